From an optimization exercise on the open Yosys and OpenROAD flow, aimed at a short achievable clock period and few clock cycles per item; shortcuts taken in it are not production practice.
Function was checked by simulation only, so behaviour that the tests miss may differ from the original.
The runs stand in the order in which they began. Some may have run side by side, so a run need not build on the results above it, and the first need not be the original design.
The series may have gaps, and a smaller design here may also do less where the tests do not look.
Power is estimated from default activity; no workload was simulated.

==> design.v <==
module CacheController (
    input logic clk,
    input logic reset,
    input logic re_imem,
    input logic hit_imem,
    input logic dmem_access,
    input logic hit_dmem,
    input logic dirty_dmem,
    input logic full_cl,
    input logic mem_valid_mm,
    output logic clr,
    output logic memValid1,
    output logic memValid2,
    output logic [1:0] sel_cl,
    output logic we_imem,
    output logic we_dmem,
    output logic we_cl,
    output logic next_cl,
    output logic re_mm,
    output logic we_mm  
    );
    typedef enum logic [2:0] {
        INIT,
        CHECK_L1,
        FETCH_IMEM,
        FILL_IMEM,
        WB_DMEM,
        FILL_MM,
        FETCH_DMEM,
        FILL_DMEM
    } state_t;
    state_t state, next_state;
    always_ff @(posedge clk) begin
        if (reset == 1) 
            state <= INIT;
        else
            state <= next_state;
    end
    always_comb begin
        clr = 1'b0; memValid1 = 1'b0; memValid2 = 1'b0; sel_cl = 2'b0; 
        we_imem = 1'b0; we_dmem = 1'b0; we_cl = 1'b0; next_cl = 1'b0; re_mm = 1'b0; we_mm = 1'b0;
        case (state)
            INIT: begin
                clr = 1'b1;
                next_state = CHECK_L1;
            end
            CHECK_L1: begin
                memValid1 = hit_imem & re_imem;
                memValid2 = hit_dmem & dmem_access;
                if (hit_imem && re_imem && ~dmem_access) begin
                    next_state = CHECK_L1;
                end
                else if (!hit_imem && re_imem) begin
                    next_state = FETCH_IMEM;
                end
                else if (hit_dmem && dmem_access) begin
                    next_state = CHECK_L1;
                end
                else if (!hit_dmem && dmem_access && dirty_dmem) begin
                    next_state = WB_DMEM;
                end
                else if (!hit_dmem && dmem_access && !dirty_dmem) begin
                    next_state = FETCH_DMEM;
                end
                else begin
                    next_state = CHECK_L1;
                end
            end
            FETCH_IMEM: begin
                we_cl = 1'b1;
                next_cl = mem_valid_mm;
                sel_cl = 2'b00;
                re_mm = 1'b1;
                if (full_cl & mem_valid_mm)
                    next_state = FILL_IMEM;
                else 
                    next_state = FETCH_IMEM;
            end
            FILL_IMEM: begin
                we_imem = 1'b1;
                sel_cl = 2'b00;
                next_cl = 1'b1;
                if (full_cl)
                    next_state = CHECK_L1;
                else
                    next_state = FILL_IMEM;
            end
            WB_DMEM: begin
                we_cl = 1'b1;
                sel_cl = 2'b10;
                next_cl = 1'b1;
                if (full_cl)
                    next_state = FILL_MM;
                else
                    next_state = WB_DMEM;
            end
            FILL_MM: begin
                we_mm = 1'b1;
                next_cl = mem_valid_mm;
                sel_cl = 2'b10;
                if (full_cl & mem_valid_mm)
                    next_state = FETCH_DMEM;
                else
                    next_state = FILL_MM;
            end
            FETCH_DMEM: begin
                we_cl = 1'b1;
                sel_cl = 2'b01;
                next_cl = mem_valid_mm;
                re_mm = 1'b1;
                if (full_cl & mem_valid_mm)
                    next_state = FILL_DMEM;
                else
                    next_state = FETCH_DMEM;
            end
            FILL_DMEM: begin
                we_dmem = 1'b1;
                sel_cl = 2'b01;
                next_cl = 1'b1;
                if (full_cl)
                    next_state = CHECK_L1;
                else
                    next_state = FILL_DMEM;
            end
        default: next_state = INIT;
        endcase
    end
endmodule
module CacheLineAdapter #(
    parameter WORD_SIZE = 32,
    parameter WORDS_PER_LINE = 8
    ) (
    input clk,
    input clr,
    input [WORD_SIZE - 1:0] addr_i,
    input [WORD_SIZE - 1:0] data_i,
    input we,
    input next,
    output logic [WORD_SIZE - 1:0] addr_o,
    output logic [WORD_SIZE - 1:0] data_o,
    output logic full
    );
    localparam LINE_BITS = $clog2(WORDS_PER_LINE);
    localparam BYTE_BITS = 2;
    logic [LINE_BITS - 1:0] counter;
    always_ff @(posedge clk) begin
        if (clr == 1) begin
            counter <= 0;
        end
        else if (next == 1)
            counter <= counter + 1;
    end
    logic [WORD_SIZE - 1:0] line_buffer [WORDS_PER_LINE - 1:0];
    always_comb begin
        full = (counter == WORDS_PER_LINE - 1);
        addr_o = {addr_i[WORD_SIZE - 1:LINE_BITS + BYTE_BITS], counter, {BYTE_BITS{1'b0}}};
        data_o = line_buffer[counter]; 
    end
    always_ff @(posedge clk) begin
        if (we) 
            line_buffer[counter] <= data_i;
    end
endmodule
module DataL1 #(
    parameter WORD_SIZE = 32,
    parameter ADDR_SIZE = 32,
    parameter LINES_PER_SET = 32,
    parameter WORDS_PER_LINE = 8
    ) (
    input logic clk,
    input logic reset,
    input logic we,
    input logic we_cache,
    input logic sign,
    input logic [1:0] size,
    input logic [ADDR_SIZE - 1:0] addr,
    input logic [WORD_SIZE - 1:0] data,
    output logic [ADDR_SIZE - 1:0] aout,
    output logic [WORD_SIZE - 1:0] dout,
    output logic hit,
    output logic dirty
    );
    localparam BYTE_SIZE = 8;
    localparam BYTE_OFFSET_BITS = 2;
    localparam SET_LINE_BITS = $clog2(LINES_PER_SET);
    localparam WORD_OFFSET_BITS = $clog2(WORDS_PER_LINE);
    localparam TAG_BITS = ADDR_SIZE - SET_LINE_BITS - WORD_OFFSET_BITS - BYTE_OFFSET_BITS;
    localparam SET_SIZE = WORDS_PER_LINE * WORD_SIZE;
    logic [SET_SIZE - 1:0] set0 [LINES_PER_SET - 1:0];
    logic [SET_SIZE - 1:0] set1 [LINES_PER_SET - 1:0];
    logic [TAG_BITS - 1:0] tag0 [LINES_PER_SET - 1:0];
    logic [TAG_BITS - 1:0] tag1 [LINES_PER_SET - 1:0];
    logic [LINES_PER_SET - 1:0] dirty0, dirty1;
    logic [LINES_PER_SET - 1:0] valid0, valid1;
    logic [LINES_PER_SET - 1:0] lru_bits;    
    logic [WORD_SIZE * WORDS_PER_LINE - 1:0] line_buffer;
    logic [WORD_SIZE - 1:0] word_buffer;
    logic [WORD_OFFSET_BITS - 1:0] word_offset;
    logic [SET_LINE_BITS - 1:0] set_index;
    logic [TAG_BITS:0] tag;
    logic [BYTE_OFFSET_BITS - 1:0] byte_offset;
    logic hit0, hit1;
    always_comb begin
        byte_offset = addr[BYTE_OFFSET_BITS - 1:0];
        word_offset = addr[WORD_OFFSET_BITS + BYTE_OFFSET_BITS - 1:BYTE_OFFSET_BITS];
        set_index = addr[SET_LINE_BITS + WORD_OFFSET_BITS + BYTE_OFFSET_BITS - 1:WORD_OFFSET_BITS + BYTE_OFFSET_BITS];
        tag = addr[ADDR_SIZE - 1:SET_LINE_BITS + WORD_OFFSET_BITS + BYTE_OFFSET_BITS];
    end
    always_comb begin
        if (valid0[set_index] && tag0[set_index] == tag) begin
            hit0 = 1'b1;
            hit1 = 1'b0;
            line_buffer = set0[set_index];
        end else if (valid1[set_index] && tag1[set_index] == tag) begin
            hit1 = 1'b1;
            hit0 = 1'b0;
            line_buffer = set1[set_index];
        end else begin
            hit0 = 1'b0;
            hit1 = 1'b0;
            line_buffer = lru_bits[set_index] ? set1[set_index] : set0[set_index];
        end
        dirty = lru_bits[set_index] ? dirty1[set_index] : dirty0[set_index];
        hit = hit0 ^ hit1;
        word_buffer = line_buffer[WORD_SIZE * (word_offset + 1) - 1 -: WORD_SIZE];
        aout = lru_bits[set_index] ? {tag1[set_index], set_index} << (WORD_OFFSET_BITS + BYTE_OFFSET_BITS) : {tag0[set_index], set_index} << (WORD_OFFSET_BITS + BYTE_OFFSET_BITS);
    end
    always_comb begin
        case({sign, size, byte_offset})
            5'b00011: dout = {{24{word_buffer[31]}},word_buffer[31:24]};     
            5'b00010: dout = {{24{word_buffer[23]}},word_buffer[23:16]};
            5'b00001: dout = {{24{word_buffer[15]}},word_buffer[15:8]};
            5'b00000: dout = {{24{word_buffer[7]}},word_buffer[7:0]};
            5'b00110: dout = {{16{word_buffer[31]}},word_buffer[31:16]};     
            5'b00101: dout = {{16{word_buffer[23]}},word_buffer[23:8]};
            5'b00100: dout = {{16{word_buffer[15]}},word_buffer[15:0]};
            5'b01000: dout = word_buffer;                    
            5'b10011: dout = {24'd0,word_buffer[31:24]};     
            5'b10010: dout = {24'd0,word_buffer[23:16]};
            5'b10001: dout = {24'd0,word_buffer[15:8]};
            5'b10000: dout = {24'd0,word_buffer[7:0]};
            5'b10110: dout = {16'd0,word_buffer[31:16]};     
            5'b10101: dout = {16'd0,word_buffer[23:8]};
            5'b10100: dout = {16'd0,word_buffer[15:0]};
            default:  dout = word_buffer;      
        endcase
    end
    always_ff @( posedge clk ) begin
        if (reset) begin
            for (int i = 0; i < LINES_PER_SET; i++) begin
                valid0[i] <= 0;
                valid1[i] <= 0;
                lru_bits[i] <= 0;
                dirty0[i] <= 0;
                dirty1[i] <= 0;
            end
        end
        else begin
            if (we_cache) begin  
                if (lru_bits[set_index] == 0) begin  
                    set0[set_index][WORD_SIZE * word_offset +: WORD_SIZE] <= data;
                    if (word_offset == 2 ** WORD_OFFSET_BITS - 1) begin   
                        valid0[set_index] <= 1;
                        tag0[set_index] <= tag;
                        dirty0[set_index] <= 0;
                    end
                end
                else begin    
                    set1[set_index][WORD_SIZE * word_offset +: WORD_SIZE] <= data;
                    if (word_offset == 2 ** WORD_OFFSET_BITS - 1) begin   
                        valid1[set_index] <= 1;
                        tag1[set_index] <= tag;
                        dirty1[set_index] <= 0;
                    end
                end
            end
            else if (we) begin  
                if (hit0) begin
                    case (size)
                        2'b00: set0[set_index][WORD_SIZE * word_offset + (BYTE_SIZE * byte_offset) +: WORD_SIZE / 4] <= data[WORD_SIZE / 2 - 1:0];  
                        2'b01: set0[set_index][WORD_SIZE * word_offset + (BYTE_SIZE * byte_offset) +: WORD_SIZE / 2] <= data[WORD_SIZE / 2 - 1:0];  
                        2'b10: set0[set_index][WORD_SIZE * word_offset +: WORD_SIZE] <= data;  
                    endcase
                    dirty0[set_index] <= 1;
                end
                else if (hit1) begin
                    case (size)
                        2'b00: set1[set_index][WORD_SIZE * word_offset + (BYTE_SIZE * byte_offset) +: WORD_SIZE / 4] <= data[WORD_SIZE / 4 - 1:0];  
                        2'b01: set1[set_index][WORD_SIZE * word_offset + (BYTE_SIZE * byte_offset) +: WORD_SIZE / 2] <= data[WORD_SIZE / 2 - 1:0];  
                        2'b10: set1[set_index][WORD_SIZE * word_offset +: WORD_SIZE] <= data;  
                    endcase
                    dirty1[set_index] <= 1;
                end
            end
            if (hit0) begin
                lru_bits[set_index] <= 1;
            end
            else if (hit1) begin
                lru_bits[set_index] <= 0;
            end
        end
    end
endmodule
module InstrL1 #(
    parameter WORD_SIZE = 32,
    parameter ADDR_SIZE = 14,
    parameter LINES_PER_SET = 32,
    parameter WORDS_PER_LINE = 8
    ) (
    input logic clk,
    input logic reset,
    input logic we,
    input logic [ADDR_SIZE - 1:0] addr,
    input logic [WORD_SIZE - 1:0] data,
    output logic [WORD_SIZE - 1:0] dout,
    output logic hit
    );
    localparam SET_LINE_BITS = $clog2(LINES_PER_SET);
    localparam WORD_OFFSET_BITS = $clog2(WORDS_PER_LINE);
    localparam TAG_BITS = ADDR_SIZE - SET_LINE_BITS - WORD_OFFSET_BITS;
    localparam SET_SIZE = WORDS_PER_LINE * WORD_SIZE;
    logic [SET_SIZE - 1:0] set0 [LINES_PER_SET - 1:0];
    logic [SET_SIZE - 1:0] set1 [LINES_PER_SET - 1:0];
    logic [TAG_BITS - 1:0] tag0 [LINES_PER_SET - 1:0];
    logic [TAG_BITS - 1:0] tag1 [LINES_PER_SET - 1:0];
    logic [LINES_PER_SET - 1:0] valid0, valid1;
    logic [LINES_PER_SET - 1:0] lru_bits;
    logic [WORD_SIZE * WORDS_PER_LINE - 1:0] line_buffer;
    logic [WORD_OFFSET_BITS - 1:0] word_offset;
    logic [SET_LINE_BITS - 1:0] set_index;
    logic [TAG_BITS:0] tag;
    logic hit0, hit1;
    always_comb begin
        word_offset = addr[WORD_OFFSET_BITS - 1:0];
        set_index = addr[SET_LINE_BITS + WORD_OFFSET_BITS - 1:WORD_OFFSET_BITS];
        tag = addr[ADDR_SIZE - 1:SET_LINE_BITS + WORD_OFFSET_BITS];
    end
    always_comb begin
        if (valid0[set_index] && tag0[set_index] == tag) begin
            hit0 = 1'b1;
            hit1 = 1'b0;
            line_buffer = set0[set_index];
        end else if (valid1[set_index] && tag1[set_index] == tag) begin
            hit1 = 1'b1;
            hit0 = 1'b0;
            line_buffer = set1[set_index];
        end else begin
            hit0 = 1'b0;
            hit1 = 1'b0;
            line_buffer = -1;
        end
        hit = hit0 ^ hit1;
        dout = line_buffer[WORD_SIZE * (word_offset + 1) - 1 -: WORD_SIZE];
    end
    always_ff @( posedge clk ) begin
        if (reset) begin
            for (int i = 0; i < LINES_PER_SET; i++) begin
                valid0[i] <= 0;
                valid1[i] <= 0;
                lru_bits[i] <= 0;
            end
        end
        else begin
            if (we) begin
                if (lru_bits[set_index] == 0) begin  
                    set0[set_index][WORD_SIZE * word_offset +: WORD_SIZE] <= data;
                    if (word_offset == 2 ** WORD_OFFSET_BITS - 1) begin   
                        valid0[set_index] <= 1;
                        tag0[set_index] <= tag;
                    end
                end
                else begin    
                    set1[set_index][WORD_SIZE * word_offset +: WORD_SIZE] <= data;
                    if (word_offset == 2 ** WORD_OFFSET_BITS - 1) begin   
                        valid1[set_index] <= 1;
                        tag1[set_index] <= tag;
                    end
                end
            end
            if (hit0) begin
                lru_bits[set_index] <= 1;
            end
            else if (hit1) begin
                lru_bits[set_index] <= 0;
            end
        end
    end
endmodule
module OtterMemory (
    input MEM_RST,
    input MEM_CLK,
    input MEM_RDEN1,                 
    input MEM_RDEN2,                 
    input MEM_WE2,                   
    input [13:0] MEM_ADDR1,          
    input [31:0] MEM_ADDR2,          
    input [31:0] MEM_DIN2,           
    input [1:0] MEM_SIZE,            
    input MEM_SIGN,                  
    input [31:0] IO_IN,              
    output logic IO_WR,              
    output logic [31:0] MEM_DOUT1,   
    output logic [31:0] MEM_DOUT2,   
    output logic MEM_VALID1,
    output logic MEM_VALID2,
    output logic MM_RE,
    output logic MM_WE,
    output logic [13:0] MM_ADDR,
    output logic [31:0] MM_DIN,
    input [31:0] MM_DOUT,
    input MM_VALID
    );
    localparam INSTR_ADDR_BITS = 14;
    localparam DATA_ADDR_BITS = 32;
    localparam WORD_SIZE = 32;
    localparam WORDS_PER_LINE = 4;
    localparam LINES_PER_SET = 8;
    localparam WORD_OFFSET_BITS = $clog2(WORDS_PER_LINE);
    localparam BYTE_OFFSET_BITS = 2;
    logic imem_hit;
    logic [31:0] instr_buffer;
    logic dmem_hit, dmem_dirty;
    logic [31:0] wb_addr, data_buffer, dmem_addr_i;
    logic cl_full;
    logic [31:0] line_data, line_addr, cl_addr_i, cl_data_i;
    logic mm_mem_valid;
    logic [31:0] mm_data;
    logic clr, imem_we, dmem_we, cl_we, cl_next, mm_re, mm_we, memValid2_control;
    logic [1:0] cl_sel;
    logic mem_addr_valid1, mem_addr_valid2, mem_map_io;
    always_comb begin
        mem_addr_valid1 = MEM_ADDR1 < (16'h6000 >> 2);
        mem_addr_valid2 = MEM_ADDR2 >= (16'h6000 >> 2);
        mem_map_io = MEM_ADDR2 >= (17'h1_0000);
    end
    InstrL1 #(
        .ADDR_SIZE      (INSTR_ADDR_BITS),
        .WORD_SIZE      (WORD_SIZE),
        .LINES_PER_SET  (LINES_PER_SET),
        .WORDS_PER_LINE (WORDS_PER_LINE)
    ) instr_mem (
        .clk            (MEM_CLK),
        .reset          (clr),
        .we             (imem_we),
        .addr           (imem_we ? line_addr[15:2] : MEM_ADDR1),
        .data           (line_data),
        .dout           (instr_buffer),
        .hit            (imem_hit)
    );
    always_comb begin
       case (cl_sel)
            2'b00: dmem_addr_i = MEM_ADDR2;
            2'b01: dmem_addr_i = {MEM_ADDR2[31:WORD_OFFSET_BITS + BYTE_OFFSET_BITS], line_addr[WORD_OFFSET_BITS + BYTE_OFFSET_BITS - 1:0]};
            2'b10: dmem_addr_i = {MEM_ADDR2[31:WORD_OFFSET_BITS + BYTE_OFFSET_BITS], line_addr[WORD_OFFSET_BITS + BYTE_OFFSET_BITS - 1:0]};
            default: dmem_addr_i = 32'hdead_beef;
        endcase
    end
    DataL1 #(
        .ADDR_SIZE      (DATA_ADDR_BITS),
        .WORD_SIZE      (WORD_SIZE),
        .LINES_PER_SET  (LINES_PER_SET),
        .WORDS_PER_LINE (WORDS_PER_LINE)
    ) data_mem (
        .clk            (MEM_CLK),
        .reset          (clr),
        .we             (MEM_WE2),
        .we_cache       (dmem_we),
        .sign           (cl_sel != 2'b00 ? 1'b0 : MEM_SIGN),
        .size           (cl_sel != 2'b00 ? 2'b10 : MEM_SIZE),
        .addr           (dmem_addr_i),
        .data           (cl_sel[0] ? line_data : MEM_DIN2),
        .aout           (wb_addr),
        .dout           (data_buffer),
        .hit            (dmem_hit),
        .dirty          (dmem_dirty)
    );
    always_comb begin
        case (cl_sel)
            2'b00: cl_addr_i = {16'h0, MEM_ADDR1, 2'b0};
            2'b01: cl_addr_i = MEM_ADDR2;
            2'b10: cl_addr_i = {wb_addr[31:WORD_OFFSET_BITS + BYTE_OFFSET_BITS], line_addr[WORD_OFFSET_BITS + BYTE_OFFSET_BITS - 1:0]};
            default: cl_addr_i = 32'hdead_beef;
        endcase
    end
    CacheLineAdapter #(
        .WORD_SIZE      (WORD_SIZE),
        .WORDS_PER_LINE (WORDS_PER_LINE)
    ) cache_line_adapter (
        .clk            (MEM_CLK),
        .clr            (clr),
        .addr_i         (cl_addr_i),
        .data_i         (cl_sel[1] ? data_buffer : mm_data),
        .we             (cl_we),
        .next           (cl_next),
        .addr_o         (line_addr),
        .data_o         (line_data),
        .full           (cl_full)
    );
    always_comb begin
        MM_RE = mm_re;
        MM_WE = mm_we;
        MM_ADDR = line_addr[15:2];
        MM_DIN = line_data;
        mm_data = MM_DOUT;
        mm_mem_valid = MM_VALID;
    end
    CacheController cache_controller (
        .clk            (MEM_CLK),
        .reset          (MEM_RST),
        .re_imem        (MEM_RDEN1),
        .hit_imem       (imem_hit),
        .dmem_access    ((MEM_RDEN2 | MEM_WE2) & ~mem_map_io),
        .hit_dmem       (dmem_hit),
        .dirty_dmem     (dmem_dirty),
        .full_cl        (cl_full),
        .mem_valid_mm   (mm_mem_valid),
        .clr            (clr),
        .memValid1      (MEM_VALID1),
        .memValid2      (memValid2_control),
        .sel_cl         (cl_sel),
        .we_imem        (imem_we),
        .we_dmem        (dmem_we),
        .we_cl          (cl_we),
        .next_cl        (cl_next),
        .re_mm          (mm_re),
        .we_mm          (mm_we)
    );
    always_comb begin
        if (mem_map_io) begin  
            IO_WR = MEM_WE2;
            MEM_DOUT2 = MEM_RDEN2 ? IO_IN : 32'hdead_beef;
        end
        else begin
            IO_WR = 1'b0;
            MEM_DOUT2 = memValid2_control & mem_addr_valid2 ? data_buffer : 32'hdead_beef;
        end
        MEM_DOUT1 = MEM_VALID1 & mem_addr_valid1 ? instr_buffer : 32'hdead_beef;
        MEM_VALID2 = (MEM_WE2 || MEM_RDEN2) && ~mem_map_io ? memValid2_control : 1'b1;
    end
endmodule
==> run.sh <==
#!/bin/bash
# synth_recipe.tcl (not shown) runs the flow's synth.tcl, then flattens the netlist and writes it again
# the make line also repeats each setting of config.mk as NAME=value (left out here)
make -C /OpenROAD-flow-scripts/flow DESIGN_CONFIG=/design/flow/config.mk WORK_HOME=/design/flow/orfs CLKGATE_MAP_FILE= SYNTH_SCRIPT=/design/flow/synth_recipe.tcl finish
==> config.mk <==
export PLATFORM = sky130hd
export DESIGN_NAME = OtterMemory
export DESIGN_NICKNAME = OtterMemory
export VERILOG_FILES = /design/flow/design.v
export SDC_FILE = /design/flow/constraint.sdc
export NUM_CORES = 4
export LEC_CHECK = 0
export ABC_CLOCK_PERIOD_IN_PS = 9000
export CAP_MARGIN = 20
export CORE_MARGIN = 2
export CORE_UTILIZATION = 30
export SETUP_SLACK_MARGIN = 0.3
export SLEW_MARGIN = 20
==> constraint.sdc <==
create_clock -name core_clock -period 12.0 [get_ports {MEM_CLK}]
set_input_delay 2.4000 -clock core_clock [delete_from_list [all_inputs] [get_ports {MEM_CLK}]]
set_output_delay 2.4000 -clock core_clock [all_outputs]
set_load 0.01 [all_outputs]
==> flow_summary.json, run 1 <==
{
  "status": "no timing/DRC/antenna violations",
  "drt_wl_total_mm": 749.1,
  "drive_gt1_share_pct": 12.03,
  "r2r_cells": 19,
  "final_max_slew_viol_count": 0,
  "start_kind": "input pin",
  "hold_path_class": "reg -> reg",
  "critPathCaptureType": "output pin",
  "portBuffers": 265,
  "syn_to_final_growth_pct": 16.78,
  "place_congestion": 0.9882,
  "nNetsFinal": 14650,
  "r2r_end": "instr_mem.set0[4][112]$_DFFE_PP_",
  "cp.depth": 21,
  "r2r_start": "cache_controller.state[2]$_SDFF_PP0_",
  "fp.dieW_um": 808.7,
  "initial_core_util_pct": 30.11,
  "grt_pass1_wl_mm": 1024,
  "power_density_mw_per_mm2": 165.0,
  "die_area_sq_mm": 0.6539,
  "r2r_slack_ns": 3.36,
  "cp_top_family": "buffers and inverters",
  "htree_num_levels": 5,
  "worstPathMaxFanout": 56,
  "period_needed_ns": 11.62,
  "vias_per_cell": 5.796,
  "instances_no_fill": 23560,
  "cts_made_buffers": 463,
  "vias": 136500,
  "power_leakage_nw": 72.29,
  "grt_max_degree": 135,
  "cts_tree": "built",
  "wl_per_cell_um": 31.80,
  "async_flop_share_pct": 0,
  "grt_usage_pct": 21.88,
  "synth-seq-cells": 4839,
  "path_cells": "clkdlybuf4s50_1 -> nor2b_1 -> nand3_1 -> buf_4 -> buf_4 -> a211oi_1 -> or3_1 -> nand4_1 -> nor4_1 -> nand4_1 -> buf_4 -> a2bb2oi_4 -> buf_12 -> buf_4 -> mux2_2 -> o22ai_1 -> a41oi_2 -> a2111oi_1 -> buf_4 -> nor2_1 -> clkdlybuf4s50_1",
  "critPathSlowestCell": "clkdlybuf4s50_1",
  "grt_pass1_vias": 124500,
  "yosysTopAreaCellShare_pct": 73.71,
  "synth_edf_count": 4768,
  "critPathRequiredTime_ns": 9.60,
  "hpwl_mm": 484.7,
  "yosys-top-cells-area": "edfxtp_1 74%, nand2_1 3.9%, nor2_1 2.2%",
  "netlist_area_sq_mm": 0.1942,
  "yosysWarnings": 5,
  "crit_buf_inv": 8,
  "synthCells": 14070,
  "grt-ovfl-total": 0,
  "drt-initial-drc-count": 22580,
  "synthDistinctLibCells": 98,
  "clkTransAtPathRegs_ns": 0.06,
  "worstPathArrival_ns": 9.22,
  "finalHoldViolations": 0,
  "seq_area_frac_synth_pct": 74.44,
  "final_antenna_net_count": 0,
  "max_freq_mhz": 86.07,
  "drc_errors": 0,
  "avgSynthCellArea_sq_um": 13.80,
  "drt_pass1_iterations": 7,
  "antenna_found_initial": 81,
  "core.rowCount": 295,
  "cts_sinks": 4839,
  "setup.worst_path.class": "in -> out",
  "core_sq_mm": 0.6452,
  "synth_top_area_cell": "edfxtp_1",
  "setup_tns_ns": 0,
  "fin_crit_sh_pct": 96.82,
  "cp-endpoint": "MEM_DOUT2[1]",
  "cpMostUsedCell": "buf_4",
  "slew_headroom_pct": 11.76,
  "cts-root-buf": "clkbuf_16",
  "cpPeakStageDelay_ns": 0.73,
  "setup_ws_ns": 0.3816,
  "numPlacedInstances": 22600,
  "dp_slack_ns": -0.03051,
  "rsz0062_at_grt": "false",
  "fin_util_pct": 35.16,
  "startpoint": "MEM_ADDR2[6]",
  "ys.flop_type": "edfxtp_1",
  "peakVddDrop_mv": 0.1613,
  "clock_path_buffers": 4,
  "die_h_um": 808.7,
  "syn_nets": 14240,
  "io_pins": 266,
  "finalSetupViolations": 0,
  "synth_commonest_cells": "4768 x edfxtp_1, 2043 x nand2_1, 1159 x nor2_1",
  "synthMostInstantiatedCell": "edfxtp_1",
  "maxCapViolations": 0,
  "worstMarginPinSlew_ns": 1.287,
  "fin_worst_skew_ns": 0.09670,
  "insertion_delay_ns": 1.10
}
==> metal layers <==
metal / routed length (um) / global-route usage (%) / vias to the layer above
met5: 119 / 0 / -
met2: 326200 / 32.71 / 10260
met4: 42610 / 10.58 / 18
met3: 105600 / 6.857 / 1830
li1: - / - / 55510
met1: 274700 / 28.84 / 68920
==> how the worst min path moves through the flow <==
stage                                                 from                          endpoint  slack [ns]  cells after the start
after global placement    instr_mem.valid1[6]$_SDFFE_PN0P_  instr_mem.valid1[6]$_SDFFE_PN0P_        0.44                      2
after floorplan            data_mem.valid0[7]$_SDFFE_PN0P_   data_mem.valid0[7]$_SDFFE_PN0P_        0.42                      2
after detailed placement  instr_mem.valid1[4]$_SDFFE_PN0P_  instr_mem.valid1[4]$_SDFFE_PN0P_        0.44                      2
after CTS                 instr_mem.valid1[4]$_SDFFE_PN0P_  instr_mem.valid1[4]$_SDFFE_PN0P_        0.46                      2
final                     instr_mem.valid1[5]$_SDFFE_PN0P_  instr_mem.valid1[5]$_SDFFE_PN0P_        0.46                      2
after global routing      instr_mem.valid1[4]$_SDFFE_PN0P_  instr_mem.valid1[4]$_SDFFE_PN0P_        0.48                      2
==> placed cells by master, fill, tap and decap left out, types with 107 or more instances in the layout <==
master,n
edfxtp_1,4768
nand2_1,2024
nor2_1,1028
a21oi_1,603
o21ai_0,598
o22ai_1,597
buf_4,569
clkbuf_16,467
nand3_1,416
a31oi_1,273
clkdlybuf4s50_1,259
o221ai_1,252
nor3_1,235
a211oi_1,223
mux2i_1,211
and3_1,125
clkbuf_1,108
a221oi_1,107
==> cell families (layout without fill, tap and decap cells) <==
family,after synthesis,after routing,synth area share [%]
and+or+nand+nor,4358,4358,9.564
DFF,4839,4839,74.44
other,0,74,0
buffers and inverters,1052,1848,2.110
adders and majority gates,21,21,0.1353
xor gates and xnor gates,49,49,0.2209
muxes,355,355,2.133
AOI/OAI and AO/OA,3398,3398,11.40
==> flip-flops by register name (all words and copies together), names as in the netlist, 72 cells and up, named ones only <==
signal	cells
instr_mem.tag1	72
cache_line_adapter.line_buffer	128
data_mem.set0	1024
instr_mem.set0	1024
data_mem.tag1	200
instr_mem.tag0	72
data_mem.set1	1024
data_mem.tag0	200
instr_mem.set1	1024
==> tightest hold or removal path, stage by stage, from the launching register on <==
cell and delay [ns]:
dfxtp_1 0.32, nand2_1 0.05, o21ai_0 0.06
==> per-stage QoR <==
| step | hold slack, ns | power (mW) | instance area (sq um) |
|---|---|---|---|
| 2_1_floorplan | 0.4168 | 20.50 | 194200 |
| 3_3_place_gp | 0.4356 | 22.71 | 210900 |
| 3_5_place_dp | 0.4437 | 22.74 | 211100 |
| 4_1_cts | 0.4581 | 37.27 | 226300 |
| 5_1_grt | 0.4791 | 38.12 | 226700 |
| 6_report | 0.4563 | 37.43 | 226800 |
==> area by class of cell <==
cell class                      count  area, sq um
Multi-Input combinational cell   8181        47280
Antenna cell                       74        185.2
Sequential cell                  4839       144600
Tap cell                         8613        10780
Inverter                           74        307.8
Timing Repair Buffer              917         8542
Clock buffer                      586        12240
Fill cell                       61900       418400
Clock inverter                    271         2895
==> power breakdown <==
| group | leakage, nW | internal, mW | switching [mW] |
|---|---|---|---|
| Combinational | 20.4 | 0.870 | 3.01 |
| Sequential | 44.5 | 18.7 | 0.0188 |
| Clock | 7.35 | 8.25 | 6.61 |
==> repair_timing <==
action / CTS / global route
gates resized for setup: 5 / 5
hold buffers: 0 / 0
setup endpoints to repair: 18 / 18
setup buffers: 2 / 8
pin swaps: 1 / 4
Testbench counts, summed over its fixed seeds: cycles 593,015, instrs 80,000.
==> run 2, diff against run 1 <==
==> design.v (replaced) <==
module OtterMemory (
    input MEM_RST,
    input MEM_CLK,
    input MEM_RDEN1,                 
    input MEM_RDEN2,                 
    input MEM_WE2,                   
    input [13:0] MEM_ADDR1,          
    input [31:0] MEM_ADDR2,          
    input [31:0] MEM_DIN2,           
    input [1:0] MEM_SIZE,            
    input MEM_SIGN,                  
    input [31:0] IO_IN,              
    output logic IO_WR,              
    output logic [31:0] MEM_DOUT1,   
    output logic [31:0] MEM_DOUT2,   
    output logic MEM_VALID1,
    output logic MEM_VALID2,
    output logic MM_RE,
    output logic MM_WE,
    output logic [13:0] MM_ADDR,
    output logic [31:0] MM_DIN,
    input [31:0] MM_DOUT,
    input MM_VALID
    );
    localparam K_I  = 2'd0;          
    localparam K_D  = 2'd1;
    localparam K_WB = 2'd2;
    logic [31:0] idat [0:63];
    logic [8:0]  itag [0:15];
    logic [15:0] ilv;                
    logic [63:0] iwv;                
    logic [7:0]  ilru;               
    logic [31:0] ddat [0:63];
    logic [8:0]  dtag [0:15];
    logic [15:0] dlv;
    logic [63:0] dwv;
    logic [15:0] ddirty;
    logic [7:0]  dlru;
    logic [127:0] wbuf;              
    logic        mb;                 
    logic [1:0]  mk;
    logic [11:0] mline;
    logic [1:0]  mctr, mcnt;
    logic        mway;
    logic        xfer;               
    logic [13:0] m_addr;             
    assign m_addr = {mline, mctr};
    assign xfer = MM_VALID && mb;
    logic [13:0] P;                  
    logic        ph, pway, pmiss;    
    logic [31:0] pw;                 
    logic        dact;               
    logic [15:0] dq_addr;
    logic        dq_we, dq_sign;
    logic [1:0]  dq_size;
    logic [31:0] dq_din;
    logic        dk_h0, dk_h1, dk_miss;
    logic        dk_vway, dk_vdirty;    
    logic [8:0]  dk_vtag;
    logic [31:0] dk_load;           
    function automatic logic [34:0] ilookup(input logic [13:0] a, input logic fwd, input logic fway,
                                     input logic [31:0] fword);
        logic [34:0] r;
        logic [2:0] s;
        logic m0, m1, h0, h1;
        s  = a[4:2];
        m0 = ilv[{1'b0, s}] && itag[{1'b0, s}] == a[13:5];
        m1 = ilv[{1'b1, s}] && itag[{1'b1, s}] == a[13:5];
        h0 = m0 && iwv[{1'b0, s, a[1:0]}];
        h1 = m1 && iwv[{1'b1, s, a[1:0]}];
        r[32] = !(m0 || m1);
        if (fwd) begin
            r[34] = 1'b1; r[33] = fway; r[31:0] = fword;
        end else begin
            r[34] = h0 || h1;
            r[33] = !h0;
            r[31:0] = h0 ? idat[{1'b0, s, a[1:0]}] : idat[{1'b1, s, a[1:0]}];
        end
        ilookup = r;
    endfunction
    function automatic logic [31:0] align(input logic [31:0] w, input logic [1:0] off,
                                          input logic [1:0] size, input logic uns);
        logic [31:0] r;
        case (size)
            2'd0: begin
                case (off)
                    2'd0: r = {{24{!uns && w[7]}},  w[7:0]};
                    2'd1: r = {{24{!uns && w[15]}}, w[15:8]};
                    2'd2: r = {{24{!uns && w[23]}}, w[23:16]};
                    default: r = {{24{!uns && w[31]}}, w[31:24]};
                endcase
            end
            2'd1: r = off[1] ? {{16{!uns && w[31]}}, w[31:16]} : {{16{!uns && w[15]}}, w[15:0]};
            default: r = w;
        endcase
        align = r;
    endfunction
    logic        i_mm, i_done, a_eq_p;
    logic [13:0] P1;
    logic [34:0] lk_p, lk_p1, lk_a, lk_n;
    always_comb begin
        a_eq_p = MEM_ADDR1 == P;
        i_mm   = MM_VALID && mb && mk == K_I && m_addr == P;
        i_done = MEM_RDEN1 && a_eq_p && (ph || i_mm);
        MEM_VALID1 = i_done;
        MEM_DOUT1  = ph ? pw : MM_DOUT;
        P1 = P + 14'd1;
        lk_p  = ilookup(P,  xfer && mk == K_I && m_addr == P,  mway, MM_DOUT);
        lk_p1 = ilookup(P1, xfer && mk == K_I && m_addr == P1, mway, MM_DOUT);
        lk_a  = ilookup(MEM_ADDR1, xfer && mk == K_I && m_addr == MEM_ADDR1, mway, MM_DOUT);
        if (i_done) lk_n = lk_p1;
        else if (MEM_RDEN1 && !a_eq_p) lk_n = lk_a;
        else lk_n = lk_p;
    end
    always_ff @(posedge MEM_CLK) begin
        if (i_done) P <= P1;
        else if (MEM_RDEN1 && !a_eq_p) P <= MEM_ADDR1;
        ph    <= lk_n[34] && !MEM_RST;
        pway  <= lk_n[33];
        pmiss <= lk_n[32];
        pw    <= lk_n[31:0];
    end
    logic        io, d_mm, d_hit, d_done, d_way;
    logic [2:0]  dsa;
    logic [1:0]  doa;
    logic        fwd_d;
    logic        h0n, h1n, m0n, m1n;
    logic [31:0] w0n, w1n;
    always_comb begin
        io = MEM_ADDR2[31:16] != 16'd0;
        IO_WR = MEM_WE2 && io;
        dsa = MEM_ADDR2[6:4];
        doa = MEM_ADDR2[3:2];
        fwd_d = xfer && mk == K_D && m_addr == MEM_ADDR2[15:2];
        m0n = dlv[{1'b0, dsa}] && dtag[{1'b0, dsa}] == MEM_ADDR2[15:7];
        m1n = dlv[{1'b1, dsa}] && dtag[{1'b1, dsa}] == MEM_ADDR2[15:7];
        h0n = m0n && dwv[{1'b0, dsa, doa}];
        h1n = m1n && dwv[{1'b1, dsa, doa}];
        w0n = ddat[{1'b0, dsa, doa}];
        w1n = ddat[{1'b1, dsa, doa}];
        if (fwd_d) begin
            if (mway) begin h1n = 1'b1; w1n = MM_DOUT; end
            else       begin h0n = 1'b1; w0n = MM_DOUT; end
        end
        d_hit  = dk_h0 || dk_h1;
        d_mm   = MM_VALID && dact && dq_we && mb && mk == K_D && m_addr == dq_addr[15:2];
        d_done = (dact && d_hit) || d_mm;
        d_way  = d_hit ? !dk_h0 : mway;
        MEM_VALID2 = io || d_done;
        MEM_DOUT2 = dact ? dk_load : IO_IN;
    end
    always_ff @(posedge MEM_CLK) begin
        dact    <= (MEM_RDEN2 || MEM_WE2) && !io && !d_done && !MEM_RST;
        dq_addr <= MEM_ADDR2[15:0];
        dq_we   <= MEM_WE2;
        dq_sign <= MEM_SIGN;
        dq_size <= MEM_SIZE;
        dq_din  <= MEM_DIN2;
        dk_h0   <= h0n;
        dk_h1   <= h1n;
        dk_miss <= !(m0n || m1n);
        dk_vway   <= dlru[dsa];
        dk_vdirty <= dlv[{dlru[dsa], dsa}] && ddirty[{dlru[dsa], dsa}];
        dk_vtag   <= dtag[{dlru[dsa], dsa}];
        dk_load <= align(h0n ? w0n : w1n, MEM_ADDR2[1:0], MEM_SIZE, MEM_SIGN);
    end
    logic [3:0]  st_be;
    logic [31:0] st_data;
    always_comb begin
        case (dq_size)
            2'd0: begin st_be = 4'b0001 << dq_addr[1:0]; st_data = {4{dq_din[7:0]}}; end
            2'd1: begin st_be = dq_addr[1] ? 4'b1100 : 4'b0011; st_data = {2{dq_din[15:0]}}; end
            default: begin st_be = 4'b1111; st_data = dq_din; end
        endcase
    end
    logic         d_need, i_need, d_go, i_go, w_go;
    logic [3:0]   dvl;               
    logic [2:0]   ms;                
    logic [127:0] wb_line;
    always_comb begin
        d_need = dact && dk_miss;
        i_need = pmiss && MEM_RDEN1 && a_eq_p;    
        dvl    = {dk_vway, dq_addr[6:4]};
        d_go   = !mb && d_need && !dk_vdirty;
        w_go   = !mb && d_need && dk_vdirty;
        i_go   = !mb && !d_need && i_need;
        MM_RE  = (mb ? mk != K_WB : d_go) || (!mb && !d_need && pmiss && MEM_RDEN1 && a_eq_p);
        MM_WE  = mb ? mk == K_WB : w_go;
        MM_ADDR = mb ? m_addr : d_go ? dq_addr[15:2] : w_go ? {dk_vtag, dq_addr[6:4], 2'b00} : P;
        MM_DIN = wbuf[32 * mctr +: 32];
        wb_line = {ddat[{dvl, 2'd3}], ddat[{dvl, 2'd2}], ddat[{dvl, 2'd1}], ddat[{dvl, 2'd0}]};
        ms = mline[2:0];
    end
    always_ff @(posedge MEM_CLK) begin
        if (MEM_RST) begin
            mb <= 1'b0;
        end else if (mb) begin
            if (xfer && mcnt == 2'd3) mb <= 1'b0;
        end else begin
            mb <= d_go || w_go || i_go;
        end
        if (mb) begin
            mctr <= mctr + {1'b0, xfer};
            mcnt <= mcnt + {1'b0, xfer};
        end else if (d_go) begin
            mk <= K_D; mline <= dq_addr[15:4]; mctr <= dq_addr[3:2]; mcnt <= 2'd0; mway <= dk_vway;
        end else if (w_go) begin
            mk <= K_WB; mline <= {dk_vtag, dq_addr[6:4]}; mctr <= 2'd0; mcnt <= 2'd0;
            wbuf <= wb_line;
        end else begin
            mk <= K_I; mline <= P[13:2]; mctr <= P[1:0]; mcnt <= 2'd0; mway <= ilru[P[4:2]];
        end
    end
    always_ff @(posedge MEM_CLK) begin
        if (MEM_RST) begin
            ilv  <= '0;
            ilru <= '0;
        end else begin
            if (i_go) begin
                ilv[{ilru[P[4:2]], P[4:2]}]  <= 1'b1;
                itag[{ilru[P[4:2]], P[4:2]}] <= P[13:5];
                for (int o = 0; o < 4; o++) iwv[{ilru[P[4:2]], P[4:2], o[1:0]}] <= 1'b0;
            end
            if (xfer && mk == K_I) begin
                idat[{mway, ms, mctr}] <= MM_DOUT;
                iwv[{mway, ms, mctr}]  <= 1'b1;
            end
            if (i_done) ilru[P[4:2]] <= ph ? !pway : !mway;
        end
    end
    always_ff @(posedge MEM_CLK) begin
        if (MEM_RST) begin
            dlv    <= '0;
            dlru   <= '0;
            ddirty <= '0;
        end else begin
            if (w_go) dlv[dvl] <= 1'b0;
            if (d_go) begin
                dlv[dvl]    <= 1'b1;
                dtag[dvl]   <= dq_addr[15:7];
                ddirty[dvl] <= 1'b0;
                for (int o = 0; o < 4; o++) dwv[{dvl, o[1:0]}] <= 1'b0;
            end
            if (xfer && mk == K_D) begin
                for (int b = 0; b < 4; b++)
                    ddat[{mway, ms, mctr}][8*b +: 8] <=
                        (d_mm && st_be[b]) ? st_data[8*b +: 8] : MM_DOUT[8*b +: 8];
                dwv[{mway, ms, mctr}] <= 1'b1;
            end
            if (d_done && d_hit && dq_we) begin
                for (int b = 0; b < 4; b++)
                    if (st_be[b]) ddat[{d_way, dq_addr[6:4], dq_addr[3:2]}][8*b +: 8] <= st_data[8*b +: 8];
            end
            if (d_done && dq_we) ddirty[{d_way, dq_addr[6:4]}] <= 1'b1;
            if (d_done) dlru[dq_addr[6:4]] <= !d_way;
        end
    end
endmodule
==> config.mk (replaced) <==
export PLATFORM = sky130hd
export DESIGN_NAME = OtterMemory
export DESIGN_NICKNAME = OtterMemory
export VERILOG_FILES = /design/flow/design.v
export SDC_FILE = /design/flow/constraint.sdc
export NUM_CORES = 4
export LEC_CHECK = 0
export ABC_CLOCK_PERIOD_IN_PS = 5000
export CAP_MARGIN = 20
export CORE_MARGIN = 2
export CORE_UTILIZATION = 40
export SETUP_SLACK_MARGIN = 5
export SLEW_MARGIN = 20
==> run 2 against run 1 <==
Still clean on timing, DRC and antenna. Die area is 3.6% higher. Sequential power is essentially flat. Register-to-register slack better by 1.9 ns. Critical path depth down 11. Design area up 33%. Final cell count rose by 5.7%. Core utilization is 10 points higher. Non-clock buffer count increased by 1. Critical path type unchanged. Largest cell class unchanged. Highest routed layer unchanged.
==> flow_summary.json, run 2 <==
{
  "start_kind": "input pin",
  "cpPeakStageDelay_ns": 0.56,
  "r2r_end": "pw[14]$_DFF_P_",
  "synthAdderAreaFrac_pct": 0.1118,
  "area.sequential_sq_mm": 0.1444,
  "hold-path-cell-count": 2,
  "period_needed_ns": 7.149,
  "antenna_found_initial": 143,
  "syn_to_final_growth_pct": 12.38,
  "insertion_delay_ns": 1.12,
  "r2r_slack_ns": 5.26,
  "min-delay-start": "ilru[5]$_SDFFE_PP0P_",
  "critPathRequiredTime_ns": 9.60,
  "yosys.area_share.simple_pct": 2.839,
  "synth_compound_area_share_pct": 2.666,
  "instances_no_fill": 24910,
  "cts_tree": "built",
  "whs_endpoint": "ilru[5]$_SDFFE_PP0P_",
  "final_cell_mix": "4669 x edfxtp_1, 3322 x mux4_2, 1907 x mux2i_1, 863 x nand2_1, 623 x mux2_2",
  "core_sq_mm": 0.6681,
  "place_congestion": 0.9769,
  "fp.dieW_um": 823.3,
  "syn_nets": 15610,
  "vias": 176900,
  "slew_headroom_pct": 8.617,
  "die_h_um": 823.3,
  "worstPathArrival_ns": 4.75,
  "clkTransAtPathRegs_ns": 0.06,
  "core.rowCount": 300,
  "htree_num_levels": 6,
  "cts-root-buf": "clkbuf_16",
  "setup_tns_ns": 0,
  "hold_path_class": "reg -> reg",
  "fin_worst_skew_ns": 0.04105,
  "final_antenna_net_count": 0,
  "synth-seq-cells": 4876,
  "finalHoldViolations": 0,
  "synth_commonest_cells": "4669 x edfxtp_1, 3322 x mux4_2, 1942 x mux2i_1",
  "r2r_cells": 14,
  "cp_top_family": "simple AND/OR/NAND/NOR gates",
  "cts_hold_buffers": 0,
  "synthCells": 15430,
  "cts_made_buffers": 551,
  "drt_wl_total_mm": 1102,
  "rsz0062_at_grt": "true",
  "synth.area.mux_share_pct": 37.79,
  "multi_input_area_sq_mm": 0.1197,
  "fillCellCount": 57300,
  "wl_per_cell_um": 44.26,
  "synthXorXnorAreaFrac_pct": 0.5513,
  "async_flop_share_pct": 0,
  "synthMostInstantiatedCell": "edfxtp_1",
  "die_area_sq_mm": 0.6778,
  "fin_crit_sh_pct": 59.57,
  "critPathCaptureType": "output pin",
  "use_met3_pct": 11.63,
  "max_freq_mhz": 139.9,
  "worstMarginPinSlew_ns": 1.367,
  "synth_top_family_by_area": "multiplexers",
  "met1_usage_pct": 39.67,
  "setup.worst_path.class": "in -> out",
  "worstPathMaxFanout": 6,
  "grt_busiest_layer": "met2",
  "reg.largest.list": "ddat (2048), idat (2048)",
  "power_density_mw_per_mm2": 138.1,
  "yosys-top-cells-area": "edfxtp_1 52%, mux4_2 28%, mux2i_1 7.2%",
  "initial_core_util_pct": 40.19,
  "drc_errors": 0,
  "r2r_start": "P[3]$_DFFE_PN_",
  "ys.flop_type": "edfxtp_1",
  "grt-ovfl-total": 0,
  "drt_pass1_iterations": 9,
  "grt_usage_pct": 31.63,
  "synth_top_area_cell": "edfxtp_1",
  "peakVddDrop_mv": 0.1607,
  "clock_path_buffers": 4,
  "crit_buf_inv": 3,
  "netlist_area_sq_mm": 0.2685,
  "status": "no timing/DRC/antenna violations",
  "layout_commonest_cell": "edfxtp_1",
  "cts_sinks": 4876,
  "avgSynthCellArea_sq_um": 17.40,
  "hpwl_mm": 714.8,
  "path_cells": "clkdlybuf4s15_2 -> xor2_1 -> nor4_2 -> nand4_1 -> buf_4 -> nor2_4 -> nand2_2 -> nor3b_4 -> nand2b_4 -> clkdlybuf4s50_1",
  "io_pins": 266,
  "yosysTopAreaCellShare_pct": 52.22,
  "met2_usage_pct": 46.67,
  "synth_edf_count": 4669,
  "drt-initial-drc-count": 27670,
  "portBuffers": 265,
  "grt_pass1_vias": 168000,
  "synthDistinctLibCells": 83,
  "maxCapViolations": 0,
  "grt_pass1_wl_mm": 1483,
  "critPathSlowestCell": "clkdlybuf4s50_1",
  "yosysWarnings": 1,
  "numPlacedInstances": 23720,
  "seq_area_frac_synth_pct": 53.76,
  "nNetsFinal": 15560,
  "vias_per_cell": 7.101,
  "drive_gt1_share_pct": 36.43,
  "power_leakage_nw": 98.81,
  "grt_max_degree": 132,
  "final_max_slew_viol_count": 0,
  "finalSetupViolations": 0
}
-- run 2: changes by cell type after synthesis, moves of 260 or more --
cell      before   now
mux2i_1      211  1942
o21ai_0      653   347
mux2_2       106   631
a31oi_1      274    14
nand3_1      420   102
clkbuf_1     675  1117
o22ai_1      597    40
mux4_2        36  3322
nand2_1     2043   875
a21oi_1      609   269
nor2_1      1159   412
-- run 2: worst max path at each step --
stage                        startpoint  endpoint  slack (ns)  cells past startpoint
after detailed placement  MEM_ADDR1[10]     MM_RE        3.67                      9
after global placement    MEM_ADDR1[10]     MM_RE        3.53                      9
after floorplan            MEM_ADDR1[2]     MM_RE        5.16                     11
final                     MEM_ADDR1[10]     MM_RE        4.85                     10
after global routing      MEM_ADDR1[10]     MM_RE        4.76                     10
after CTS                  MEM_ADDR1[7]     MM_RE        4.82                     10
-- run 2: final cells by class --
cell class	instances	share of cell area, %
clock inverters	296	0.9932
well taps	8909	3.694
flip-flops and latches	4876	47.86
multi-input cells	8982	39.68
diodes	176	0.1460
clock buffers	698	4.922
inverters	52	0.07506
repair buffers	918	2.636
-- run 2: stage by stage --
stage | util (%) | setup WS (ns) | cell area, sq um | power, mW | hold slack, ns
2_1_floorplan | - | 5.159 | 268500 | 22.57 | 0.4289
3_3_place_gp | 42.35 | 3.535 | 283000 | 24.64 | 0.4418
3_5_place_dp | 42.36 | 3.674 | 283100 | 24.65 | 0.4542
4_1_cts | 45.06 | 4.816 | 301100 | 41.60 | 0.4641
5_1_grt | 45.11 | 4.759 | 301400 | 42.49 | 0.4868
6_report | 45.16 | 4.851 | 301700 | 41.68 | 0.4633
-- run 2: logic make-up after synthesis --
| kind of cell | count (synthesis) |
|---|---|
| AO/OA/AOI/OAI | 1143 |
| AND/OR/NAND/NOR | 1745 |
| multiplexers | 5900 |
| adder cells (fa/ha/maj) | 24 |
| XOR/XNOR | 169 |
| flip-flops | 4876 |
| buffers and inverters | 1573 |
-- run 2: metal layers --
| layer | vias to the layer above | part of all wire, % | routed length, um |
|---|---|---|---|
| met3 | 3042 | 14 | 154900 |
| met5 | - | 0.048 | 533 |
| met1 | 93610 | 34 | 379800 |
| met2 | 14900 | 44 | 486500 |
| met4 | 82 | 7.3 | 80520 |
| li1 | 65220 | - | - |
-- run 2: repair_timing --
| action | CTS | global route |
|---|---|---|
| pin swaps | 9 | 1 |
| buffers inserted | 9 | 0 |
| gates cloned | 1 | 1 |
| setup endpoints to repair | 8 | 10 |
| resized for setup | 42 | 13 |
-- run 2: worst register-to-register path, cell delays in order, from the launching register on --
cell	delay, ns
edfxtp_1	0.33
buf_4	0.61
ha_1	0.71
nand2_1	0.33
xnor2_2	0.60
buf_4	0.61
mux2i_1	0.17
a211oi_1	0.53
xnor2_1	0.16
nor3_1	0.20
nand4_1	0.48
or3_2	0.63
buf_4	0.38
a221oi_1	0.67
o21ai_0	0.17
-- run 2: power by group --
| group | internal (mW) | switching (mW) | leakage (nW) |
|---|---|---|---|
| Sequential | 18.7 | 0.205 | 43.8 |
| Combinational | 2.29 | 3.24 | 46.3 |
| Clock | 9.73 | 7.50 | 8.72 |
Testbench counts for the RTL of run 2, summed over its fixed seeds: cycles 414,706, instrs 80,000.
==> run 3, diff against run 2 <==
==> flow/run.sh (new file) <==
#!/bin/bash
set -euo pipefail
bash standard.sh SETUP_SLACK_MARGIN=6.5 finish > make_finish.log 2>&1
==> standard.sh (new file) <==
#!/bin/bash
# synth_recipe.tcl (not shown) runs the flow's synth.tcl, then flattens the netlist and writes it again
# the make line also repeats each setting of config.mk as NAME=value (left out here)
make -C /OpenROAD-flow-scripts/flow DESIGN_CONFIG=/design/flow/config.mk WORK_HOME=/design/flow/orfs CLKGATE_MAP_FILE= SYNTH_SCRIPT=/design/flow/synth_recipe.tcl "${@:-finish}"
--- a/config.mk
+++ b/config.mk
@@ -9,5 +9,4 @@
 export CAP_MARGIN = 20
 export CORE_MARGIN = 2
 export CORE_UTILIZATION = 40
-export SETUP_SLACK_MARGIN = 5
 export SLEW_MARGIN = 20
removed: run.sh
==> run 3 against run 2 <==
Power up 0.89%. Non-clock buffer count up 73. Core utilization up 0.43 points. Sequential power about the same. Design area up 0.96%. Critical endpoint unchanged. Combinational power up 2%. Count of clock-buffer cells in the layout up 15. Clock power about the same. Critical path depth unchanged.
==> flow_summary.json, run 3 <==
{
  "status": "no timing/DRC/antenna violations",
  "worstPathMaxFanout": 31,
  "hpwl_mm": 708.8,
  "synth_edf_count": 4669,
  "final_max_slew_viol_count": 0,
  "cp_top_family": "simple AND/OR/NAND/NOR gates",
  "r2r_end": "ddat[55][13]$_DFFE_PP_",
  "final_cell_mix": "4669 x edfxtp_1, 3322 x mux4_2, 1886 x mux2i_1, 859 x nand2_1, 600 x buf_4",
  "multi_input_area_sq_mm": 0.1204,
  "hold_path_class": "reg -> reg",
  "fin_util_pct": 45.59,
  "dpl_cell_area_sq_mm": 0.2830,
  "nNetsFinal": 15640,
  "synth.area.mux_share_pct": 37.79,
  "synthAdderAreaFrac_pct": 0.1118,
  "hold-path-cell-count": 2,
  "power_density_mw_per_mm2": 138.0,
  "yosys-top-cells-area": "edfxtp_1 52%, mux4_2 28%, mux2i_1 7.2%",
  "yosys.area_share.simple_pct": 2.839,
  "synthMostInstantiatedCell": "edfxtp_1",
  "htree_num_levels": 6,
  "start_kind": "input pin",
  "drive_gt1_share_pct": 37.74,
  "drt_wl_total_mm": 1102,
  "clkTransAtPathRegs_ns": 0.06,
  "clock_path_buffers": 4,
  "syn_nets": 15610,
  "ys.flop_type": "edfxtp_1",
  "critPathRequiredTime_ns": 9.60,
  "netlist_area_sq_mm": 0.2685,
  "fillCellCount": 57210,
  "stdcell_area_sq_mm": 0.3046,
  "core_sq_mm": 0.6681,
  "r2r_cells": 8,
  "cpPeakStageDelay_ns": 0.26,
  "synthDistinctLibCells": 83,
  "avgSynthCellArea_sq_um": 17.40,
  "slew_headroom_pct": 10.37,
  "report.power.total_mw": 42.05,
  "drt_pass1_iterations": 8,
  "critPathCaptureType": "output pin",
  "setup_tns_ns": 0,
  "vias": 176200,
  "path_cells": "clkbuf_8 -> xor2_1 -> nor2_1 -> nand4_1 -> buf_6 -> nor2_4 -> nand2_4 -> nor3b_4 -> nand2b_4 -> buf_6",
  "r2r_start": "mway$_DFFE_PP_",
  "peakVddDrop_mv": 0.1627,
  "finalSetupViolations": 0,
  "cts_hold_buffers": 0,
  "syn_to_final_growth_pct": 13.46,
  "synthCells": 15430,
  "reg.largest.list": "ddat (2048), idat (2048)",
  "fin_crit_sh_pct": 54.51,
  "cts-root-buf": "clkbuf_16",
  "synth_commonest_cells": "4669 x edfxtp_1, 3322 x mux4_2, 1942 x mux2i_1",
  "yosysTopAreaCellShare_pct": 52.22,
  "die_area_sq_mm": 0.6778,
  "vias_per_cell": 7.066,
  "finalHoldViolations": 0,
  "fin_worst_skew_ns": 0.06214,
  "synth_compound_area_share_pct": 2.666,
  "synth_top_family_by_area": "multiplexers",
  "final_antenna_net_count": 0,
  "layout_commonest_cell": "edfxtp_1",
  "cts_sinks": 4876,
  "io_pins": 266,
  "setup.worst_path.class": "in -> out",
  "worstMarginPinSlew_ns": 1.343,
  "initial_core_util_pct": 40.19,
  "place_congestion": 0.9800,
  "crit_buf_inv": 3,
  "synth-seq-cells": 4876,
  "drc_errors": 0,
  "rsz0062_at_grt": "true",
  "yosysWarnings": 1,
  "maxCapViolations": 0,
  "grt-ovfl-total": 0,
  "period_needed_ns": 6.541,
  "area.sequential_sq_mm": 0.1444,
  "seq_area_frac_synth_pct": 53.76,
  "synth_top_area_cell": "edfxtp_1",
  "critPathSlowestCell": "clkbuf_8",
  "r2r_slack_ns": 6.22,
  "max_freq_mhz": 152.9,
  "grt_usage_pct": 31.63,
  "cts_tree": "built",
  "whs_ns": 0.4751,
  "drt-initial-drc-count": 28570,
  "fp.dieW_um": 823.3,
  "whs_endpoint": "ilru[5]$_SDFFE_PP0P_",
  "die_h_um": 823.3,
  "async_flop_share_pct": 0,
  "cpMostUsedCell": "buf_6",
  "antenna_found_initial": 145,
  "cts_made_buffers": 559,
  "grt_max_degree": 119,
  "portBuffers": 265,
  "grt_pass1_wl_mm": 1482,
  "insertion_delay_ns": 1.12,
  "wl_per_cell_um": 44.20,
  "power_leakage_nw": 100.4,
  "min-delay-start": "ilru[5]$_SDFFE_PP0P_",
  "core.rowCount": 300,
  "grt_pass1_vias": 168300,
  "cp.depth": 10,
  "synthXorXnorAreaFrac_pct": 0.5513,
  "worstPathArrival_ns": 4.14
}
[run 3: cells by family (layout without fill, tap and decap cells)]
| kind of cell | Yosys count | count (layout) |
|---|---|---|
| DFF | 4876 | 4876 |
| xor gates and xnor gates | 169 | 169 |
| muxes | 5900 | 5900 |
| buffers and inverters | 1573 | 2054 |
| adders and majority gates | 24 | 24 |
| and+or+nand+nor | 1745 | 1746 |
| AOI/OAI and AO/OA | 1143 | 1144 |
| other | 0 | 118 |
[run 3: how the worst max path moves through the flow]
stage / to / slack [ns] / startpoint
after floorplan: MM_RE / 5.64 / MEM_ADDR1[2]
after global placement: MM_RE / 3.63 / MEM_ADDR1[8]
after detailed placement: MEM_VALID1 / 3.65 / MM_VALID
after CTS: MM_RE / 5.51 / MEM_ADDR1[2]
after global routing: MM_RE / 5.38 / MEM_ADDR1[9]
final: MM_RE / 5.46 / MEM_ADDR1[3]
[run 3: what timing repair did]
action	4_1_cts	5_1_grt
buffers inserted	69	3
gates resized for setup	827	138
gates cloned	23	3
setup endpoints to repair	4049	132
pin swaps	27	10
[run 3: worst min-delay path, delay by kind of cell (launching register included)]
family	cells	cell delay (ns)
compound gates	1	0.06
flops	1	0.31
simple gates	1	0.05
[run 3: layout make-up]
type	count	share of cell area, %
clock inverter	297	1.094
timing repair buffer	991	3.239
inverter	52	0.08790
timing repair inverter	1	0.001643
tap	8909	3.659
multi-input combinational	8983	39.52
clock buffer	713	4.900
sequential	4876	47.41
antenna	118	0.09693
[run 3: routing by layer]
metal,up-vias,global-route usage [%],routed length [um]
li1,65390,-,-
met2,13920,47.43,493400
met1,93770,39.44,379200
met5,-,0.02825,866
met4,98,18.95,80010
met3,3040,11.39,148800
[run 3: report_power, final]
part	internal, mW	switching (mW)
registers	18.7	0.175
logic	2.36	3.29
clock network	9.98	7.53
total	31.1	11.0
[run 3: metrics by stage]
step                worst slack, ns  instances
detailed placement            3.653      23710
finish                        5.459      24940
global placement              3.633      23710
floorplan                     5.644      15430
global route                  5.379      24830
CTS                           5.506      24810
==> run 4, diff against run 3 <==
--- a/design.v
+++ b/design.v
@@ -37,6 +37,7 @@
     logic [15:0] ddirty;
     logic [7:0]  dlru;
     logic [127:0] wbuf;              
+    logic [31:0]  mdin;              
     logic        mb;                 
     logic [1:0]  mk;
     logic [11:0] mline;
@@ -47,14 +48,20 @@
     assign m_addr = {mline, mctr};
     assign xfer = MM_VALID && mb;
     logic [13:0] P;                  
+    logic        preq;               
+    logic        i_pre, d_pre;       
     logic        ph, pway, pmiss;    
     logic [31:0] pw;                 
+    logic        sel;                
+    logic [13:0] Pa, Pb;
+    logic [34:0] lkA, lkB;           
+    logic        ipa, ipb;           
     logic        dact;               
     logic [15:0] dq_addr;
     logic        dq_we, dq_sign;
     logic [1:0]  dq_size;
     logic [31:0] dq_din;
-    logic        dk_h0, dk_h1, dk_miss;
+    logic        dk_h0, dk_hit, dk_miss;
     logic        dk_vway, dk_vdirty;    
     logic [8:0]  dk_vtag;
     logic [31:0] dk_load;           
@@ -96,29 +103,33 @@
         align = r;
     endfunction
     logic        i_mm, i_done, a_eq_p;
-    logic [13:0] P1;
-    logic [34:0] lk_p, lk_p1, lk_a, lk_n;
-    always_comb begin
+    logic [13:0] P1, PB;
+    logic [34:0] lk_cur, lk_p1, lk_b;
+    always_comb begin
+        P      = sel ? Pa : Pb;
+        lk_cur = sel ? lkA : lkB;
+        ph     = lk_cur[34];
+        pway   = lk_cur[33];
+        pmiss  = lk_cur[32];
+        pw     = lk_cur[31:0];
+        i_pre  = sel ? ipa : ipb;
         a_eq_p = MEM_ADDR1 == P;
-        i_mm   = MM_VALID && mb && mk == K_I && m_addr == P;
+        i_mm   = MM_VALID && i_pre;
         i_done = MEM_RDEN1 && a_eq_p && (ph || i_mm);
         MEM_VALID1 = i_done;
         MEM_DOUT1  = ph ? pw : MM_DOUT;
         P1 = P + 14'd1;
-        lk_p  = ilookup(P,  xfer && mk == K_I && m_addr == P,  mway, MM_DOUT);
+        PB = MEM_RDEN1 ? MEM_ADDR1 : P;
         lk_p1 = ilookup(P1, xfer && mk == K_I && m_addr == P1, mway, MM_DOUT);
-        lk_a  = ilookup(MEM_ADDR1, xfer && mk == K_I && m_addr == MEM_ADDR1, mway, MM_DOUT);
-        if (i_done) lk_n = lk_p1;
-        else if (MEM_RDEN1 && !a_eq_p) lk_n = lk_a;
-        else lk_n = lk_p;
-    end
-    always_ff @(posedge MEM_CLK) begin
-        if (i_done) P <= P1;
-        else if (MEM_RDEN1 && !a_eq_p) P <= MEM_ADDR1;
-        ph    <= lk_n[34] && !MEM_RST;
-        pway  <= lk_n[33];
-        pmiss <= lk_n[32];
-        pw    <= lk_n[31:0];
+        lk_b  = ilookup(PB, xfer && mk == K_I && m_addr == PB, mway, MM_DOUT);
+    end
+    always_ff @(posedge MEM_CLK) begin
+        sel  <= i_done;
+        Pa   <= P1;
+        Pb   <= PB;
+        lkA  <= {lk_p1[34] && !MEM_RST, lk_p1[33:0]};
+        lkB  <= {lk_b[34] && !MEM_RST, lk_b[33:0]};
+        preq <= MEM_RDEN1 && !i_done && !MEM_RST;
     end
     logic        io, d_mm, d_hit, d_done, d_way;
     logic [2:0]  dsa;
@@ -142,9 +153,9 @@
             if (mway) begin h1n = 1'b1; w1n = MM_DOUT; end
             else       begin h0n = 1'b1; w0n = MM_DOUT; end
         end
-        d_hit  = dk_h0 || dk_h1;
-        d_mm   = MM_VALID && dact && dq_we && mb && mk == K_D && m_addr == dq_addr[15:2];
-        d_done = (dact && d_hit) || d_mm;
+        d_hit  = dk_hit;
+        d_mm   = MM_VALID && d_pre;
+        d_done = d_hit || d_mm;              
         d_way  = d_hit ? !dk_h0 : mway;
         MEM_VALID2 = io || d_done;
         MEM_DOUT2 = dact ? dk_load : IO_IN;
@@ -156,8 +167,8 @@
         dq_sign <= MEM_SIGN;
         dq_size <= MEM_SIZE;
         dq_din  <= MEM_DIN2;
-        dk_h0   <= h0n;
-        dk_h1   <= h1n;
+        dk_h0   <= h0n;    
+        dk_hit  <= (h0n || h1n) && (MEM_RDEN2 || MEM_WE2) && !io && !d_done && !MEM_RST;
         dk_miss <= !(m0n || m1n);
         dk_vway   <= dlru[dsa];
         dk_vdirty <= dlv[{dlru[dsa], dsa}] && ddirty[{dlru[dsa], dsa}];
@@ -177,39 +188,47 @@
     logic [3:0]   dvl;               
     logic [2:0]   ms;                
     logic [127:0] wb_line;
+    logic        mb_n, mway_n;
+    logic [1:0]  mk_n, mctr_n, mcnt_n;
+    logic [11:0] mline_n;
     always_comb begin
         d_need = dact && dk_miss;
-        i_need = pmiss && MEM_RDEN1 && a_eq_p;    
+        i_need = preq && pmiss;
         dvl    = {dk_vway, dq_addr[6:4]};
         d_go   = !mb && d_need && !dk_vdirty;
         w_go   = !mb && d_need && dk_vdirty;
         i_go   = !mb && !d_need && i_need;
-        MM_RE  = (mb ? mk != K_WB : d_go) || (!mb && !d_need && pmiss && MEM_RDEN1 && a_eq_p);
+        MM_RE  = mb ? mk != K_WB : (d_go || i_go);
         MM_WE  = mb ? mk == K_WB : w_go;
         MM_ADDR = mb ? m_addr : d_go ? dq_addr[15:2] : w_go ? {dk_vtag, dq_addr[6:4], 2'b00} : P;
-        MM_DIN = wbuf[32 * mctr +: 32];
+        MM_DIN = mdin;
         wb_line = {ddat[{dvl, 2'd3}], ddat[{dvl, 2'd2}], ddat[{dvl, 2'd1}], ddat[{dvl, 2'd0}]};
         ms = mline[2:0];
-    end
-    always_ff @(posedge MEM_CLK) begin
-        if (MEM_RST) begin
-            mb <= 1'b0;
-        end else if (mb) begin
-            if (xfer && mcnt == 2'd3) mb <= 1'b0;
-        end else begin
-            mb <= d_go || w_go || i_go;
-        end
-        if (mb) begin
-            mctr <= mctr + {1'b0, xfer};
-            mcnt <= mcnt + {1'b0, xfer};
-        end else if (d_go) begin
-            mk <= K_D; mline <= dq_addr[15:4]; mctr <= dq_addr[3:2]; mcnt <= 2'd0; mway <= dk_vway;
-        end else if (w_go) begin
-            mk <= K_WB; mline <= {dk_vtag, dq_addr[6:4]}; mctr <= 2'd0; mcnt <= 2'd0;
-            wbuf <= wb_line;
-        end else begin
-            mk <= K_I; mline <= P[13:2]; mctr <= P[1:0]; mcnt <= 2'd0; mway <= ilru[P[4:2]];
-        end
+        mk_n = mk; mline_n = mline; mway_n = mway;
+        mctr_n = mctr + {1'b0, xfer};
+        mcnt_n = mcnt + {1'b0, xfer};
+        if (MEM_RST)  mb_n = 1'b0;
+        else if (mb)  mb_n = !(xfer && mcnt == 2'd3);
+        else          mb_n = d_go || w_go || i_go;
+        if (!mb) begin
+            mcnt_n = 2'd0;
+            if (d_go) begin
+                mk_n = K_D; mline_n = dq_addr[15:4]; mctr_n = dq_addr[3:2]; mway_n = dk_vway;
+            end else if (w_go) begin
+                mk_n = K_WB; mline_n = {dk_vtag, dq_addr[6:4]}; mctr_n = 2'd0;
+            end else begin
+                mk_n = K_I; mline_n = P[13:2]; mctr_n = P[1:0]; mway_n = ilru[P[4:2]];
+            end
+        end
+    end
+    always_ff @(posedge MEM_CLK) begin
+        mb <= mb_n; mk <= mk_n; mline <= mline_n; mctr <= mctr_n; mcnt <= mcnt_n; mway <= mway_n;
+        if (w_go) wbuf <= wb_line;
+        mdin <= w_go ? wb_line[31:0] : wbuf[32 * mctr_n +: 32];
+        ipa   <= mb_n && mk_n == K_I && {mline_n, mctr_n} == P1;
+        ipb   <= mb_n && mk_n == K_I && {mline_n, mctr_n} == PB;
+        d_pre <= mb_n && mk_n == K_D && {mline_n, mctr_n} == MEM_ADDR2[15:2] && MEM_WE2
+                 && !io && !d_done && !MEM_RST;
     end
     always_ff @(posedge MEM_CLK) begin
         if (MEM_RST) begin
==> run 4 against run 3 <==
Hold slack lost 0.016 ns. Power grew 2.3%. Clock skew grew 0.041 ns.
==> flow_summary.json, run 4 <==
{
  "status": "no timing/DRC/antenna violations",
  "synthDistinctLibCells": 80,
  "vias": 179200,
  "grt_usage_pct": 32.85,
  "worstMarginPinSlew_ns": 1.287,
  "grt-ovfl-total": 0,
  "vias_per_cell": 6.792,
  "r2r_start": "sel$_DFF_P_",
  "reg.largest.list": "ddat (2048), idat (2048)",
  "drive_gt1_share_pct": 27.56,
  "core.rowCount": 291,
  "wl_per_cell_um": 40.89,
  "instances_no_fill": 26380,
  "synthCells": 17490,
  "antenna_found_initial": 128,
  "grt_max_degree": 138,
  "final_antenna_net_count": 0,
  "clock_path_buffers": 4,
  "core_sq_mm": 0.6270,
  "avgSynthCellArea_sq_um": 14.38,
  "setup_tns_ns": 0,
  "syn_to_final_growth_pct": 14.66,
  "portBuffers": 265,
  "netlist_area_sq_mm": 0.2514,
  "final_cell_mix": "4641 x edfxtp_1, 2558 x mux4_2, 2327 x nand2_1, 1383 x nor2_1, 1286 x o21ai_0",
  "power_density_mw_per_mm2": 149.3,
  "initial_core_util_pct": 40.09,
  "ys.flop_type": "edfxtp_1",
  "io_pins": 266,
  "drt_wl_total_mm": 1079,
  "seq_area_frac_synth_pct": 57.96,
  "r2r_slack_ns": 6.36,
  "fillCellCount": 54260,
  "syn_nets": 17660,
  "max_freq_mhz": 171.0,
  "min-delay-start": "dlru[1]$_SDFFE_PP0N_",
  "clkTransAtPathRegs_ns": 0.06,
  "maxCapViolations": 0,
  "whs_ns": 0.4592,
  "htree_num_levels": 6,
  "setup.worst_path.class": "in -> out",
  "critPathCaptureType": "output pin",
  "synth_commonest_cells": "4641 x edfxtp_1, 2558 x mux4_2, 2373 x nand2_1",
  "cts_made_buffers": 559,
  "hpwl_mm": 676.9,
  "cts-root-buf": "clkbuf_16",
  "fp.dieW_um": 796.8,
  "synth_edf_count": 4641,
  "critPathRequiredTime_ns": 9.60,
  "numPlacedInstances": 25090,
  "startpoint": "MM_VALID",
  "synthMostInstantiatedCell": "edfxtp_1",
  "yosys-top-cells-area": "edfxtp_1 55%, mux4_2 23%, nand2_1 3.5%",
  "cts_hold_buffers": 0,
  "fin_util_pct": 45.97,
  "layout_commonest_cell": "edfxtp_1",
  "yosysTopAreaCellShare_pct": 55.44,
  "insertion_delay_ns": 1.16,
  "start_kind": "input pin",
  "final_max_slew_viol_count": 0,
  "stdcell_area_sq_mm": 0.2882,
  "dpl_cell_area_sq_mm": 0.2649,
  "worstPathMaxFanout": 7,
  "grt_pass1_vias": 166600,
  "fin_worst_skew_ns": 0.1033,
  "worstPathArrival_ns": 3.45,
  "cts_tree": "built",
  "period_needed_ns": 5.849,
  "synth_top_area_cell": "edfxtp_1",
  "hold_path_class": "reg -> reg",
  "drt_pass1_iterations": 9,
  "finalHoldViolations": 0,
  "grt_pass1_wl_mm": 1438,
  "cts_sinks": 4957,
  "power_leakage_nw": 92.61,
  "finalSetupViolations": 0,
  "async_flop_share_pct": 0,
  "drt-initial-drc-count": 32710,
  "peakVddDrop_mv": 0.1601,
  "die_h_um": 796.8,
  "rsz0062_at_grt": "true",
  "slew_headroom_pct": 13.70,
  "drc_errors": 0,
  "fin_crit_sh_pct": 48.74,
  "yosysWarnings": 1,
  "nNetsFinal": 17660,
  "synth-seq-cells": 4957,
  "die_area_sq_mm": 0.6348,
  "place_congestion": 1.003
}
==> run 4: changes by cell type after synthesis, sizes merged, moves of 158 or more <==
cell / previous run / this run
nand3: 102 / 262
mux4: 3324 / 2558
mux2i: 1944 / 269
a21oi: 270 / 1125
o21ai: 373 / 1461
a22oi: 190 / 32
nor2: 412 / 1550
mux2: 632 / 72
nand2: 875 / 2373
==> run 4: final timing paths <==
check	cells past startpoint	end
max reg2reg	14	lkA[3]$_DFF_P_
min	2	dlru[1]$_SDFFE_PP0N_
min reg2reg	2	dlru[1]$_SDFFE_PP0N_
max	6	MEM_VALID1
==> run 4: area by class of cell <==
| cell class | instances | area, sq um | share of cell area [%] |
|---|---|---|---|
| Multi-Input combinational cell | 10810 | 102200 | 35.45 |
| Antenna cell | 89 | 222.7 | 0.07727 |
| Tap cell | 8350 | 10450 | 3.625 |
| Inverter | 98 | 478.0 | 0.1658 |
| Sequential cell | 4957 | 145800 | 50.57 |
| Timing Repair inverter | 1 | 8.758 | 0.003039 |
| Clock buffer | 724 | 15200 | 5.273 |
| Timing Repair Buffer | 1062 | 10860 | 3.768 |
| Clock inverter | 290 | 3089 | 1.072 |
==> run 4: through the flow <==
| step | power, mW | setup WS, ns |
|---|---|---|
| 3_3_place_gp | 25.35 | 4.042 |
| 2_1_floorplan | 23.07 | 6.448 |
| 3_5_place_dp | 25.38 | 4.027 |
| 6_report | 43.03 | 6.151 |
| 5_1_grt | 43.83 | 6.096 |
| 4_1_cts | 42.78 | 6.144 |
==> run 4: cell families after synthesis <==
group	share of synthesized area (%)
XOR/XNOR	0.5988
buffers and inverters	2.714
AO/OA/AOI/OAI	6.949
multiplexers	24.32
AND/OR/NAND/NOR	7.346
adder cells (fa/ha/maj)	0.1195
flip-flops	57.96
==> run 4: what timing repair did <==
action / 4_1_cts / 5_1_grt
pin swaps: 25 / 14
cloned: 39 / 12
endpoints found under the setup margin: 3037 / 349
hold endpoints to repair: 0 / 0
resized for setup: 886 / 218
buffers inserted: 96 / 38
==> run 4: critical path, cell delays in order <==
cell and delay (ns):
buf_6 0.19, nand2_2 0.11, a2111oi_4 0.37, nand3_2 0.15, inv_4 0.12, buf_6 0.10
==> run 4: layer usage <==
layer | part of all wire [%] | routed length, um | vias to the layer above | GRT usage [%]
met5 | 0.14 | 1554 | - | 0.8318
met4 | 8.1 | 87730 | 119 | 21.32
met3 | 15 | 162400 | 3473 | 13.13
met2 | 44 | 470800 | 15440 | 48.63
met1 | 33 | 356100 | 91120 | 39.85
li1 | - | - | 69030 | -
==> run 4: where the power goes <==
group | total [mW] | internal [mW] | switching, mW | leakage (nW)
sequential | 19.3 | 19.1 | 0.244 | 44.4
clock | 17.5 | 9.99 | 7.56 | 8.90
combinational | 6.17 | 2.34 | 3.83 | 39.3
total | 43.0 | 31.4 | 11.6 | 92.6
Testbench counts for the RTL of run 4, summed over its fixed seeds: cycles 416,325, instrs 80,000.
==> run 5, diff against run 4 <==
--- a/design.v
+++ b/design.v
@@ -65,6 +65,7 @@
     logic        dk_vway, dk_vdirty;    
     logic [8:0]  dk_vtag;
     logic [31:0] dk_load;           
+    logic        dm_w;
     function automatic logic [34:0] ilookup(input logic [13:0] a, input logic fwd, input logic fway,
                                      input logic [31:0] fword);
         logic [34:0] r;
@@ -158,7 +159,8 @@
         d_done = d_hit || d_mm;              
         d_way  = d_hit ? !dk_h0 : mway;
         MEM_VALID2 = io || d_done;
-        MEM_DOUT2 = dact ? dk_load : IO_IN;
+        for (int i = 0; i < 32; i++)
+            MEM_DOUT2[i] = (!dact && IO_IN[i]) || (dk_hit && dk_load[i]) || (dm_w && MM_DOUT[i]);
     end
     always_ff @(posedge MEM_CLK) begin
         dact    <= (MEM_RDEN2 || MEM_WE2) && !io && !d_done && !MEM_RST;
@@ -173,6 +175,8 @@
         dk_vway   <= dlru[dsa];
         dk_vdirty <= dlv[{dlru[dsa], dsa}] && ddirty[{dlru[dsa], dsa}];
         dk_vtag   <= dtag[{dlru[dsa], dsa}];
+        dm_w    <= (MEM_RDEN2 || MEM_WE2) && !io && !d_done && !MEM_RST && !(h0n || h1n)
+                   && MEM_SIZE == 2'd2;
         dk_load <= align(h0n ? w0n : w1n, MEM_ADDR2[1:0], MEM_SIZE, MEM_SIGN);
     end
     logic [3:0]  st_be;
@@ -227,8 +231,8 @@
         mdin <= w_go ? wb_line[31:0] : wbuf[32 * mctr_n +: 32];
         ipa   <= mb_n && mk_n == K_I && {mline_n, mctr_n} == P1;
         ipb   <= mb_n && mk_n == K_I && {mline_n, mctr_n} == PB;
-        d_pre <= mb_n && mk_n == K_D && {mline_n, mctr_n} == MEM_ADDR2[15:2] && MEM_WE2
-                 && !io && !d_done && !MEM_RST;
+        d_pre <= mb_n && mk_n == K_D && {mline_n, mctr_n} == MEM_ADDR2[15:2]
+                 && (MEM_WE2 || (MEM_RDEN2 && MEM_SIZE == 2'd2)) && !io && !d_done && !MEM_RST;
     end
     always_ff @(posedge MEM_CLK) begin
         if (MEM_RST) begin
@@ -263,7 +267,7 @@
             if (xfer && mk == K_D) begin
                 for (int b = 0; b < 4; b++)
                     ddat[{mway, ms, mctr}][8*b +: 8] <=
-                        (d_mm && st_be[b]) ? st_data[8*b +: 8] : MM_DOUT[8*b +: 8];
+                        (d_mm && dq_we && st_be[b]) ? st_data[8*b +: 8] : MM_DOUT[8*b +: 8];
                 dwv[{mway, ms, mctr}] <= 1'b1;
             end
             if (d_done && d_hit && dq_we) begin
--- a/config.mk
+++ b/config.mk
@@ -8,5 +8,5 @@
 export ABC_CLOCK_PERIOD_IN_PS = 5000
 export CAP_MARGIN = 20
 export CORE_MARGIN = 2
-export CORE_UTILIZATION = 40
+export CORE_UTILIZATION = 50
 export SLEW_MARGIN = 20
==> run 5 against run 4 <==
Still clean. First-iteration DRC count down 8.6%. Hold slack better by 0.0023 ns. Synthesized area down 0.13%. Flip-flop and latch count up 1. Setup slack worse by 0.17 ns. Critical path type unchanged. Critical endpoint is now MEM_DOUT2[8].
==> flow_summary.json, run 5 <==
{
  "status": "no timing/DRC/antenna violations",
  "setup_tns_ns": 0,
  "ys.flop_type": "edfxtp_1",
  "drt_wl_total_mm": 1004,
  "reg.largest.list": "ddat (2048), idat (2048)",
  "fp.dieW_um": 712.6,
  "critPathRequiredTime_ns": 9.60,
  "yosysWarnings": 1,
  "path_cells": "buf_12 -> buf_12 -> a22oi_2 -> o21ai_1 -> buf_2",
  "synth_top_area_cell": "edfxtp_1",
  "grt_pass1_vias": 162600,
  "hold_path_class": "reg -> reg",
  "clkTransAtPathRegs_ns": 0.06,
  "final_max_slew_viol_count": 0,
  "clock_path_buffers": 4,
  "syn_nets": 17330,
  "grt_pass1_wl_mm": 1357,
  "cp-endpoint": "MEM_DOUT2[8]",
  "nNetsFinal": 17440,
  "initial_core_util_pct": 50.15,
  "critPathCaptureType": "output pin",
  "met1_usage_pct": 48.59,
  "synthDistinctLibCells": 81,
  "peakVddDrop_mv": 0.1638,
  "wl_per_cell_um": 41.03,
  "synth_commonest_cells": "4641 x edfxtp_1, 2610 x mux4_2, 2177 x nand2_1",
  "netlist_area_sq_mm": 0.2511,
  "synthCells": 17150,
  "core_sq_mm": 0.5007,
  "r2r_start": "mway$_DFFE_PP_",
  "finalHoldViolations": 0,
  "synth_edf_count": 4641,
  "avgSynthCellArea_sq_um": 14.64,
  "drt-initial-drc-count": 29900,
  "numPlacedInstances": 23150,
  "rsz0062_at_grt": "true",
  "r2r_end": "ddat[33][26]$_DFFE_PP_",
  "cp_top_family": "compound AO/OA/AOI/OAI gates",
  "startpoint": "MM_DOUT[8]",
  "yosys-top-cells-area": "edfxtp_1 56%, mux4_2 23%, nand2_1 3.3%",
  "max_freq_mhz": 166.1,
  "grt_usage_pct": 38.78,
  "met2_usage_pct": 57.40,
  "crit_buf_inv": 3,
  "vias_per_cell": 7.099,
  "die_h_um": 712.6,
  "final_cell_mix": "4641 x edfxtp_1, 2610 x mux4_2, 2153 x nand2_1, 1357 x nor2_1, 1196 x o21ai_0",
  "period_needed_ns": 6.022,
  "seq_area_frac_synth_pct": 58.04,
  "cpMostUsedCell": "buf_12",
  "synthAdderAreaFrac_pct": 0.1196,
  "synth-seq-cells": 4958,
  "hpwl_mm": 618.6,
  "cts-root-buf": "clkbuf_16",
  "power_leakage_nw": 92.93,
  "start_kind": "input pin",
  "layout_commonest_cell": "edfxtp_1",
  "instances_no_fill": 24480,
  "cts_tree": "built",
  "syn_to_final_growth_pct": 14.18,
  "insertion_delay_ns": 1.12,
  "place_congestion": 0.9753,
  "drc_errors": 0,
  "maxCapViolations": 0,
  "yosys.area_share.simple_pct": 6.759,
  "cts_made_buffers": 552,
  "grt_max_degree": 146,
  "hold-path-cell-count": 2,
  "die_area_sq_mm": 0.5078,
  "grt_busiest_layer": "met2",
  "worstPathArrival_ns": 3.62,
  "cts_hold_buffers": 0,
  "vias": 173800,
  "synthXorXnorAreaFrac_pct": 0.6070,
  "htree_num_levels": 6,
  "power_density_mw_per_mm2": 148.0,
  "cts_sinks": 4958,
  "critPathSlowestCell": "a22oi_2",
  "slew_headroom_pct": 16.14,
  "r2r_cells": 7,
  "drive_gt1_share_pct": 28.30,
  "cp.depth": 5,
  "portBuffers": 265,
  "io_pins": 266,
  "fin_crit_sh_pct": 50.18,
  "fin_worst_skew_ns": 0.06445,
  "yosysTopAreaCellShare_pct": 55.51,
  "use_met3_pct": 13.63,
  "final_antenna_net_count": 0,
  "r2r_slack_ns": 6.37,
  "synthMostInstantiatedCell": "edfxtp_1",
  "setup.worst_path.class": "in -> out",
  "drt_pass1_iterations": 8,
  "worstMarginPinSlew_ns": 1.258,
  "worstPathMaxFanout": 2,
  "synth_top_family_by_area": "multiplexers",
  "antenna_found_initial": 107,
  "finalSetupViolations": 0,
  "synth_compound_area_share_pct": 6.539,
  "grt-ovfl-total": 0,
  "synth.area.mux_share_pct": 25.21,
  "core.rowCount": 260,
  "cpPeakStageDelay_ns": 0.66,
  "async_flop_share_pct": 0
}
==> run 5: through the flow <==
step / worst slack, ns / util [%] / area [sq um] / total power [mW] / hold slack, ns
4_1_cts: 6.047 / 56.97 / 285200 / 42.23 / 0.4616
2_1_floorplan: 5.627 / - / 251400 / 22.98 / 0.4289
3_3_place_gp: 3.467 / 52.35 / 262100 / 24.92 / 0.4407
6_report: 5.978 / 57.26 / 286700 / 42.44 / 0.4615
3_5_place_dp: 3.753 / 52.37 / 262200 / 24.95 / 0.4536
5_1_grt: 5.935 / 57.22 / 286500 / 43.30 / 0.4894
==> run 5: cell type report <==
cell class	instances	area, sq um
clock inverters	265	2870
repair buffers	1139	12380
multi-input cells	10480	101200
diodes	87	217.7
flip-flops and latches	4958	145800
well taps	6681	8359
clock buffers	732	15260
inverters	134	633.1
fillers	38800	214000
==> run 5: worst register-to-register path: cells and delay by family, from the launching register on <==
family,cells,cell delay [ns]
DFF,1,0.32
AOI/OAI and AO/OA,1,0.94
buffers and inverters,2,1.14
and+or+nand+nor,4,2.82
==> run 5: worst min path at each step <==
stage	startpoint	slack (ns)	to
global placement	dlru[1]$_SDFFE_PP0N_	0.44	dlru[1]$_SDFFE_PP0N_
CTS	ilv[12]$_SDFFE_PP0P_	0.46	ilv[12]$_SDFFE_PP0P_
detailed placement	ilv[3]$_SDFFE_PP0P_	0.45	ilv[3]$_SDFFE_PP0P_
global route	dlru[1]$_SDFFE_PP0N_	0.49	dlru[1]$_SDFFE_PP0N_
floorplan	dlru[1]$_SDFFE_PP0N_	0.43	dlru[1]$_SDFFE_PP0N_
finish	ilv[12]$_SDFFE_PP0P_	0.46	ilv[12]$_SDFFE_PP0P_
==> run 5: power breakdown <==
part / switching, mW / internal [mW] / total (mW)
Sequential: 0.159 / 19.1 / 19.2
Clock: 7.33 / 10.0 / 17.4
Combinational: 3.47 / 2.37 / 5.83
==> run 5: metal layers <==
layer | share of wire (%) | wire length (um)
met5 | 0.11 | 1091
met4 | 8.2 | 82400
met3 | 14 | 144300
met2 | 44 | 443900
met1 | 33 | 332500
==> run 5: kinds of logic after synthesis <==
kind of cell / after synthesis
compound gates: 3013
xor+xnor: 174
fa+ha+maj: 24
buf+inv: 1728
flops: 4958
mux: 3038
simple gates: 4219
==> run 5: timing repair <==
item / in CTS / in global routing
cloned: 63 / 15
buffers inserted: 124 / 41
endpoints found under the setup margin: 3100 / 434
pin swaps: 46 / 29
gates resized for setup: 981 / 145
Testbench counts for the RTL of run 5, summed over its fixed seeds: cycles 412,779, instrs 80,000.

## separate check: timing with driven ports
The flow's constraints put no driver on any port. The routed layouts listed below were extracted and timed again, unchanged, in two steps.
Step 1: set_driving_cell puts a clkbuf_16 on MEM_CLK and a buf_2 on each other input, an assumption about the parent block.
Step 2, shift: input delay + t, output delay - t, t = (earliest + latest rising clock arrival at the registers) / 2. This alone moves slack from input paths to output paths.
Three values: ideal, step 1, step 2; two values: the first two.
run	t (ns)	setup WS [ns]	hold WS [ns]	worst data-port slew with drivers (ns)	pins driven straight from the clock port
run 1	1.174	0.382 / 0.358 / 0.358	0.456 / 0.456 / 0.456	0.24	1
run 2	1.234	4.851 / 4.703 / 4.065	0.463 / 0.463 / 0.463	0.27	1
run 3	1.226	5.459 / 5.269 / 5.113	0.475 / 0.475 / 0.475	0.41	1
run 4	1.242	6.151 / 6.081 / 5.132	0.459 / 0.459 / 0.459	0.28	1
run 5	1.222	5.978 / 5.897 / 5.084	0.461 / 0.461 / 0.461	0.36	1
After both steps setup and hold are still met in every run listed. The setup slack of run 4, which loses most, moves by -0.070 ns with the drivers and by -1.019 ns with both steps.
